Background: an optimization exercise with open tools, aiming at a short achievable clock period and few clock cycles. Do not read the settings as production practice.
RTL that was checked went through simulation tests only; none was proved equivalent to the original.
The runs stand in the order in which they began. Some may have run side by side, so a run need not build on the results above it, and the first need not be the original design.
Some runs may be left out. An edit can pass the tests and still lose a function that they never use.
The RTL of run 3 was laid out without a check of its function.
No activity file was given, so power comes from the tool's default toggle rates.

<file path="flow/config.mk">
export PLATFORM = sky130hd
export DESIGN_NAME = mips
export DESIGN_NICKNAME = mips
export VERILOG_FILES = /design/flow/design.v
export SDC_FILE = /design/flow/constraint.sdc
export NUM_CORES = 4
export LEC_CHECK = 0
export CAP_MARGIN = 20
export CORE_MARGIN = 2
export CORE_UTILIZATION = 40
export SETUP_SLACK_MARGIN = 0.3
export SLEW_MARGIN = 20
</file>
<file path="flow/constraint.sdc">
create_clock -name core_clock -period 9.0 [get_ports {clk}]
set_input_delay 1.8000 -clock core_clock [delete_from_list [all_inputs] [get_ports {clk}]]
set_output_delay 1.8000 -clock core_clock [all_outputs]
set_load 0.01 [all_outputs]
</file>
<file path="flow/run.sh">
#!/bin/bash
# synth_recipe.tcl (not shown) runs the flow's synth.tcl, then flattens the netlist and writes it again
# the make line also repeats each setting of config.mk as NAME=value (left out here)
make -C /OpenROAD-flow-scripts/flow DESIGN_CONFIG=/design/flow/config.mk WORK_HOME=/design/flow/orfs CLKGATE_MAP_FILE= SYNTH_SCRIPT=/design/flow/synth_recipe.tcl finish
</file>
<file path="flow/design.v">
module add(input [31:0] a,b,output reg[31:0] res);
always @(*)begin
	res = a + b;
end
endmodule
module alu(input [31:0] a,b,input [3:0] sel,output reg [31:0] res,output zero);
assign zero = (a == b);
always @(*) begin
case(sel)
4'b0000: res = a & b;
4'b0001: res = a | b;
4'b0010: res = a+b;
4'b0110: res = a-b;
4'b0111: res = (a<b) ? 32'd1 : 32'd0;
4'b1100: res = ~(a | b);
default: res = 32'd0;
endcase
end
endmodule
module ALU_control(
input [1:0]ALU_op,
input [5:0]inst,
input [5:0]opcode,
output reg [3:0]op,
output reg valid
 );
always @(*)
begin
	op = 4'b0010;
	valid = 1;
	if(ALU_op == 2'b00)
		op = 4'b0010 ;
	else if(ALU_op == 2'b01)
		op = 4'b0110 ;
	else if(ALU_op == 2'b11)
	begin
		if(opcode[0]) op = 4'b0001 ;  
		else op = 4'b0000 ;           
	end
	else
	begin
		case (inst)
		6'b100000: op = 4'b0010 ;
		6'b011000: op = 4'b0010 ;
		6'b100010: op = 4'b0110 ;
		6'b100100: op = 4'b0000 ;
		6'b100101: op = 4'b0001 ;
		6'b101010: op = 4'b0111 ;
		6'b001100: op = 4'b0000 ;
		6'b001101: op = 4'b0001 ;
		default: valid = 0;
		endcase
	end
end
endmodule
module Control(
    input [5:0] inst_in,
    output reg RegDst,
    output reg Branch,
    output reg MemRead,
    output reg MemtoReg,
    output reg [1:0] ALUop,
    output reg ALUsrc,
    output reg RegWrite,
    output reg jump_reg,
    output reg jump,
    output reg jump_link
    );
always @(*)
begin
	RegDst = 0;
	ALUsrc = 0;
	MemtoReg = 0;
	RegWrite = 0;
	MemRead = 0;
	Branch = 0;
	ALUop = 2'b00;
	jump_reg = 0;
	jump = 0;
	jump_link = 0;
	case (inst_in)
	6'b000000: begin  
		RegDst = 1;
		RegWrite = 1;
		ALUop = 2'b10;
	end
	6'b100011: begin  
		ALUsrc = 1;
		MemtoReg = 1;
		RegWrite = 1;
		MemRead = 1;
		ALUop = 2'b00;
	end
	6'b001000: begin  
		ALUsrc = 1;
		RegWrite = 1;
		ALUop = 2'b00;
	end
	6'b001100: begin  
		ALUsrc = 1;
		RegWrite = 1;
		ALUop = 2'b11;
	end
	6'b001101: begin  
		ALUsrc = 1;
		RegWrite = 1;
		ALUop = 2'b11;
	end
	6'b000100: begin  
		Branch = 1;
		ALUop = 2'b01;
	end
	6'b100000: begin  
		jump_reg = 1;
	end
	6'b110000: begin  
		jump = 1;
	end
	6'b111000: begin  
		jump = 1;
		jump_link = 1;
		RegWrite = 1;
	end
	default: ;
	endcase
end
endmodule
module incrementer(input [31:0] data,output [31:0] res);
assign res = data + 32'd1;
endmodule
module mux(input [31:0] a,b,input s,output reg[31:0] res);
always @(*)begin
	if (s == 0)
		res = a;
	else
	    res = b;
end
endmodule
module mux3bit(input [31:0] a,b,c,input jump,jump_reg,output reg [31:0] res);
always @(*)begin
if (jump)
   res = c;
else if (jump_reg)
   res = b;
else
   res = a;
end
endmodule
module mux5(input [4:0] a,b,input s,output reg[4:0] res);
always @(*)begin
	if (s == 0)
		res = a;
	else
	    res = b;
end
endmodule
module register(input clk,input rst,input [31:0] in,output reg[31:0] res);
always @(posedge clk)begin
	if (rst) res <= 32'd0;
	else res <= in;
end
endmodule
module registerbank #(parameter M=5, N=32) (input clk,rst,regwrite,
					    input [4:0] read_reg_1,read_reg_2,write_reg,
		                            input [31:0] write_data,
				            output [31:0] read_data_1,read_data_2);
reg [31:0] mem [1:31];
integer i;
always @(posedge clk) begin
	if (rst) begin
		for (i = 1; i < 32; i = i + 1)
			mem[i] <= 32'd0;
	end
	else if (regwrite == 1 && write_reg != 5'd0)
		mem[write_reg] <= write_data;
end
assign read_data_1 = (read_reg_1 == 5'd0) ? 32'd0 : mem[read_reg_1];
assign read_data_2 = (read_reg_2 == 5'd0) ? 32'd0 : mem[read_reg_2];
endmodule
module shift(input [25:0] data,input [31:0] pc_next,output reg[31:0] res);
always @(*)begin
res = {pc_next[31:26],data};
end
endmodule
module sign_extend(input [15:0] data, output [31:0] res);
assign res = {{16{data[15]}},data};
endmodule
module mips(input clk,
	    input rst,
	    output [31:0] pc,
	    input  [31:0] instr,
	    output [6:0]  dmem_addr,
	    input  [31:0] dmem_rdata,
	    output        wb_en,
	    output [4:0]  wb_reg,
	    output [31:0] wb_data
 );
wire RegDst,Branch,MemRead,MemtoReg,ALUsrc,RegWrite,zero,jump_reg,jump,jump_link,alu_valid;
wire [31:0] pc_output,new_pc,si_out,add_out,shift_out,m2_out,m3_out,m4_out,m5_out;
wire [31:0] read_data_1,read_data_2,alu_out;
wire [4:0] m1_out,dest;
wire [1:0] ALUop;
wire [3:0] alu_con_out;
register pc_reg(clk,rst,m5_out,pc_output);
incrementer inc(pc_output,new_pc);
Control c(instr[31:26],RegDst,Branch,MemRead,MemtoReg,ALUop,ALUsrc,RegWrite,jump_reg,jump,jump_link);
sign_extend si_ex(instr[15:0],si_out);
add ad(new_pc,si_out,add_out);
shift sh(instr[25:0],new_pc,shift_out);
mux5 m1(instr[20:16],instr[15:11],RegDst,m1_out);
assign dest = jump_link ? 5'd31 : m1_out;
mux m2(read_data_2,si_out,ALUsrc,m2_out);
mux3bit m3(alu_out,dmem_rdata,new_pc,jump_link,MemtoReg,m3_out);
mux m4(new_pc,add_out,zero&Branch,m4_out);
mux3bit m5(m4_out,read_data_1,shift_out,jump,jump_reg,m5_out);
wire do_write = RegWrite & alu_valid & ~rst & (dest != 5'd0);
registerbank rb(clk,rst,do_write,instr[25:21],instr[20:16],dest,m3_out,read_data_1,read_data_2);
ALU_control alu_con(ALUop,instr[5:0],instr[31:26],alu_con_out,alu_valid);
alu al(read_data_1,m2_out,alu_con_out,alu_out,zero);
assign pc        = pc_output;
assign dmem_addr = alu_out[6:0];
assign wb_en     = do_write;
assign wb_reg    = dest;
assign wb_data   = m3_out;
endmodule
</file>
==> results of run 1 <==
## registers in the layout (all words and copies together), names as in the netlist
signal / flops
rb.mem: 1024
pc_reg.res: 32
## kinds of logic (layout without fill, tap and decap cells)
kind of cell | Yosys count | count (layout) | synth area share [%]
XOR/XNOR | 56 | 56 | 0.781
other | 1 | 33 | 0.00597
flip-flops | 1056 | 1056 | 50.0
buffers and inverters | 633 | 1270 | 4.22
multiplexers | 737 | 737 | 23.1
AO/OA/AOI/OAI | 782 | 782 | 8.41
adder cells (fa/ha/maj) | 132 | 132 | 2.67
AND/OR/NAND/NOR | 1597 | 1597 | 10.8
## cell type report
cell class / count / share of cell area [%]
Sequential cell: 1056 / 40.7
Multi-Input combinational cell: 3336 / 39.3
Timing Repair Buffer: 926 / 11.4
Clock buffer: 131 / 3.70
Tap cell: 2058 / 3.34
Clock inverter: 76 / 0.849
Inverter: 137 / 0.677
Antenna cell: 1 / 0.00325
## worst max-delay path, stage by stage
cell             delay [ns]
buf_16                 0.14
buf_16                 0.15
buf_12                 0.16
buf_4                  0.16
mux4_2                 0.50
mux2_2                 0.28
a22oi_1                0.17
nand2_2                0.16
a32o_1                 0.33
ha_4                   0.18
a2111oi_4              0.35
o21ai_2                0.14
buf_4                  0.16
a31o_2                 0.25
a311oi_2               0.34
buf_4                  0.19
o21ai_0                0.13
a2111o_1               0.44
a31oi_1                0.20
nor3_2                 0.07
buf_6                  0.17
inv_1                  0.15
clkdlybuf4s15_1        0.30
## cell usage in the layout, fill, tap and decap left out, drive strengths merged, types with 59 or more instances in the layout
cell / count
edfxtp: 1024
nor2: 1017
buf: 788
mux4: 562
a21oi: 217
nand2: 203
inv: 139
clkbuf: 139
o21ai: 135
ha: 129
nor3: 128
mux2i: 121
clkdlybuf4s50: 107
clkinv: 59
## report_power, final
group	total [uW]	leakage, uW	internal [uW]	switching, uW
registers	5720	0.0108	5610	113
logic	4830	0.0167	1940	2880
clock network	4560	0.00170	2500	2070
## through the flow
| stage | setup WS, ns | total power (uW) | instances | utilization [%] | TNS (ns) |
|---|---|---|---|---|---|
| finish | 0.242 | 15100 | 7721 | 49.4 | 0 |
| floorplan | 0.531 | 7940 | 5025 | - | 0 |
| global route | 0.118 | 15500 | 7720 | 49.4 | 0 |
| CTS | 0.128 | 14900 | 7685 | 48.9 | 0 |
| global placement | -0.468 | 10200 | 7420 | 45.6 | -4.72 |
| detailed placement | -0.497 | 10200 | 7421 | 45.6 | -5.03 |
## metal layers
layer | global-route usage [%] | vias to the layer above
li1 | - | 20300
met1 | 41.3 | 25300
met2 | 49.0 | 3606
met3 | 8.35 | 677
met4 | 13.1 | 12
met5 | 0.0908 | -
## worst paths after layout
path                                                start  slack (ns)                         to  cells past startpoint
worst max-delay path                            instr[16]        0.24                wb_data[31]                     23
worst min-delay path            pc_reg.res[31]$_SDFF_PP0_        0.71  pc_reg.res[31]$_SDFF_PP0_                      2
worst min register to register  pc_reg.res[31]$_SDFF_PP0_        0.71  pc_reg.res[31]$_SDFF_PP0_                      2
worst max register to register   pc_reg.res[0]$_SDFF_PP0_        3.36  pc_reg.res[31]$_SDFF_PP0_                     16
## timing repair
action                                  4_1_cts  5_1_grt
hold buffers                                  0        0
resized for setup                           217      121
buffers inserted                             50       33
endpoints found under the setup margin       26       27
gates cloned                                  7        2
pin swaps                                    30       47
==> impl_metrics.tcl, run 1 <==
set metrics [dict create \
    yosysTopAreaCellShare_pct 49.0 \
    worstHoldPathType "reg -> reg" \
    cp_data_arrival_time_ns 6.96 \
    drv_slew 0 \
    cts.htree.levels 3 \
    cap_violations 0 \
    max_freq_mhz 114 \
    whs_ns 0.707 \
    met2_wirelength_um 116000 \
    synthTopCellsByCount "edfxtp_1 (1024), nor2_1 (1016), mux4_2 (562)" \
    wl_met1_um 93800 \
    cp_max_fo 7 \
    grt_max_degree 48 \
    worst_clock_skew_ns 0.0610 \
    required_ns 7.20 \
    drc 0 \
    status "complete, no violations" \
    async_reset_ff_share_pct 0 \
    clockBufferDepth 3 \
    multiInputGateArea_sq_um 30300 \
    tightest_slew_ns 1.19 \
    numClockSinks 1056 \
    critPathLaunchType "input port" \
    ir_drop_v 0.000196 \
    hold_viol 0 \
    stdcell_area_sq_um 77100 \
    antenna_found_initial 8 \
    cp-end-kind "output pin" \
    yosys-top-cells-area "edfxtp_1 (49%), mux4_2 (20%), nor2_1 (6.1%)" \
    viasPerCell 6.47 \
    yosys_most_used_dff "edfxtp_1" \
    cts-buffers-inserted 110 \
    yosys_warnings 10 \
    synth_area_sq_um 62800 \
    synth-edff-count 1024 \
    fin_crit_ns 8.76 \
    drive_above_1_share_pct 33.2 \
    fillerInstances 13600 \
    start_util_pct 40.2 \
    dr.pass1.iters 6 \
    netlist-cell-type-count 95 \
    grt_first_pass_wirelength_um 357000 \
    area_growth_syn_to_layout_pct 22.8 \
    final-seq-area_sq_um 31400 \
    first_global_vias 49100 \
    overflow 0 \
    clk_latency_ns 0.77 \
    ys_ff_latch 1056 \
    root_buffer "clkbuf_16" \
    fin_nets 5765 \
    die_w_um 400 \
    dp_hpwl_um 167000 \
    grt_setup_unrepaired "true" \
    ant_nets 0 \
    powerDensity_nw_per_um2 196 \
    synth_area_per_cell_sq_um 12.6 \
    ios 143 \
    cts_tree "done" \
    synth_cells 4994 \
    gp_congestion 0.992 \
    wl_met3_um 32800 \
    io_buffers 142 \
    highest_layer "met5" \
    dpl-instance-area_sq_um 71200 \
    avgRoutedWirePerCell_um 32.9 \
    gr-usage-all-layers_pct 31.3 \
    fp.dieArea_sq_um 160000 \
    synth_area_leader_cell "edfxtp_1" \
    rows 145 \
    die_height_um 400 \
    path_class "in -> out" \
    yosysMostFrequentCell "edfxtp_1" \
    slew_headroom_pct 20.1 \
    drtIter0Drc 7578 \
    clk_pin_slew_ns 0.08 \
    finalSetupViolations 0 \
    core_area_sq_um 156000 \
    leakage_uw 0.0292 \
    min_period_over_period_pct 97.3 \
    vias 49900 \
    ys_seq_area_share_pct 50.0 \
    wirelength_um 254000 \
]
Testbench counts, summed over its fixed seeds: cycles 16,610.
==> inputs of run 2 (changes only) <==
==> flow/design.v (replaced) <==
module mips(input clk,
	    input rst,
	    output [31:0] pc,
	    input  [31:0] instr,
	    output [6:0]  dmem_addr,
	    input  [31:0] dmem_rdata,
	    output        wb_en,
	    output [4:0]  wb_reg,
	    output [31:0] wb_data
 );
reg [31:0] pc_f;
reg [31:0] ras;
reg        v_d;
reg [31:0] ir_d;
reg [31:0] pc1_d;
reg [31:0] pred_d;
reg        wen_e;
reg [4:0]  dest_e;
reg [31:0] a_e, b_e, btgt_e;
reg        fa_e, fb_e;
reg        add_e, sub_e, and_e, or_e, slt_e, passb_e, ld_e, beq_e, jr_e;
reg [6:0]  daddr;
reg        wen_w;
reg [4:0]  dest_w;
reg [31:0] data_w;
reg [31:0] rf [1:31];
wire [5:0] op_d = ir_d[31:26];
wire [4:0] rs_d = ir_d[25:21];
wire [4:0] rt_d = ir_d[20:16];
wire [4:0] rd_d = ir_d[15:11];
wire [5:0] fn_d = ir_d[5:0];
wire [31:0] imm_d = {{16{ir_d[15]}}, ir_d[15:0]};
wire r_d    = (op_d == 6'b000000);
wire lw_d   = (op_d == 6'b100011);
wire addi_d = (op_d == 6'b001000);
wire andi_d = (op_d == 6'b001100);
wire ori_d  = (op_d == 6'b001101);
wire beq_d  = (op_d == 6'b000100);
wire jr_d   = (op_d == 6'b100000);
wire jal_d  = (op_d == 6'b111000);
wire radd_d = r_d & ((fn_d == 6'b100000) | (fn_d == 6'b011000));
wire rsub_d = r_d & (fn_d == 6'b100010);
wire rand_d = r_d & ((fn_d == 6'b100100) | (fn_d == 6'b001100));
wire ror_d  = r_d & ((fn_d == 6'b100101) | (fn_d == 6'b001101));
wire rslt_d = r_d & (fn_d == 6'b101010);
wire rok_d  = radd_d | rsub_d | rand_d | ror_d | rslt_d;
wire immop_d = addi_d | andi_d | ori_d;
wire [4:0] dest_d = rok_d ? rd_d :
                    (lw_d | immop_d) ? rt_d :
                    jal_d ? 5'd31 : 5'd0;
wire wen_d = v_d & (dest_d != 5'd0);
wire [31:0] rfa = (rs_d == 5'd0) ? 32'd0 : rf[rs_d];
wire [31:0] rfb = (rt_d == 5'd0) ? 32'd0 : rf[rt_d];
wire [31:0] va_d = (wen_w && dest_w == rs_d) ? data_w : rfa;
wire [31:0] vb_d = (wen_w && dest_w == rt_d) ? data_w : rfb;
wire stall = v_d & lw_d & wen_e & (dest_e == rs_d);
wire [31:0] A = fa_e ? data_w : a_e;
wire [31:0] B = fb_e ? data_w : b_e;
wire [31:0] sum  = A + B;
wire [31:0] diff = A - B;
wire        lt   = A < B;
wire        eq   = (A == B);
wire [31:0] res = ({32{add_e}}   & sum)
                | ({32{sub_e}}   & diff)
                | ({32{and_e}}   & (A & B))
                | ({32{or_e}}    & (A | B))
                | {31'd0, slt_e & lt}
                | ({32{passb_e}} & B)
                | ({32{ld_e}}    & dmem_rdata);
wire redirect = (beq_e & eq) | (jr_e & ~eq);
wire [31:0] target = jr_e ? A : btgt_e;
wire [31:0] pc1_f = pc_f + 32'd1;
wire [5:0]  op_f  = instr[31:26];
wire        j_f   = (op_f == 6'b110000) | (op_f == 6'b111000);
wire        jal_f = (op_f == 6'b111000);
wire        jr_f  = (op_f == 6'b100000);
wire [31:0] npc_f = stall ? pc_f :
                    j_f   ? {pc1_f[31:26], instr[25:0]} :
                    jr_f  ? ras : pc1_f;
wire [31:0] next_pc = redirect ? target : npc_f;
wire go = v_d & ~stall & ~redirect;
integer i;
always @(posedge clk) begin
	if (rst) begin
		pc_f  <= 32'd0;
		ras   <= 32'd0;
		v_d   <= 1'b0;
		wen_e <= 1'b0;
		beq_e <= 1'b0;
		jr_e  <= 1'b0;
		wen_w <= 1'b0;
	end else begin
		pc_f <= next_pc;
		if (jal_f & ~stall)
			ras <= pc1_f;
		if (redirect)
			v_d <= 1'b0;
		else if (~stall)
			v_d <= 1'b1;
		wen_e <= go & wen_d;
		beq_e <= go & beq_d;
		jr_e  <= go & jr_d;
		wen_w <= wen_e;
	end
end
always @(posedge clk) begin
	if (~stall) begin
		ir_d   <= instr;
		pc1_d  <= pc1_f;
		pred_d <= ras;
	end
	dest_e  <= dest_d;
	a_e     <= va_d;
	b_e     <= immop_d ? imm_d : jal_d ? pc1_d : jr_d ? pred_d : vb_d;
	btgt_e  <= pc1_d + imm_d;
	fa_e    <= wen_e & (dest_e == rs_d);
	fb_e    <= wen_e & (dest_e == rt_d) & ~immop_d & ~jal_d & ~jr_d;
	add_e   <= radd_d | addi_d;
	sub_e   <= rsub_d;
	and_e   <= rand_d | andi_d;
	or_e    <= ror_d | ori_d;
	slt_e   <= rslt_d;
	passb_e <= jal_d;
	ld_e    <= lw_d;
	daddr   <= va_d[6:0] + imm_d[6:0];
	dest_w  <= dest_e;
	data_w  <= res;
end
always @(posedge clk) begin
	if (rst) begin
		for (i = 1; i < 32; i = i + 1)
			rf[i] <= 32'd0;
	end else if (wen_w)
		rf[dest_w] <= data_w;
end
assign pc        = pc_f;
assign dmem_addr = daddr;
assign wb_en     = wen_w;
assign wb_reg    = dest_w;
assign wb_data   = data_w;
endmodule
--- a/flow/config.mk
+++ b/flow/config.mk
@@ -6,7 +6,8 @@
 export NUM_CORES = 4
 export LEC_CHECK = 0
+export ABC_CLOCK_PERIOD_IN_PS = 2000
 export CAP_MARGIN = 20
 export CORE_MARGIN = 2
 export CORE_UTILIZATION = 40
-export SETUP_SLACK_MARGIN = 0.3
+export SETUP_SLACK_MARGIN = 5
 export SLEW_MARGIN = 20
==> impl_metrics.tcl, run 2 <==
set metrics [dict create \
    grt_max_degree 102 \
    start_util_pct 40.2 \
    max_freq_mhz 245 \
    layout_common_cells "edfxtp_1 (1120), and2_1 (1004), mux4_2 (640), nand2_1 (248), dfxtp_1 (212)" \
    worstHoldPathType "reg -> reg" \
    ant_nets 0 \
    gp_congestion 0.972 \
    hold_path.startpoint "dest_e[2]$_DFF_P_" \
    tightest_slew_ns 1.22 \
    synth_xor_area_share_pct 1.17 \
    rows 157 \
    multiInputGateArea_sq_um 33600 \
    dr.pass1.iters 8 \
    cts_hold_buf 0 \
    cts-buffers-inserted 151 \
    synth-simple-area-share_pct 12.9 \
    synth_area_leader_cell "edfxtp_1" \
    yosys_most_used_dff "edfxtp_1" \
    drv_slew 0 \
    grt_first_pass_wirelength_um 374000 \
    netlist-cell-type-count 90 \
    synth_top_family_by_area "multiplexers" \
    yosys-top-cells-area "edfxtp_1 (46%), mux4_2 (20%), and2_1 (8.5%)" \
    wirelength_um 271000 \
    yosysMostFrequentCell "edfxtp_1" \
    yosys_warnings 1 \
    synth-edff-count 1120 \
    final-seq-area_sq_um 38300 \
    synth_area_per_cell_sq_um 13.5 \
    avgRoutedWirePerCell_um 33.7 \
    ir_drop_v 0.000198 \
    grt_setup_unrepaired "true" \
    ios 143 \
    slew_headroom_pct 18.6 \
    leakage_uw 0.0303 \
    ys_ff_latch 1353 \
    synth_cells 5454 \
    tns_ns 0 \
    cp-end-kind "register" \
    die_w_um 433 \
    area_growth_syn_to_layout_pct 13.6 \
    overflow 0 \
    synth-adder-area-share_pct 2.54 \
    dpl-instance-area_sq_um 77600 \
    async_reset_ff_share_pct 0 \
    cts.htree.levels 4 \
    drtIter0Drc 6901 \
    core_area_sq_um 183000 \
    clockBufferDepth 3 \
    first_global_vias 48600 \
    finalSetupViolations 0 \
    final_common_cell "edfxtp_1" \
    numClockSinks 1353 \
    fillerInstances 16300 \
    required_ns 9.58 \
    synth_area_sq_um 73700 \
    fin_crit_ns 4.08 \
    fin_nets 5658 \
    top_register "rf" \
    synth_mux_area_share_pct 21.4 \
    largest_reg_flops 1024 \
    io_buffers 142 \
    drive_above_1_share_pct 22.4 \
    cp_data_arrival_time_ns 4.66 \
    dp_hpwl_um 169000 \
    antenna_found_initial 33 \
    critPathLaunchType "register" \
    viasPerCell 6.26 \
    min_period_over_period_pct 45.4 \
    stdcell_area_sq_um 83700 \
    cp_max_fo 101 \
    root_buffer "clkbuf_16" \
    ys_seq_area_share_pct 52.0 \
    die_height_um 433 \
    synth-compound-area-share_pct 6.65 \
    yosysTopAreaCellShare_pct 45.7 \
    hold_viol 0 \
    synthTopCellsByCount "edfxtp_1 (1120), and2_1 (1003), mux4_2 (640)" \
    drc 0 \
    clk_latency_ns 0.80 \
    cap_violations 0 \
    vias 50300 \
    gr-usage-all-layers_pct 28.4 \
    path_class "reg -> reg" \
    powerDensity_nw_per_um2 197 \
    clk_pin_slew_ns 0.06 \
    status "complete, no violations" \
    cts_tree "done" \
    fp.dieArea_sq_um 188000 \
    worst_clock_skew_ns 0.0296 \
]
[run 2: changes by cell type in the layout (fill, tap and decap cells not counted), moves of 40 or more]
cell,delta
and2_1,+990
nor2_1,-798
buf_4,-581
dfxtp_1,+180
edfxtp_1,+96
nand2_1,+93
mux4_2,+78
nor3_1,-73
buf_12,-58
clkbuf_16,+46
nand2_2,-45
mux2i_1,-40
o21ai_0,+40
[run 2: where the power goes]
group	internal [uW]	switching, uW
combinational	1090	2030
clock	3450	2630
sequential	7060	240
total	11600	4900
[run 2: worst paths after layout]
path	slack [ns]	cells after the start	endpoint
hold / removal	0.40	0	dest_w[2]$_DFF_P_
hold reg to reg	0.40	0	dest_w[2]$_DFF_P_
setup reg to reg	4.92	6	b_e[19]$_DFF_P_
setup / recovery	4.92	6	b_e[19]$_DFF_P_
[run 2: cell families (layout without fill, tap and decap cells)]
group,after synthesis,count (layout)
adder cells (fa/ha/maj),147,147
other,0,4
multiplexers,772,772
AO/OA/AOI/OAI,737,738
buffers and inverters,625,718
XOR/XNOR,98,98
AND/OR/NAND/NOR,1722,1735
flip-flops,1353,1353
[run 2: metrics by stage]
stage	hold slack, ns	setup slack, ns	std cells	util (%)	power (uW)
4_1_cts	0.404	5.00	8000	45.4	16400
6_report	0.404	4.92	8029	45.7	16500
3_3_place_gp	0.395	3.39	7698	42.4	10300
5_1_grt	0.415	4.91	8026	45.7	16900
2_1_floorplan	0.375	5.09	5454	-	8980
3_5_place_dp	0.402	3.37	7698	42.4	10400
[run 2: per-layer routing]
layer	vias up	share of wire (%)	global-route usage [%]
met3	529	11	5.82
met5	-	0.020	0
met4	8	5.0	12.7
met2	3105	45	43.2
li1	20600	-	-
met1	26000	39	39.5
[run 2: layout make-up]
cell class                 instances  area share (%)
multi-input combinational       3490            40.1
clock buffer                     214            5.00
clock inverter                    55           0.625
timing repair buffer             315            4.11
tap                             2464            3.68
inverter                         134           0.604
sequential                      1353            45.8
antenna                            4          0.0120
[run 2: repair_timing]
item | 4_1_cts | 5_1_grt
resized for setup | 126 | 58
endpoints found under the setup margin | 854 | 392
setup buffers | 19 | 18
hold endpoints to repair | 0 | 0
pin swaps | 10 | 6
cloned | 14 | 7
[run 2: worst max-delay path, stage by stage, from the launching register on]
cell	delay, ns
dfxtp_4	0.74
buf_12	0.63
mux4_2	0.49
mux4_2	0.55
mux2_2	0.38
a221oi_1	0.63
o31ai_1	0.29
Testbench counts for the RTL of run 2, summed over its fixed seeds: cycles 17,918.
==> inputs of run 3 (changes only) <==
--- a/flow/design.v
+++ b/flow/design.v
@@ -13,5 +13,6 @@
 reg        v_d;
 reg [31:0] ir_d;
-reg [31:0] pc1_d;
+reg [31:1] rsoh_d, rtoh_d;
+reg [31:0] pc_d, pc1_d;
 reg [31:0] pred_d;
 reg        wen_e;
@@ -50,9 +51,16 @@
                     jal_d ? 5'd31 : 5'd0;
 wire wen_d = v_d & (dest_d != 5'd0);
-wire [31:0] rfa = (rs_d == 5'd0) ? 32'd0 : rf[rs_d];
-wire [31:0] rfb = (rt_d == 5'd0) ? 32'd0 : rf[rt_d];
+reg [31:0] rfa, rfb;
+integer k;
+always @(*) begin
+	rfa = 32'd0;
+	rfb = 32'd0;
+	for (k = 1; k < 32; k = k + 1) begin
+		rfa = rfa | ({32{rsoh_d[k]}} & rf[k]);
+		rfb = rfb | ({32{rtoh_d[k]}} & rf[k]);
+	end
+end
 wire [31:0] va_d = (wen_w && dest_w == rs_d) ? data_w : rfa;
 wire [31:0] vb_d = (wen_w && dest_w == rt_d) ? data_w : rfb;
-wire stall = v_d & lw_d & wen_e & (dest_e == rs_d);
 wire [31:0] A = fa_e ? data_w : a_e;
 wire [31:0] B = fb_e ? data_w : b_e;
@@ -68,6 +76,13 @@
                 | ({32{passb_e}} & B)
                 | ({32{ld_e}}    & dmem_rdata);
-wire redirect = (beq_e & eq) | (jr_e & ~eq);
+wire [6:0] res7 = ({7{add_e}}   & sum[6:0])
+                | ({7{sub_e}}   & diff[6:0])
+                | ({7{and_e}}   & (A[6:0] & B[6:0]))
+                | ({7{or_e}}    & (A[6:0] | B[6:0]))
+                | ({7{passb_e}} & B[6:0]);
+wire redirect_e = (beq_e & eq) | (jr_e & ~eq);
 wire [31:0] target = jr_e ? A : btgt_e;
+wire afwd_d = wen_e & (dest_e == rs_d);
+wire redirect_d = v_d & lw_d & afwd_d & (ld_e | slt_e);
 wire [31:0] pc1_f = pc_f + 32'd1;
 wire [5:0]  op_f  = instr[31:26];
@@ -75,9 +90,13 @@
 wire        jal_f = (op_f == 6'b111000);
 wire        jr_f  = (op_f == 6'b100000);
-wire [31:0] npc_f = stall ? pc_f :
-                    j_f   ? {pc1_f[31:26], instr[25:0]} :
-                    jr_f  ? ras : pc1_f;
-wire [31:0] next_pc = redirect ? target : npc_f;
-wire go = v_d & ~stall & ~redirect;
+wire        keep_f = ~redirect_e & ~redirect_d;
+wire [31:0] base   = redirect_e ? target : redirect_d ? pc_d : pc1_f;
+wire        sel_j  = keep_f & j_f;
+wire        sel_jr = keep_f & jr_f;
+wire        sel_b  = ~sel_j & ~sel_jr;
+wire [31:0] next_pc = ({32{sel_j}}  & {pc1_f[31:26], instr[25:0]})
+                    | ({32{sel_jr}} & ras)
+                    | ({32{sel_b}}  & base);
+wire go = v_d & keep_f;
 integer i;
 always @(posedge clk) begin
@@ -92,10 +111,7 @@
 	end else begin
 		pc_f <= next_pc;
-		if (jal_f & ~stall)
+		if (jal_f)
 			ras <= pc1_f;
-		if (redirect)
-			v_d <= 1'b0;
-		else if (~stall)
-			v_d <= 1'b1;
+		v_d   <= keep_f;
 		wen_e <= go & wen_d;
 		beq_e <= go & beq_d;
@@ -105,14 +121,15 @@
 end
 always @(posedge clk) begin
-	if (~stall) begin
-		ir_d   <= instr;
-		pc1_d  <= pc1_f;
-		pred_d <= ras;
-	end
+	ir_d    <= instr;
+	rsoh_d  <= 32'd1 << instr[25:21] >> 1;
+	rtoh_d  <= 32'd1 << instr[20:16] >> 1;
+	pc_d    <= pc_f;
+	pc1_d   <= pc1_f;
+	pred_d  <= ras;
 	dest_e  <= dest_d;
 	a_e     <= va_d;
 	b_e     <= immop_d ? imm_d : jal_d ? pc1_d : jr_d ? pred_d : vb_d;
 	btgt_e  <= pc1_d + imm_d;
-	fa_e    <= wen_e & (dest_e == rs_d);
+	fa_e    <= afwd_d;
 	fb_e    <= wen_e & (dest_e == rt_d) & ~immop_d & ~jal_d & ~jr_d;
 	add_e   <= radd_d | addi_d;
@@ -123,5 +140,5 @@
 	passb_e <= jal_d;
 	ld_e    <= lw_d;
-	daddr   <= va_d[6:0] + imm_d[6:0];
+	daddr   <= (afwd_d ? res7 : va_d[6:0]) + imm_d[6:0];
 	dest_w  <= dest_e;
 	data_w  <= res;
==> flow/flow/run.sh (new file) <==
#!/bin/bash
# Standard layout, with timing repair aimed well below the 9 ns clock so the
# paths are made as short as the tools can. Each tool's output goes to a log here.
set -euo pipefail
bash standard.sh SETUP_SLACK_MARGIN=${MARGIN:-6.6} finish > standard.log 2>&1
==> flow/standard.sh (new file) <==
#!/bin/bash
# synth_recipe.tcl (not shown) runs the flow's synth.tcl, then flattens the netlist and writes it again
# the make line also repeats each setting of config.mk as NAME=value (left out here)
make -C /OpenROAD-flow-scripts/flow DESIGN_CONFIG=/design/flow/config.mk WORK_HOME=/design/flow/orfs CLKGATE_MAP_FILE= SYNTH_SCRIPT=/design/flow/synth_recipe.tcl "${@:-finish}"
--- a/flow/config.mk
+++ b/flow/config.mk
@@ -10,4 +10,3 @@
 export CORE_MARGIN = 2
 export CORE_UTILIZATION = 40
-export SETUP_SLACK_MARGIN = 5
 export SLEW_MARGIN = 20
removed: flow/run.sh
==> impl_metrics.tcl, run 3 <==
set metrics [dict create \
    numClockSinks 1405 \
    root_buffer "clkbuf_16" \
    netlist-cell-type-count 72 \
    synth_area_leader_cell "edfxtp_1" \
    die_height_um 417 \
    dp_hpwl_um 200000 \
    cts-buffers-inserted 155 \
    yosys-top-cells-area "edfxtp_1 (44%), dfxtp_1 (12%), and2_1 (9.1%)" \
    yosysTopAreaCellShare_pct 43.7 \
    yosys_most_used_dff "edfxtp_1" \
    ys_seq_area_share_pct 55.9 \
    synth_cells 6092 \
    synthTopCellsByCount "and2_1 (996), edfxtp_1 (992), clkbuf_1 (468)" \
    async_reset_ff_share_pct 0 \
    ios 143 \
    synth_area_per_cell_sq_um 11.2 \
    ys_ff_latch 1405 \
    cts_hold_buf 0 \
    rows 151 \
    start_util_pct 40.2 \
    synth-edff-count 992 \
    tool.error "[ERROR RSZ-0074] Failed to build tree from global routes for pin '_7515_/Y' and net '_4044_' at grid (182850, 203550): found route to 1 pins, expected 2" \
    haltStage "5_1_grt" \
    clockBufferDepth 3 \
    grt_max_degree 72 \
    gp_congestion 0.982 \
    cts.htree.levels 4 \
    yosysMostFrequentCell "and2_1" \
    die_w_um 417 \
    yosys_warnings 1 \
    io_buffers 142 \
    status "aborted with a tool error" \
    preCtsSetupSlack_ns 3.85 \
    synth_area_sq_um 68100 \
]
[run 3: cell types whose count changed after synthesis, sizes merged, moves of 96 or more]
cell    delta
edfxtp   -128
nand4    +132
mux4     -640
a22oi    +381
dfxtp    +180
nand2     -96
a22o     +259
a221oi   +222
[run 3: power by group through the flow]
stage	Combinational [uW]	Sequential (uW)	Clock, uW
2_1_floorplan	1080	7420	0
3_3_place_gp	1820	7520	0
3_5_place_dp	1820	7510	0
4_1_cts	2620	7370	6590
[run 3: kinds of logic after synthesis]
group                    count (synthesis)  share of synthesized area (%)
AO/OA/AOI/OAI                         1628                           18.1
XOR/XNOR                               128                           1.65
adder cells (fa/ha/maj)                138                           2.58
buffers and inverters                  665                           3.69
flip-flops                            1405                           55.9
multiplexers                           117                           1.79
AND/OR/NAND/NOR                       2011                           16.4
[run 3: how the worst min path moves through the flow]
stage,startpoint,to,cells after the start
CTS,ras[14]$_SDFFE_PP0P_,pred_d[14]$_DFF_P_,0
detailed placement,ras[21]$_SDFFE_PP0P_,pred_d[21]$_DFF_P_,0
global placement,ras[10]$_SDFFE_PP0P_,pred_d[10]$_DFF_P_,0
floorplan,ras[27]$_SDFFE_PP0P_,pred_d[27]$_DFF_P_,0
[run 3: stage by stage]
step	utilization [%]	cell area, sq um	hold slack, ns	std cells	power, uW
CTS	54.8	92800	0.368	9169	16600
detailed placement	42.9	72600	0.363	8123	9330
global placement	42.9	72600	0.359	8123	9330
floorplan	-	69700	0.350	6092	8500
[run 3: what timing repair did]
action / CTS
pin swaps: 301
resized for setup: 1751
gates cloned: 142
setup endpoints to repair: 2309
buffers inserted: 623
==> inputs of run 4 (changes only) <==
==> flow/design.v (replaced) <==
module mips(input clk,
	    input rst,
	    output [31:0] pc,
	    input  [31:0] instr,
	    output [6:0]  dmem_addr,
	    input  [31:0] dmem_rdata,
	    output        wb_en,
	    output [4:0]  wb_reg,
	    output [31:0] wb_data
 );
reg [31:0] pc_f;
reg [31:0] ras;
reg        v_d;
reg [31:0] ir_d;
reg [31:1] rsoh_d, rtoh_d;
reg [31:0] pc_d, pc1_d;
reg [31:0] pred_d;
reg        wen_e;
reg [4:0]  dest_e;
reg [31:0] a_e, b_e, btgt_e;
reg        cin_e;
reg        fa_e, fb_e;
reg        and_e, or_e, slt_e, passb_e, ld_e, beq_e, jr_e;
reg        ar00_e, ar10_e, add01_e, sub01_e, add11_e, zero11_e;
reg        slt00_e, slt10_e, slt01_e;
reg        eq00_e, eq10_e, eq01_e, eq11_e;
reg [6:0]  daddr;
reg        wen_w;
reg [4:0]  dest_w;
reg [31:0] data_w;
reg [4:0]  wbreg_w;
reg [31:0] wbdata_w;
reg [31:0] rf [1:31];
reg        rst_q;
wire [5:0] op_d = ir_d[31:26];
wire [4:0] rs_d = ir_d[25:21];
wire [4:0] rt_d = ir_d[20:16];
wire [4:0] rd_d = ir_d[15:11];
wire [5:0] fn_d = ir_d[5:0];
wire [31:0] imm_d = {{16{ir_d[15]}}, ir_d[15:0]};
wire r_d    = (op_d == 6'b000000);
wire lw_d   = (op_d == 6'b100011);
wire addi_d = (op_d == 6'b001000);
wire andi_d = (op_d == 6'b001100);
wire ori_d  = (op_d == 6'b001101);
wire beq_d  = (op_d == 6'b000100);
wire jr_d   = (op_d == 6'b100000);
wire jal_d  = (op_d == 6'b111000);
wire radd_d = r_d & ((fn_d == 6'b100000) | (fn_d == 6'b011000));
wire rsub_d = r_d & (fn_d == 6'b100010);
wire rand_d = r_d & ((fn_d == 6'b100100) | (fn_d == 6'b001100));
wire ror_d  = r_d & ((fn_d == 6'b100101) | (fn_d == 6'b001101));
wire rslt_d = r_d & (fn_d == 6'b101010);
wire rok_d  = radd_d | rsub_d | rand_d | ror_d | rslt_d;
wire immop_d = addi_d | andi_d | ori_d;
wire add_d  = radd_d | addi_d;
wire inv_d  = rsub_d | rslt_d;      
wire [4:0] dest_d = rok_d ? rd_d :
                    (lw_d | immop_d) ? rt_d :
                    jal_d ? 5'd31 : 5'd0;
wire wen_d = v_d & (dest_d != 5'd0);
reg [31:0] rfa, rfb;
integer k;
always @(*) begin
	rfa = 32'd0;
	rfb = 32'd0;
	for (k = 1; k < 32; k = k + 1) begin
		rfa = rfa | ({32{rsoh_d[k]}} & rf[k]);
		rfb = rfb | ({32{rtoh_d[k]}} & rf[k]);
	end
end
wire        bpa_d = wen_w && dest_w == rs_d;
wire        bpb_d = wen_w && dest_w == rt_d;
wire [31:0] va_d = bpa_d ? data_w : rfa;
wire [31:0] vb_d = bpb_d ? data_w : rfb;
wire [31:0] A = fa_e ? data_w : a_e;
wire [31:0] B = fb_e ? data_w : b_e;
wire [32:0] ar00  = {1'b0, a_e}    + {1'b0, b_e}     + {32'd0, cin_e};
wire [32:0] ar10  = {1'b0, data_w} + {1'b0, b_e}     + {32'd0, cin_e};
wire [31:0] add01 = a_e + data_w;
wire [32:0] sub01 = {1'b0, a_e} + {1'b0, ~data_w} + 33'd1;
wire [31:0] add11 = data_w + data_w;
wire        eq00  = a_e == b_e;
wire        eq10  = data_w == b_e;
wire        eq01  = a_e == data_w;
wire        lt = (slt00_e & ~ar00[32]) | (slt10_e & ~ar10[32]) | (slt01_e & ~sub01[32]);
wire [31:0] res_alu = ({32{ar00_e}}  & ar00[31:0])
                    | ({32{ar10_e}}  & ar10[31:0])
                    | ({32{add01_e}} & add01)
                    | ({32{sub01_e}} & sub01[31:0])
                    | ({32{add11_e}} & add11)
                    | ({32{and_e}}   & (A & B))
                    | ({32{or_e}}    & (A | B))
                    | ({32{passb_e}} & B)
                    | {31'd0, lt};
wire [31:0] res;
late_or32 u_res(.a(res_alu), .s(ld_e), .b(dmem_rdata), .y(res));
wire [6:0] imm7 = ir_d[6:0];
wire [6:0] t00  = a_e[6:0] + b_e[6:0] + {6'd0, cin_e} + imm7;
wire [6:0] t10  = data_w[6:0] + b_e[6:0] + {6'd0, cin_e} + imm7;
wire [6:0] t01a = a_e[6:0] + data_w[6:0] + imm7;
wire [6:0] t01s = a_e[6:0] + ~data_w[6:0] + 7'd1 + imm7;
wire [6:0] t11  = data_w[6:0] + data_w[6:0] + imm7;
wire [6:0] lg7  = ({7{and_e}}   & (A[6:0] & B[6:0]))
                | ({7{or_e}}    & (A[6:0] | B[6:0]))
                | ({7{passb_e}} & B[6:0]);
wire [6:0] tlg  = lg7 + imm7;
wire eq = (eq00_e & eq00) | (eq10_e & eq10) | (eq01_e & eq01) | eq11_e;
wire redirect_e = (beq_e & eq) | (jr_e & ~eq);
wire [31:0] target = jr_e ? A : btgt_e;
wire afwd_d = wen_e & (dest_e == rs_d);
wire [31:0] btgt_d = pc1_d + imm_d;
wire replay_d = lw_d & afwd_d & (ld_e | slt_e);
wire bnz_d    = beq_d & (ir_d[15:0] != 16'd0);
wire [31:0] zs00 = a_e ^ b_e;
wire [31:0] zc00 = {a_e[30:0] | b_e[30:0], cin_e};
wire [31:0] zs10 = data_w ^ b_e;
wire [31:0] zc10 = {data_w[30:0] | b_e[30:0], cin_e};
wire        z_e  = (ar00_e & (zs00 == zc00)) | (ar10_e & (zs10 == zc10));
wire        zchk_d = wen_e & (ar00_e | ar10_e) &
                     (((rs_d == 5'd0) & (dest_e == rt_d)) | ((rt_d == 5'd0) & (dest_e == rs_d)));
wire        bres_d  = (rs_d == rt_d) | zchk_d;            
wire btake_d  = bnz_d & ((rs_d == rt_d) | (zchk_d & z_e));
wire redirect_d = v_d & (replay_d | btake_d);
wire fa_d  = afwd_d;
wire logic_e = and_e | or_e | passb_e;
wire [6:0] daddr_d = ({7{afwd_d & ar00_e}}  & t00)
                   | ({7{afwd_d & ar10_e}}  & t10)
                   | ({7{afwd_d & add01_e}} & t01a)
                   | ({7{afwd_d & sub01_e}} & t01s)
                   | ({7{afwd_d & add11_e}} & t11)
                   | ({7{afwd_d & logic_e}} & tlg)
                   | ({7{afwd_d & zero11_e}} & imm7)
                   | ({7{~afwd_d & bpa_d}}  & (data_w[6:0] + imm7))
                   | ({7{~afwd_d & ~bpa_d}} & (rfa[6:0] + imm7));
wire fb_d  = wen_e & (dest_e == rt_d) & ~immop_d & ~jal_d & ~jr_d;
wire [31:0] pc1_f = pc_f + 32'd1;
wire [31:0] base   = redirect_d ? (btake_d ? btgt_d : pc_d) : pc1_f;
wire [31:0] ras_f  = (v_d & jal_d) ? pc1_d : ras;
wire        sel_j, sel_jr, sel_b;
wire [31:0] npc_f, next_pc;
npc_sel u_npc_sel(.op(instr[31:26]), .keep(~redirect_d), .rst(rst),
                  .sj(sel_j), .sjr(sel_jr), .sb(sel_b));
ao3_32 u_npc(.sa(sel_j), .a({pc1_f[31:26], instr[25:0]}),
             .sb(sel_jr), .b(ras_f),
             .sc(sel_b), .c(base), .y(npc_f));
assign next_pc = (redirect_e & ~rst) ? target : npc_f;
wire go = v_d & ~redirect_e & ~replay_d;
integer i;
always @(posedge clk) begin
	pc_f <= next_pc;
	if (rst) begin
		ras   <= 32'd0;
		v_d   <= 1'b0;
		wen_e <= 1'b0;
		beq_e <= 1'b0;
		jr_e  <= 1'b0;
		wen_w <= 1'b0;
	end else begin
		if (v_d & jal_d)
			ras <= pc1_d;
		v_d   <= ~redirect_e & ~redirect_d;
		wen_e <= go & wen_d;
		beq_e <= go & bnz_d & ~bres_d;
		jr_e  <= go & jr_d;
		wen_w <= wen_e;
	end
end
always @(posedge clk) begin
	ir_d    <= instr;
	rsoh_d  <= 32'd1 << instr[25:21] >> 1;
	rtoh_d  <= 32'd1 << instr[20:16] >> 1;
	pc_d    <= pc_f;
	pc1_d   <= pc1_f;
	pred_d  <= ras_f;
	dest_e  <= dest_d;
	a_e     <= va_d;
	b_e     <= immop_d ? imm_d : jal_d ? pc1_d : jr_d ? pred_d : inv_d ? ~vb_d : vb_d;
	cin_e   <= inv_d;
	btgt_e  <= btgt_d;
	fa_e    <= fa_d;
	fb_e    <= fb_d;
	ar00_e  <= (add_d | rsub_d) & ~fa_d & ~fb_d;
	ar10_e  <= (add_d | rsub_d) &  fa_d & ~fb_d;
	add01_e <= add_d  & ~fa_d &  fb_d;
	sub01_e <= rsub_d & ~fa_d &  fb_d;
	add11_e <= add_d  &  fa_d &  fb_d;
	zero11_e <= rsub_d &  fa_d &  fb_d;
	slt00_e <= rslt_d & ~fa_d & ~fb_d;
	slt10_e <= rslt_d &  fa_d & ~fb_d;
	slt01_e <= rslt_d & ~fa_d &  fb_d;
	eq00_e  <= ~fa_d & ~fb_d;
	eq10_e  <=  fa_d & ~fb_d;
	eq01_e  <= ~fa_d &  fb_d;
	eq11_e  <=  fa_d &  fb_d;
	and_e   <= rand_d | andi_d;
	or_e    <= ror_d | ori_d;
	slt_e   <= rslt_d;
	passb_e <= jal_d;
	ld_e    <= lw_d;
	daddr   <= daddr_d;
	dest_w  <= dest_e;
	data_w  <= res;
	if (wen_e) begin
		wbreg_w  <= dest_e;
		wbdata_w <= res;
	end
end
always @(posedge clk)
	rst_q <= rst;
always @(posedge clk) begin
	if (rst_q) begin
		for (i = 1; i < 32; i = i + 1)
			rf[i] <= 32'd0;
	end else if (wen_w)
		rf[dest_w] <= data_w;
end
assign pc        = pc_f;
assign dmem_addr = daddr;
assign wb_en     = wen_w;
assign wb_reg    = wbreg_w;
assign wb_data   = wbdata_w;
endmodule
module late_or32(input [31:0] a, input s, input [31:0] b, output [31:0] y);
assign y = a | (b & {32{s}});
endmodule
module npc_sel(input [5:0] op, input keep, input rst, output sj, output sjr, output sb);
wire j  = (op == 6'b110000) | (op == 6'b111000);
wire jr = (op == 6'b100000);
assign sj  = ~rst & keep & j;
assign sjr = ~rst & keep & jr;
assign sb  = ~rst & ~(keep & (j | jr));
endmodule
module ao3_32(input sa, input [31:0] a, input sb, input [31:0] b, input sc, input [31:0] c,
              output [31:0] y);
assign y = ({32{sa}} & a) | ({32{sb}} & b) | ({32{sc}} & c);
endmodule
==> flow/flow/run.sh (replaced) <==
#!/bin/bash
# Standard layout, with timing repair aimed well below the 9 ns clock so the
# paths are made as short as the tools can: a tight margin up to CTS, a milder
# one for the repair after global routing. Each tool's output goes to a log here.
set -euo pipefail
bash standard.sh SETUP_SLACK_MARGIN=${MARGIN1:-6.3} TNS_END_PERCENT=20 synth floorplan place cts > standard_to_cts.log 2>&1
bash standard.sh SETUP_SLACK_MARGIN=${MARGIN2:-6.0} TNS_END_PERCENT=20 finish > standard_finish.log 2>&1
--- a/flow/config.mk
+++ b/flow/config.mk
@@ -6,7 +6,7 @@
 export NUM_CORES = 4
 export LEC_CHECK = 0
-export ABC_CLOCK_PERIOD_IN_PS = 2000
 export CAP_MARGIN = 20
 export CORE_MARGIN = 2
 export CORE_UTILIZATION = 40
 export SLEW_MARGIN = 20
+export SYNTH_HIERARCHICAL = 1
==> impl_metrics.tcl, run 4 <==
set metrics [dict create \
    status "complete, no violations" \
    synthTopCellsByCount "nor3_1 (1123), edfxtp_1 (1029), clkbuf_1 (563)" \
    fin_nets 7932 \
    crit_family "simple AND/OR/NAND/NOR gates" \
    crit_buf_inv 5 \
    vias 78200 \
    antenna_found_initial 42 \
    grt_first_pass_wirelength_um 596000 \
    synth_area_per_cell_sq_um 10.5 \
    worst_clock_skew_ns 0.0532 \
    yosys-top-cells-area "edfxtp_1 (40%), dfxtp_1 (11%), nor3_1 (7.3%)" \
    yosys_warnings 7 \
    fillerInstances 17100 \
    clk_pin_slew_ns 0.06 \
    drc 0 \
    yosysTopAreaCellShare_pct 40.0 \
    tns_ns 0 \
    synth_area_leader_cell "edfxtp_1" \
    cp-end-kind "register" \
    tightest_slew_ns 1.43 \
    dp_hpwl_um 256000 \
    r2r_slack_ns 5.13 \
    top_register "rf" \
    cap_violations 0 \
    avgRoutedWirePerCell_um 43.7 \
    max_freq_mhz 258 \
    cts.htree.levels 4 \
    layout_common_cells "nor3_1 (1081), edfxtp_1 (1029), a22oi_1 (460), buf_4 (369), nor2_1 (285)" \
    ant_nets 0 \
    critPathLaunchType "register" \
    yosysMostFrequentCell "nor3_1" \
    final-seq-area_sq_um 40000 \
    finalSetupViolations 0 \
    synth_area_sq_um 77200 \
    viasPerCell 7.61 \
    leakage_uw 0.0343 \
    io_buffers 142 \
    ys_ff_latch 1455 \
    start_util_pct 40.1 \
    worstHoldPathType "reg -> reg" \
    drv_slew 0 \
    gr-usage-all-layers_pct 43.4 \
    cts_tree "done" \
    drive_above_1_share_pct 24.0 \
    required_ns 9.74 \
    root_buffer "clkbuf_16" \
    async_reset_ff_share_pct 0 \
    largest_reg_flops 992 \
    die_w_um 443 \
    cp_data_arrival_time_ns 4.61 \
    fin_util_pct 50.2 \
    numClockSinks 1455 \
    min_period_over_period_pct 43.0 \
    multiInputGateArea_sq_um 38500 \
    core_area_sq_um 192000 \
    hold_viol 0 \
    slew_headroom_pct 3.67 \
    rows 161 \
    slowest_stage "or3_4" \
    yosys_most_used_dff "edfxtp_1" \
    ir_drop_v 0.000235 \
    drtIter0Drc 17800 \
    stdcell_area_sq_um 96500 \
    synth-edff-count 1029 \
    first_global_vias 71600 \
    fin_crit_ns 3.87 \
    crit_path_max_incr_delay_ns 0.39 \
    clk_latency_ns 0.88 \
    clockBufferDepth 3 \
    wirelength_um 449000 \
    grt_setup_unrepaired "true" \
    path_cells "inv_1 > ha_4 > xnor2_2 > nor4_2 > nand4_1 > nor4_4 > nor3_4 > or3_4 > a21boi_4 > inv_2 > nand3b_1 > buf_4 > nor4_4 > buf_4 > a222oi_1 > inv_1 > mux2_2" \
    gp_congestion 1.05 \
    ys_seq_area_share_pct 51.1 \
    cts-buffers-inserted 160 \
    cp_max_fo 5 \
    area_growth_syn_to_layout_pct 25.1 \
    cts_hold_buf 0 \
    final_common_cell "nor3_1" \
    dr.pass1.iters 14 \
    powerDensity_nw_per_um2 215 \
    netlist-cell-type-count 88 \
    fp.dieArea_sq_um 196000 \
    ios 143 \
    dpl-instance-area_sq_um 82000 \
    overflow 0 \
    die_height_um 443 \
    synth_cells 7363 \
    grt_max_degree 135 \
    path_class "reg -> reg" \
]
## run 4: cell count changes after synthesis, moves of 49 or more
cell | previous run | this run
inv_1 | 138 | 253
clkbuf_1 | 468 | 563
a21o_1 | 27 | 99
nor3_1 | 113 | 1123
a21oi_1 | 221 | 323
ha_1 | 134 | 266
and2_1 | 996 | 16
buf_2 | 5 | 54
xnor2_1 | 75 | 200
nand2_1 | 155 | 242
a22oi_1 | 410 | 466
## run 4: path summary, 6_finish.rpt
kind	from	to	cells past startpoint
setup reg to reg	a_e[29]$_DFF_P_	pc_f[22]$_DFF_P_	17
hold / removal	pc_f[18]$_DFF_P_	pc_d[18]$_DFF_P_	0
setup / recovery	a_e[29]$_DFF_P_	pc_f[22]$_DFF_P_	17
hold reg to reg	pc_f[18]$_DFF_P_	pc_d[18]$_DFF_P_	0
## run 4: final cells by class
type / instances / share of cell area [%]
Antenna cell: 48 / 0.124
Clock buffer: 193 / 4.44
Clock inverter: 104 / 1.19
Inverter: 257 / 1.29
Multi-Input combinational cell: 4943 / 39.9
Sequential cell: 1455 / 41.5
Tap cell: 2526 / 3.27
Timing Repair Buffer: 736 / 8.25
Timing Repair inverter: 9 / 0.0830
## run 4: stage by stage
step                      setup WS [ns]  std cells  hold slack (ns)  power [uW]
final                              5.13      10300            0.372       20700
after global routing               5.05      10200            0.379       21000
after CTS                          5.12      10100            0.396       19900
after detailed placement           3.93       9540            0.386       12200
after global placement             3.78       9538            0.386       12100
after floorplan                    5.40       7363            0.382       10500
## run 4: cell families after synthesis
family	share of synthesized area, %
AO/OA/AOI/OAI	19.1
adder cells (fa/ha/maj)	5.30
multiplexers	2.25
AND/OR/NAND/NOR	14.1
buffers and inverters	4.87
XOR/XNOR	3.25
flip-flops	51.1
## run 4: power breakdown
group	internal (uW)	total (uW)	leakage [uW]	switching, uW
clock	3900	6990	0.00263	3100
sequential	7470	7800	0.0142	335
combinational	2160	5910	0.0175	3750
total	13500	20700	0.0343	7170
## run 4: worst register-to-register path: stages (launching register included)
cell	delay [ns]
dfxtp_2	0.37
inv_1	0.09
ha_4	0.24
xnor2_2	0.18
nor4_2	0.30
nand4_1	0.22
nor4_4	0.38
nor3_4	0.13
or3_4	0.40
a21boi_4	0.15
inv_2	0.05
nand3b_1	0.12
buf_4	0.14
nor4_4	0.06
buf_4	0.19
a222oi_1	0.35
inv_1	0.08
mux2_2	0.26
## run 4: modules after synthesis (local to each module, per instance)
module	cell area [sq um]	cells
ao3_32	504	73
late_or32	277	35
mips	76300	7247
npc_sel	62.6	8
## run 4: layer usage
layer  GRT usage [%]  share of wire, %
met3            23.2                17
met5            7.91              0.64
met2            59.5                39
met1            48.7                32
met4            35.9                12
## run 4: timing repair
item | in CTS | in global routing
gates resized for setup | 1125 | 443
endpoints found under the setup margin | 2185 | 820
cloned | 26 | 11
pin swaps | 227 | 168
buffers inserted | 243 | 105
Testbench counts for the RTL of run 4, summed over its fixed seeds: cycles 17,338.
==> inputs of run 5 (changes only) <==
--- a/flow/design.v
+++ b/flow/design.v
@@ -29,6 +29,7 @@
 reg [4:0]  dest_w;
 reg [31:0] data_w;
-reg [4:0]  wbreg_w;
-reg [31:0] wbdata_w;
+reg        wb_en_q;
+reg [4:0]  wb_reg_q;
+reg [31:0] wb_data_q;
 reg [31:0] rf [1:31];
 reg        rst_q;
@@ -115,8 +116,6 @@
 wire [31:0] zs00 = a_e ^ b_e;
 wire [31:0] zc00 = {a_e[30:0] | b_e[30:0], cin_e};
-wire [31:0] zs10 = data_w ^ b_e;
-wire [31:0] zc10 = {data_w[30:0] | b_e[30:0], cin_e};
-wire        z_e  = (ar00_e & (zs00 == zc00)) | (ar10_e & (zs10 == zc10));
-wire        zchk_d = wen_e & (ar00_e | ar10_e) &
+wire        z_e  = (zs00 == zc00);
+wire        zchk_d = wen_e & ar00_e &
                      (((rs_d == 5'd0) & (dest_e == rt_d)) | ((rt_d == 5'd0) & (dest_e == rs_d)));
 wire        bres_d  = (rs_d == rt_d) | zchk_d;            
@@ -136,14 +135,16 @@
 wire fb_d  = wen_e & (dest_e == rt_d) & ~immop_d & ~jal_d & ~jr_d;
 wire [31:0] pc1_f = pc_f + 32'd1;
-wire [31:0] base   = redirect_d ? (btake_d ? btgt_d : pc_d) : pc1_f;
+wire [31:0] base_d = btake_d ? btgt_d : pc_d;
 wire [31:0] ras_f  = (v_d & jal_d) ? pc1_d : ras;
 wire        sel_j, sel_jr, sel_b;
 wire [31:0] npc_f, next_pc;
-npc_sel u_npc_sel(.op(instr[31:26]), .keep(~redirect_d), .rst(rst),
+npc_sel u_npc_sel(.op(instr[31:26]), .rst(rst),
                   .sj(sel_j), .sjr(sel_jr), .sb(sel_b));
 ao3_32 u_npc(.sa(sel_j), .a({pc1_f[31:26], instr[25:0]}),
              .sb(sel_jr), .b(ras_f),
-             .sc(sel_b), .c(base), .y(npc_f));
-assign next_pc = (redirect_e & ~rst) ? target : npc_f;
+             .sc(sel_b), .c(pc1_f), .y(npc_f));
+ao3_32 u_npc_r(.sa(redirect_e & ~rst), .a(target),
+               .sb(redirect_d & ~redirect_e & ~rst), .b(base_d),
+               .sc(~redirect_e & ~redirect_d), .c(npc_f), .y(next_pc));
 wire go = v_d & ~redirect_e & ~replay_d;
 integer i;
@@ -157,4 +158,5 @@
 		jr_e  <= 1'b0;
 		wen_w <= 1'b0;
+		wb_en_q <= 1'b0;
 	end else begin
 		if (v_d & jal_d)
@@ -165,4 +167,5 @@
 		jr_e  <= go & jr_d;
 		wen_w <= wen_e;
+		wb_en_q <= wen_w;
 	end
 end
@@ -202,8 +205,6 @@
 	dest_w  <= dest_e;
 	data_w  <= res;
-	if (wen_e) begin
-		wbreg_w  <= dest_e;
-		wbdata_w <= res;
-	end
+	wb_reg_q  <= dest_w;
+	wb_data_q <= data_w;
 end
 always @(posedge clk)
@@ -218,17 +219,17 @@
 assign pc        = pc_f;
 assign dmem_addr = daddr;
-assign wb_en     = wen_w;
-assign wb_reg    = wbreg_w;
-assign wb_data   = wbdata_w;
+assign wb_en     = wb_en_q;
+assign wb_reg    = wb_reg_q;
+assign wb_data   = wb_data_q;
 endmodule
 module late_or32(input [31:0] a, input s, input [31:0] b, output [31:0] y);
 assign y = a | (b & {32{s}});
 endmodule
-module npc_sel(input [5:0] op, input keep, input rst, output sj, output sjr, output sb);
+module npc_sel(input [5:0] op, input rst, output sj, output sjr, output sb);
 wire j  = (op == 6'b110000) | (op == 6'b111000);
 wire jr = (op == 6'b100000);
-assign sj  = ~rst & keep & j;
-assign sjr = ~rst & keep & jr;
-assign sb  = ~rst & ~(keep & (j | jr));
+assign sj  = ~rst & j;
+assign sjr = ~rst & jr;
+assign sb  = ~rst & ~(j | jr);
 endmodule
 module ao3_32(input sa, input [31:0] a, input sb, input [31:0] b, input sc, input [31:0] c,
==> flow/flow/run.sh (replaced) <==
#!/bin/bash
# Standard layout, with timing repair aimed well below the 9 ns clock so the
# paths are made as short as the tools can: a tight margin up to CTS, a milder
# one for the repair after global routing. Each tool's output goes to a log here.
set -euo pipefail
bash standard.sh SETUP_SLACK_MARGIN=${MARGIN1:-6.3} synth floorplan place cts > standard_to_cts.log 2>&1
bash standard.sh SETUP_SLACK_MARGIN=${MARGIN2:-6.3} finish > standard_finish.log 2>&1
--- a/flow/config.mk
+++ b/flow/config.mk
@@ -7,4 +7,6 @@
 export LEC_CHECK = 0
 export CAP_MARGIN = 20
+export CELL_PAD_IN_SITES_DETAIL_PLACEMENT = 1
+export CELL_PAD_IN_SITES_GLOBAL_PLACEMENT = 1
 export CORE_MARGIN = 2
 export CORE_UTILIZATION = 40
==> impl_metrics.tcl, run 5 <==
set metrics [dict create \
    synth_cells 7147 \
    yosysTopAreaCellShare_pct 39.2 \
    cp-startpoint "rsoh_d[20]$_SDFF_PN0_" \
    cts.htree.levels 4 \
    multiInputGateArea_sq_um 37800 \
    path_class "reg -> reg" \
    gp_congestion 0.976 \
    first_global_vias 74600 \
    cts-buffers-inserted 167 \
    r2r_slack_ns 5.26 \
    clockBufferDepth 3 \
    highest_layer "met5" \
    avgRoutedWirePerCell_um 48.7 \
    yosys_warnings 7 \
    netlist-cell-type-count 102 \
    timing.rr.start "rsoh_d[20]$_SDFF_PN0_" \
    die_w_um 440 \
    cts_hold_buf 0 \
    final-seq-area_sq_um 39800 \
    fillerInstances 19300 \
    worstHoldPathType "reg -> reg" \
    critPathLaunchType "register" \
    hold_end "pc_d[5]$_DFF_P_" \
    drc 0 \
    synthTopCellsByCount "nor3_1 (1047), edfxtp_1 (992), clkbuf_1 (572)" \
    rows 159 \
    cp_data_arrival_time_ns 4.48 \
    cp-end-kind "register" \
    dp_hpwl_um 277000 \
    tightest_slew_ns 1.20 \
    dr.pass1.iters 12 \
    io_buffers 142 \
    ir_drop_v 0.000193 \
    root_buffer "clkbuf_16" \
    drive_above_1_share_pct 28.5 \
    fin_nets 7945 \
    area_growth_syn_to_layout_pct 30.1 \
    status "complete, no violations" \
    grt_max_degree 72 \
    rr_worst_depth 11 \
    drv_slew 0 \
    drtIter0Drc 15600 \
    r2r-end "daddr[6]$_DFF_P_" \
    slew_headroom_pct 19.2 \
    min_delay_path_depth 0 \
    hold_viol 0 \
    max_freq_mhz 267 \
    final_common_cell "nor3_1" \
    top_register "rf" \
    grt_first_pass_wirelength_um 653000 \
    viasPerCell 7.70 \
    wl_met3_um 75700 \
    fin_util_pct 52.5 \
    cts_tree "done" \
    required_ns 9.74 \
    cp_max_fo 18 \
    cap_violations 0 \
    leakage_uw 0.0359 \
    yosys-top-cells-area "edfxtp_1 (39%), dfxtp_1 (12%), nor3_1 (6.9%)" \
    vias 79100 \
    worst_clock_skew_ns 0.0690 \
    clk_pin_slew_ns 0.06 \
    met2_wirelength_um 200000 \
    grt_setup_unrepaired "true" \
    numClockSinks 1456 \
    synth-edff-count 992 \
    yosysMostFrequentCell "nor3_1" \
    overflow 0 \
    hold_path.startpoint "pc_f[5]$_DFF_P_" \
    slowest_stage "or4_4" \
    power_uw 19400 \
    fp.dieArea_sq_um 193000 \
    yosys_most_used_dff "edfxtp_1" \
    min_period_over_period_pct 41.5 \
    synth_area_per_cell_sq_um 10.6 \
    core_area_sq_um 188000 \
    synth_area_leader_cell "edfxtp_1" \
    fin_crit_ns 3.74 \
    wl_met1_um 163000 \
    ant_nets 0 \
    async_reset_ff_share_pct 0 \
    antenna_found_initial 53 \
    die_height_um 440 \
    powerDensity_nw_per_um2 197 \
    start_util_pct 40.3 \
    clk_latency_ns 0.89 \
    finalSetupViolations 0 \
    ys_ff_latch 1456 \
    synth_area_sq_um 75900 \
    crit_path_max_incr_delay_ns 0.64 \
    wirelength_um 500000 \
    largest_reg_flops 992 \
    ios 143 \
    tns_ns 0 \
    ys_seq_area_share_pct 51.5 \
    path_cells "buf_4 > a22o_1 > a221oi_1 > nand3_1 > or4_4 > ha_1 > a21oi_1 > xor2_1 > a211oi_2 > mux2i_1 > or2_1" \
    layout_common_cells "nor3_1 (1021), edfxtp_1 (992), buf_4 (522), nor2_1 (312), a22o_1 (304)" \
    gr-usage-all-layers_pct 49.4 \
]
[run 5: cell count changes after synthesis, moves of 37 or more]
cell | previous run | this run
a222oi_1 | 102 | 141
a22o_1 | 233 | 305
nor3_1 | 1123 | 1047
o21ai_0 | 191 | 116
a22oi_1 | 466 | 307
nor2_1 | 296 | 334
dfxtp_1 | 426 | 464
a221oi_1 | 258 | 325
edfxtp_1 | 1029 | 992
nand2_1 | 242 | 165
[run 5: logic make-up after synthesis]
kind of cell | count (synthesis) | share of synthesized area [%]
AOI/OAI and AO/OA | 1907 | 19.3
xor gates and xnor gates | 277 | 3.20
adders and majority gates | 274 | 4.89
buffers and inverters | 953 | 4.90
DFF | 1456 | 51.5
muxes | 143 | 2.02
and+or+nand+nor | 2137 | 14.2
[run 5: report_power, final]
group          internal [uW]  switching [uW]  total (uW)
Combinational           1640            2810        4450
Clock                   4020            3120        7150
Sequential              7420             384        7800
[run 5: layout make-up]
| type | instances | share of cell area, % |
|---|---|---|
| inverter | 246 | 1.11 |
| antenna | 44 | 0.112 |
| timing repair buffer | 977 | 11.4 |
| multi-input combinational | 4753 | 38.3 |
| timing repair inverter | 4 | 0.0317 |
| clock inverter | 80 | 0.791 |
| clock buffer | 225 | 4.78 |
| tap | 2495 | 3.16 |
| sequential | 1456 | 40.3 |
[run 5: per-stage QoR]
stage                     setup WS (ns)  hold WS, ns  instances  instance area [sq um]
after global routing               5.27        0.388      10200                  98600
after global placement             4.28        0.372       9314                  80300
after CTS                          5.36        0.383      10100                  95900
after floorplan                    5.64        0.329       7147                  76900
after detailed placement           4.39        0.375       9314                  80300
final                              5.26        0.385      10300                  98700
[run 5: worst max-delay path by stage]
stage                          to  depth (start not counted)  slack (ns)
3_3_place_gp   data_w[30]$_DFF_P_                         13        4.28
4_1_cts        data_w[30]$_DFF_P_                         13        5.36
3_5_place_dp      pc_f[8]$_DFF_P_                         13        4.39
5_1_grt        data_w[30]$_DFF_P_                         16        5.27
2_1_floorplan    pc_f[26]$_DFF_P_                          7        5.64
6_report         daddr[6]$_DFF_P_                         11        5.26
[run 5: per-module statistics from Yosys, one instance, submodules excluded]
module | cells | flops+latches
mips | 6961 | 1456
late_or32 | 35 | 0
npc_sel | 5 | 0
ao3_32 | 73 | 0
[run 5: repair_timing]
item                                    in CTS  in global routing
pin swaps                                  334                231
buffers inserted                           426                134
gates cloned                                47                 10
endpoints found under the setup margin    1702               1145
gates resized for setup                   1648                320
[run 5: worst max-delay path: cells and delay by family (launching register included)]
family	cells	cell delay (ns)
xor gates and xnor gates	1	0.10
adders and majority gates	1	0.39
muxes	1	0.11
AOI/OAI and AO/OA	4	1.01
buffers and inverters	1	0.42
and+or+nand+nor	3	1.01
DFF	1	0.55
[run 5: metal layers]
layer / vias up / track usage [%]
met5: - / 0.744
met4: 51 / 44.7
met3: 2985 / 22.0
met2: 8160 / 69.4
met1: 39200 / 56.1
li1: 28800 / -
Testbench counts for the RTL of run 5, summed over its fixed seeds: cycles 17,386.
==> inputs of run 6 (changes only) <==
--- a/flow/design.v
+++ b/flow/design.v
@@ -77,8 +77,11 @@
 wire [31:0] A = fa_e ? data_w : a_e;
 wire [31:0] B = fb_e ? data_w : b_e;
-wire [32:0] ar00  = {1'b0, a_e}    + {1'b0, b_e}     + {32'd0, cin_e};
-wire [32:0] ar10  = {1'b0, data_w} + {1'b0, b_e}     + {32'd0, cin_e};
+wire [33:0] ar00w = {1'b0, a_e, 1'b1}    + {1'b0, b_e, cin_e};
+wire [33:0] ar10w = {1'b0, data_w, 1'b1} + {1'b0, b_e, cin_e};
+wire [33:0] sub01w = {1'b0, a_e, 1'b1}   + {1'b0, ~data_w, 1'b1};
+wire [32:0] ar00  = ar00w[33:1];
+wire [32:0] ar10  = ar10w[33:1];
+wire [32:0] sub01 = sub01w[33:1];
 wire [31:0] add01 = a_e + data_w;
-wire [32:0] sub01 = {1'b0, a_e} + {1'b0, ~data_w} + 33'd1;
 wire [31:0] add11 = data_w + data_w;
 wire        eq00  = a_e == b_e;
@@ -98,8 +101,11 @@
 late_or32 u_res(.a(res_alu), .s(ld_e), .b(dmem_rdata), .y(res));
 wire [6:0] imm7 = ir_d[6:0];
-wire [6:0] t00  = a_e[6:0] + b_e[6:0] + {6'd0, cin_e} + imm7;
-wire [6:0] t10  = data_w[6:0] + b_e[6:0] + {6'd0, cin_e} + imm7;
+wire [7:0] t00w  = {a_e[6:0], 1'b1}    + {b_e[6:0], cin_e}    + {imm7, 1'b0};
+wire [7:0] t10w  = {data_w[6:0], 1'b1} + {b_e[6:0], cin_e}    + {imm7, 1'b0};
+wire [7:0] t01sw = {a_e[6:0], 1'b1}    + {~data_w[6:0], 1'b1} + {imm7, 1'b0};
+wire [6:0] t00  = t00w[7:1];
+wire [6:0] t10  = t10w[7:1];
 wire [6:0] t01a = a_e[6:0] + data_w[6:0] + imm7;
-wire [6:0] t01s = a_e[6:0] + ~data_w[6:0] + 7'd1 + imm7;
+wire [6:0] t01s = t01sw[7:1];
 wire [6:0] t11  = data_w[6:0] + data_w[6:0] + imm7;
 wire [6:0] lg7  = ({7{and_e}}   & (A[6:0] & B[6:0]))
==> impl_metrics.tcl, run 6 <==
set metrics [dict create \
    cts.htree.levels 4 \
    largest_reg_flops 992 \
    clk_latency_ns 0.88 \
    power_uw 19500 \
    stdcell_area_sq_um 96900 \
    drc 0 \
    yosys-top-cells-area "edfxtp_1 (39%), dfxtp_1 (12%), nor3_1 (7.2%)" \
    highest_layer "met5" \
    start_util_pct 40.3 \
    synth_area_sq_um 75700 \
    synth_area_leader_cell "edfxtp_1" \
    area_growth_syn_to_layout_pct 28.0 \
    max_freq_mhz 257 \
    drive_above_1_share_pct 26.1 \
    status "complete, no violations" \
    cp_data_arrival_time_ns 4.63 \
    worst_clock_skew_ns 0.0524 \
    synth-edff-count 992 \
    root_buffer "clkbuf_16" \
    synth_mux_area_share_pct 1.76 \
    die_w_um 439 \
    top_register "rf" \
    worstHoldPathType "reg -> reg" \
    synth_top_family_by_area "compound AO/OA/AOI/OAI gates" \
    wirelength_um 481000 \
    hold_viol 0 \
    finalSetupViolations 0 \
    fin_crit_ns 3.89 \
    overflow 0 \
    powerDensity_nw_per_um2 201 \
    min_period_over_period_pct 43.2 \
    dr.pass1.iters 13 \
    rows 159 \
    ant_nets 0 \
    final_common_cell "nor3_1" \
    fin_util_pct 51.5 \
    io_buffers 142 \
    ios 143 \
    avgRoutedWirePerCell_um 47.3 \
    slew_headroom_pct 12.9 \
    wl_met1_um 160000 \
    synth_xor_area_share_pct 3.19 \
    numClockSinks 1456 \
    synthTopCellsByCount "nor3_1 (1090), edfxtp_1 (992), clkbuf_1 (603)" \
    fillerInstances 19400 \
    synth-simple-area-share_pct 13.7 \
    ir_drop_v 0.000156 \
    drtIter0Drc 14500 \
    drv_slew 0 \
    ys_seq_area_share_pct 51.6 \
    grt_max_degree 136 \
    yosys_warnings 7 \
    tightest_slew_ns 1.27 \
    gr-usage-all-layers_pct 47.8 \
    dp_hpwl_um 269000 \
    netlist-cell-type-count 84 \
    critPathLaunchType "register" \
    met2_wirelength_um 196000 \
    wl_met3_um 70700 \
    viasPerCell 7.61 \
    yosys_most_used_dff "edfxtp_1" \
    gp_congestion 0.951 \
    antenna_found_initial 40 \
    cts-buffers-inserted 168 \
    dpl-instance-area_sq_um 80600 \
    grt_setup_unrepaired "true" \
    synth_area_per_cell_sq_um 10.6 \
    path_class "reg -> reg" \
    yosysMostFrequentCell "nor3_1" \
    synth-adder-area-share_pct 4.84 \
    layout_common_cells "nor3_1 (1067), edfxtp_1 (992), buf_4 (451), a22oi_1 (310), a22o_1 (301)" \
    cp_max_fo 25 \
    fp.dieArea_sq_um 193000 \
    clk_pin_slew_ns 0.06 \
    cts_tree "done" \
    leakage_uw 0.0350 \
    cts_hold_buf 0 \
    first_global_vias 74600 \
    vias 77300 \
    required_ns 9.74 \
    yosysTopAreaCellShare_pct 39.3 \
    cap_violations 0 \
    die_height_um 439 \
    synth_cells 7158 \
    cp-end-kind "register" \
    synth-compound-area-share_pct 20.0 \
    grt_first_pass_wirelength_um 637000 \
    core_area_sq_um 188000 \
    clockBufferDepth 3 \
    fin_nets 7835 \
    ys_ff_latch 1456 \
    async_reset_ff_share_pct 0 \
    tns_ns 0 \
]
-- run 6: cell count changes in the layout (fill, tap and decap cells not counted), sizes merged, moves of 21 or more --
| cell | change |
|---|---|
| inv | +21 |
| or2 | -34 |
| nor2 | -29 |
| nor3 | +41 |
| o21bai | +40 |
| buf | -114 |
| and2 | -28 |
-- run 6: final timing paths --
check	start	end	slack, ns	cells after the start
worst max-delay path	rsoh_d[18]$_SDFF_PN0_	daddr[6]$_DFF_P_	5.11	15
worst min-delay path	pc_f[16]$_DFF_P_	pc_d[16]$_DFF_P_	0.39	0
worst max register to register	rsoh_d[18]$_SDFF_PN0_	daddr[6]$_DFF_P_	5.11	15
worst min register to register	pc_f[16]$_DFF_P_	pc_d[16]$_DFF_P_	0.39	0
-- run 6: cells by family after synthesis --
kind of cell	after synthesis
AND/OR/NAND/NOR	2062
AO/OA/AOI/OAI	1997
flip-flops	1456
buffers and inverters	972
XOR/XNOR	276
adder cells (fa/ha/maj)	272
multiplexers	123
-- run 6: power breakdown --
| group | internal, uW | leakage [uW] | total [uW] | switching (uW) |
|---|---|---|---|---|
| combinational | 1640 | 0.0181 | 4500 | 2860 |
| clock | 4060 | 0.00274 | 7170 | 3100 |
| sequential | 7430 | 0.0142 | 7820 | 385 |
-- run 6: per-module statistics from Yosys, one instance, submodules excluded --
module | times used | flip-flops and latches
late_or32 | 1 | 0
ao3_32 | 2 | 0
mips | 1 | 1456
npc_sel | 1 | 0
-- run 6: cell type report --
type                       count  area (sq um)  share of cell area, %
sequential                  1456         39700                   41.0
multi-input combinational   4740         37600                   38.8
timing repair buffer         853          9530                   9.83
clock buffer                 230          4730                   4.89
tap                         2495          3120                   3.22
inverter                     269          1180                   1.22
clock inverter                77           828                  0.855
antenna                       39          97.6                  0.101
timing repair inverter         9          66.3                 0.0684
-- run 6: what timing repair did --
item	in CTS	in global routing
setup buffers	346	88
pin swaps	264	219
endpoints found under the hold margin	0	0
cloned	36	11
setup endpoints to repair	2087	819
resized for setup	1486	302
-- run 6: metrics by stage --
stage	cells	worst slack [ns]	hold WS [ns]
after CTS	10000	5.30	0.389
after floorplan	7158	5.64	0.329
after global placement	9336	3.93	0.383
after detailed placement	9341	3.94	0.385
after global routing	10100	5.09	0.400
final	10200	5.11	0.394
-- run 6: worst max-delay path, stage by stage, from the launching register on --
cell and delay, ns:
dfxtp_2 0.52, buf_6 0.39, a22o_1 0.32, a221oi_1 0.21, nand3_1 0.11, or4_4 0.70
ha_1 0.44, inv_1 0.08, o21bai_2 0.21, a21oi_2 0.08, xor2_1 0.16, nand2_1 0.09
o21ai_2 0.08, xnor2_1 0.17, nand2_1 0.07, o31a_1 0.11
-- run 6: routing by layer --
layer  track usage [%]  vias up
met1              55.1    38400
met3              19.6     2699
met2              68.7     7511
met4              40.8       32
met5              1.66        -
li1                  -    28700
Testbench counts for the RTL of run 6, summed over its fixed seeds: cycles 17,386.

## what the ideal ports hide
No port has a modelled driver above. Below, the same layouts with a new extraction and two added sets of constraints.
Step 1 assumes that a clkbuf_16 drives the clock port and a buf_2 every other input.
Step 2 also shifts input and output timing later by t, the mid clock arrival at the registers, as if the neighbouring blocks saw the same clock.
Slacks: ideal / step 1 / step 2; pairs: ideal / step 1.
run	t, ns	setup slack, ns	worst hold slack (ns)
run 1	0.821	0.242 / 0.159 / 0.159	0.707 / 0.707 / 0.707
run 2	0.877	4.918 / 4.918 / 4.185	0.404 / 0.404 / 0.404
run 4	0.952	5.127 / 5.127 / 4.909	0.372 / 0.372 / 0.372
run 5	0.954	5.261 / 5.261 / 4.791	0.385 / 0.385 / 0.385
run 6	0.941	5.114 / 5.114 / 4.755	0.394 / 0.394 / 0.394
After both steps setup and hold are still met in every run listed. The setup slack of run 2, which loses most, moves by 0.000 ns with the drivers and by -0.733 ns with both steps.
